What follows belongs to an exercise in optimizing a design on an open flow for small area; a production flow would make more cautious choices.
RTL that was checked went through simulation tests only; none was proved equivalent to the original.
Runs are listed by start time; runs that overlapped did not see each other's results, and the first one shown may already differ from the original design.
Not every run is shown, and edits may drop behaviour that the tests do not exercise.
Function not checked in runs 1 to 3, 5, 6 and 9: the RTL went through the layout flow alone.
No activity file was given, so power comes from the tool's default toggle rates.

===== design.v =====
module RegFile 
  #(parameter Data_bus_width    = 8,
              Address_bus_width = 4)
   (
      input      wire       [Data_bus_width - 1:0]      WrData,
      input      wire       [Address_bus_width - 1:0]   Address,
      input      wire                                   WrEn, RdEn,
      input      wire                                   CLK,
      input      wire                                   RST,          
      output     reg        [Data_bus_width - 1:0]      RdData,
      output     wire       [Data_bus_width - 1:0]      REG0, REG1, REG2, REG3, REG4, REG5  
   );
      integer i;
      localparam memory_depth = 1 << Address_bus_width;
      reg     [Data_bus_width - 1:0]     Memory     [0:memory_depth - 1];
      assign REG0 = Memory[0];                                       
      assign REG1 = Memory[1];                                       
      assign REG2 = Memory[2];                                       
      assign REG3 = Memory[3];                                       
      assign REG4 = Memory[4];                                       
      assign REG5 = Memory[5];                                       
      always @(posedge CLK or negedge RST)
        begin
          if (!RST)
            begin
              for (i = 0; i < memory_depth; i = i + 1)
                begin
                  Memory[i]   <= 'b0;
                end
            end
          else if (WrEn)
            begin
              Memory[Address] <= WrData;
            end
          else if (RdEn)
            begin
              RdData <= Memory[Address];
            end
        end
endmodule 
module ALU 
  #(parameter Data_bus_width = 8, 
              ALU_FUNC_width = 4)
   (
    input       wire       [Data_bus_width - 1:0]         A,B,
    input       wire       [ALU_FUNC_width - 1:0]         ALU_FUN,
    input       wire                                      Enable,
    input       wire                                      CLK,
    input       wire                                      CLK_EN,       
    input       wire                                      RST,          
    output      reg        [Data_bus_width - 1:0]         ALU_OUT,
    output      reg                                       OUT_VALID                        
   );
    always @(posedge CLK or negedge RST)
      begin
        if (!RST)
          begin
            ALU_OUT   <=  'b0;
            OUT_VALID <= 1'b0;
          end
        else if (CLK_EN)
         begin
        if (Enable == 1'b1)
          begin
            case (ALU_FUN)
              'b0000 : begin
                        ALU_OUT   <= A + B;
                        OUT_VALID <= 1'b1;
                       end
              'b0001 : begin
                        ALU_OUT   <= A - B;
                        OUT_VALID <= 1'b1;
                       end
              'b0010 : begin
                        ALU_OUT   <= A * B;
                        OUT_VALID <= 1'b1;
                       end
              'b0011 : begin
                        ALU_OUT   <= (B == 'b0) ? {Data_bus_width{1'b1}} : A / B;
                        OUT_VALID <= 1'b1;
                       end
              'b0100 : begin
                        ALU_OUT   <= A & B;
                        OUT_VALID <= 1'b1;
                       end
              'b0101 : begin
                        ALU_OUT   <= A | B;
                        OUT_VALID <= 1'b1;
                       end
              'b0110 : begin
                        ALU_OUT   <= ~(A & B);
                        OUT_VALID <= 1'b1;
                       end
              'b0111 : begin
                        ALU_OUT   <= ~(A | B);
                        OUT_VALID <= 1'b1;
                       end
              'b1000 : begin
                        ALU_OUT   <= A ^ B;
                        OUT_VALID <= 1'b1;
                       end
              'b1001 : begin
                        ALU_OUT   <= A ~^ B;
                        OUT_VALID <= 1'b1;
                       end
              'b1010 : begin
                        ALU_OUT   <= (A == B) ? 'd1 : 'b0;
                        OUT_VALID <= 1'b1;
                       end
              'b1011 : begin
                        ALU_OUT   <= (A > B)  ? 'd2 : 'b0;
                        OUT_VALID <= 1'b1;
                       end
              'b1100 : begin
                        ALU_OUT   <= (A < B)  ? 'd3 : 'b0;
                        OUT_VALID <= 1'b1;
                       end
              'b1101 : begin
                        ALU_OUT   <= A >> 1;
                        OUT_VALID <= 1'b1;
                       end
              'b1110 : begin
                        ALU_OUT   <= A << 1;
                        OUT_VALID <= 1'b1;
                       end
              default: begin
                        ALU_OUT   <=  'b0;
                        OUT_VALID <= 1'b0;
                       end
            endcase
          end
        else 
          begin
            ALU_OUT   <=  'b0;
            OUT_VALID <= 1'b0;
          end
       end
      end
endmodule
module Save_State_Unit (
    input     wire                  Save_Enable,
    input     wire    [4:0]         Prev_Check_State,
    input     wire                  RST,
    input     wire                  CLK,
    output    reg     [4:0]         Saved_State
);
always @(posedge CLK or negedge RST)
    begin
        if(!RST)
            begin
                Saved_State <= 5'b0_0000;
            end 
        else if (Save_Enable)
            begin
                Saved_State <= Prev_Check_State;
            end
    end
endmodule 
module FSM_Control_Unit (
input                        Enable,
input    wire     [7:0]      ALU_Config0,
input    wire     [7:0]      ALU_Config1,
input                        UART_Busy,
input    wire                RST,
input    wire                CLK,
input    wire     [4:0]      Saved_State,
output   reg                 ALU_Enable,
output   reg      [3:0]      ALU_FUN,
output   reg                 CLKG_EN,
output   reg                 Done_Flag, 
output   reg                 Save_Enable,
output   reg      [4:0]      Prev_Check_State
);
reg      [4:0]     Current_state, Next_state;
localparam IDLE_STATE       = 5'b0_0000;
localparam Wait_STATE       = 5'b0_0001;
localparam Check_0          = 5'b0_0010;
localparam Check_1          = 5'b0_0011;
localparam Check_2          = 5'b0_0100;
localparam Check_3          = 5'b0_0101;
localparam Check_4          = 5'b0_0110;
localparam Check_5          = 5'b0_0111;
localparam Check_6          = 5'b0_1000;
localparam Check_7          = 5'b0_1001;
localparam Check_8          = 5'b0_1010;
localparam Check_9          = 5'b0_1011;
localparam Check_10         = 5'b0_1100;
localparam Check_11         = 5'b0_1101;
localparam Check_12         = 5'b0_1110;
localparam Check_13         = 5'b0_1111;
localparam Check_14         = 5'b1_0000;
localparam Check_15         = 5'b1_0001;
localparam ALU_CALC_CYCLE   = 5'b1_0010;
always @(posedge CLK or negedge RST)
    begin
        if (!RST)
          begin
              Current_state <= IDLE_STATE;
          end
        else
          begin
              Current_state <= Next_state;
          end
    end
always @(*)
    begin
        case (Current_state)
            IDLE_STATE       : begin
                                if (Enable)
                                    begin
                                        Next_state = Check_0;
                                    end
                                else 
                                    begin
                                        Next_state = IDLE_STATE;
                                    end
                               end
            ALU_CALC_CYCLE   : begin
                                 Next_state = Wait_STATE;
                               end
            Wait_STATE       : begin
                                if (!UART_Busy)
                                    begin
                                        if (Saved_State != Check_15)
                                            begin
                                                Next_state = Saved_State + 5'b0_0001;
                                            end
                                        else 
                                            begin
                                                Next_state = IDLE_STATE;
                                            end
                                    end
                                else 
                                    begin
                                        Next_state = Wait_STATE;
                                    end
                               end
            Check_0          : begin
                                if (ALU_Config0[0])
                                    begin
                                        Next_state = ALU_CALC_CYCLE;
                                    end
                                else 
                                    begin
                                        Next_state = Check_1;
                                    end
                               end
            Check_1          : begin
                                if (ALU_Config0[1])
                                    begin
                                        Next_state = ALU_CALC_CYCLE;
                                    end
                                else 
                                    begin
                                        Next_state = Check_2;
                                    end
                               end
            Check_2          : begin
                                if (ALU_Config0[2])
                                    begin
                                        Next_state = ALU_CALC_CYCLE;
                                    end
                                else 
                                    begin
                                        Next_state = Check_3;
                                    end
                               end
            Check_3          : begin
                                if (ALU_Config0[3])
                                    begin
                                        Next_state = ALU_CALC_CYCLE;
                                    end
                                else 
                                    begin
                                        Next_state = Check_4;
                                    end
                               end
            Check_4          : begin
                                if (ALU_Config0[4])
                                    begin
                                        Next_state = ALU_CALC_CYCLE;
                                    end
                                else 
                                    begin
                                        Next_state = Check_5;
                                    end
                               end
            Check_5          : begin
                                if (ALU_Config0[5])
                                    begin
                                        Next_state = ALU_CALC_CYCLE;
                                    end
                                else 
                                    begin
                                        Next_state = Check_6;
                                    end
                               end
            Check_6          : begin
                                if (ALU_Config0[6])
                                    begin
                                        Next_state = ALU_CALC_CYCLE;
                                    end
                                else 
                                    begin
                                        Next_state = Check_7;
                                    end
                               end
            Check_7          : begin
                                if (ALU_Config0[7])
                                    begin
                                        Next_state = ALU_CALC_CYCLE;
                                    end
                                else 
                                    begin
                                        Next_state = Check_8;
                                    end
                               end
            Check_8          : begin
                                if (ALU_Config1[0])
                                    begin
                                        Next_state = ALU_CALC_CYCLE;
                                    end
                                else 
                                    begin
                                        Next_state = Check_9;
                                    end
                               end
            Check_9          : begin
                                if (ALU_Config1[1])
                                    begin
                                        Next_state = ALU_CALC_CYCLE;
                                    end
                                else 
                                    begin
                                        Next_state = Check_10;
                                    end
                               end
            Check_10         : begin
                                if (ALU_Config1[2])
                                    begin
                                        Next_state = ALU_CALC_CYCLE;
                                    end
                                else 
                                    begin
                                        Next_state = Check_11;
                                    end
                               end
            Check_11         : begin
                                if (ALU_Config1[3])
                                    begin
                                        Next_state = ALU_CALC_CYCLE;
                                    end
                                else 
                                    begin
                                        Next_state = Check_12;
                                    end
                               end
            Check_12         : begin
                                if (ALU_Config1[4])
                                    begin
                                        Next_state = ALU_CALC_CYCLE;
                                    end
                                else 
                                    begin
                                        Next_state = Check_13;
                                    end
                               end
            Check_13         : begin
                                if (ALU_Config1[5])
                                    begin
                                        Next_state = ALU_CALC_CYCLE;
                                    end
                                else 
                                    begin
                                        Next_state = Check_14;
                                    end
                               end
            Check_14         : begin
                                if (ALU_Config1[6])
                                    begin
                                        Next_state = ALU_CALC_CYCLE;
                                    end
                                else 
                                    begin
                                        Next_state = Check_15;
                                    end
                               end
            Check_15         : begin
                                if (ALU_Config1[7])
                                    begin
                                        Next_state = ALU_CALC_CYCLE;
                                    end
                                else 
                                    begin
                                        Next_state = IDLE_STATE;
                                    end
                               end
            default          : begin
                                Next_state = IDLE_STATE;
                               end
        endcase
    end
always @(*)
    begin
        case (Current_state)
            IDLE_STATE       : begin
                                ALU_Enable                  = 1'b0;
                                ALU_FUN                     = 4'b0000; 
                                CLKG_EN                     = 1'b0;
                                Done_Flag				    = 1'b1;
                                Save_Enable                 = 1'b0;
                                Prev_Check_State            = IDLE_STATE;
                               end
            ALU_CALC_CYCLE   : begin
                                ALU_Enable                  = 1'b0;
                                ALU_FUN                     = 4'b0000; 
                                CLKG_EN                     = 1'b1;
                                Done_Flag				    = 1'b0;
                                Save_Enable                 = 1'b0;
                                Prev_Check_State            = IDLE_STATE;
                               end
            Wait_STATE       : begin
                                ALU_Enable                  = 1'b0;
                                ALU_FUN                     = 4'b0000; 
                                CLKG_EN                     = 1'b0;
                                Done_Flag				    = 1'b0;
                                Save_Enable                 = 1'b0;
                                Prev_Check_State            = IDLE_STATE;
                               end
            Check_0          : begin
                                if (ALU_Config0[0])
                                    begin
                                        ALU_Enable                  = 1'b1;
                                        ALU_FUN                     = 4'b0000; 
                                        CLKG_EN                     = 1'b1;
                                        Done_Flag				    = 1'b0;
                                        Save_Enable                 = 1'b1;
                                        Prev_Check_State            = Check_0;
                                    end
                                else 
                                    begin
                                        ALU_Enable                  = 1'b0;
                                        ALU_FUN                     = 4'b0000; 
                                        CLKG_EN                     = 1'b0;
                                        Done_Flag				    = 1'b0;
                                        Save_Enable                 = 1'b0;
                                        Prev_Check_State            = Check_0;
                                    end
                               end
            Check_1          : begin
                                if (ALU_Config0[1])
                                    begin
                                        ALU_Enable                  = 1'b1;
                                        ALU_FUN                     = 4'b0001; 
                                        CLKG_EN                     = 1'b1;
                                        Done_Flag				    = 1'b0;
                                        Save_Enable                 = 1'b1;
                                        Prev_Check_State            = Check_1;
                                    end
                                else 
                                    begin
                                        ALU_Enable                  = 1'b0;
                                        ALU_FUN                     = 4'b0000; 
                                        CLKG_EN                     = 1'b0;
                                        Done_Flag				    = 1'b0;
                                        Save_Enable                 = 1'b0;
                                        Prev_Check_State            = Check_1;
                                    end
                               end
            Check_2          : begin
                                if (ALU_Config0[2])
                                    begin
                                        ALU_Enable                  = 1'b1;
                                        ALU_FUN                     = 4'b0010; 
                                        CLKG_EN                     = 1'b1;
                                        Done_Flag				    = 1'b0;
                                        Save_Enable                 = 1'b1;
                                        Prev_Check_State            = Check_2;
                                    end
                                else 
                                    begin
                                        ALU_Enable                  = 1'b0;
                                        ALU_FUN                     = 4'b0000; 
                                        CLKG_EN                     = 1'b0;
                                        Done_Flag				    = 1'b0;
                                        Save_Enable                 = 1'b0;
                                        Prev_Check_State            = Check_2;
                                    end
                               end
            Check_3          : begin
                                if (ALU_Config0[3])
                                    begin
                                        ALU_Enable                  = 1'b1;
                                        ALU_FUN                     = 4'b0011; 
                                        CLKG_EN                     = 1'b1;
                                        Done_Flag				    = 1'b0;
                                        Save_Enable                 = 1'b1;
                                        Prev_Check_State            = Check_3;
                                    end
                                else 
                                    begin
                                        ALU_Enable                  = 1'b0;
                                        ALU_FUN                     = 4'b0000; 
                                        CLKG_EN                     = 1'b0;
                                        Done_Flag				    = 1'b0;
                                        Save_Enable                 = 1'b0;
                                        Prev_Check_State            = Check_3;
                                    end
                               end
            Check_4          : begin
                                if (ALU_Config0[4])
                                    begin
                                        ALU_Enable                  = 1'b1;
                                        ALU_FUN                     = 4'b0100; 
                                        CLKG_EN                     = 1'b1;
                                        Done_Flag				    = 1'b0;
                                        Save_Enable                 = 1'b1;
                                        Prev_Check_State            = Check_4;
                                    end
                                else 
                                    begin
                                        ALU_Enable                  = 1'b0;
                                        ALU_FUN                     = 4'b0000; 
                                        CLKG_EN                     = 1'b0;
                                        Done_Flag				    = 1'b0;
                                        Save_Enable                 = 1'b0;
                                        Prev_Check_State            = Check_4;
                                    end
                               end
            Check_5          : begin
                                if (ALU_Config0[5])
                                    begin
                                        ALU_Enable                  = 1'b1;
                                        ALU_FUN                     = 4'b0101; 
                                        CLKG_EN                     = 1'b1;
                                        Done_Flag				    = 1'b0;
                                        Save_Enable                 = 1'b1;
                                        Prev_Check_State            = Check_5;
                                    end
                                else 
                                    begin
                                        ALU_Enable                  = 1'b0;
                                        ALU_FUN                     = 4'b0000; 
                                        CLKG_EN                     = 1'b0;
                                        Done_Flag				    = 1'b0;
                                        Save_Enable                 = 1'b0;
                                        Prev_Check_State            = Check_5;
                                    end
                               end
            Check_6          : begin
                                if (ALU_Config0[6])
                                    begin
                                        ALU_Enable                  = 1'b1;
                                        ALU_FUN                     = 4'b0110; 
                                        CLKG_EN                     = 1'b1;
                                        Done_Flag				    = 1'b0;
                                        Save_Enable                 = 1'b1;
                                        Prev_Check_State            = Check_6;
                                    end
                                else 
                                    begin
                                        ALU_Enable                  = 1'b0;
                                        ALU_FUN                     = 4'b0000; 
                                        CLKG_EN                     = 1'b0;
                                        Done_Flag				    = 1'b0;
                                        Save_Enable                 = 1'b0;
                                        Prev_Check_State            = Check_6;
                                    end
                               end
            Check_7          : begin
                                if (ALU_Config0[7])
                                    begin
                                        ALU_Enable                  = 1'b1;
                                        ALU_FUN                     = 4'b0111; 
                                        CLKG_EN                     = 1'b1;
                                        Done_Flag				    = 1'b0;
                                        Save_Enable                 = 1'b1;
                                        Prev_Check_State            = Check_7;
                                    end
                                else 
                                    begin
                                        ALU_Enable                  = 1'b0;
                                        ALU_FUN                     = 4'b0000; 
                                        CLKG_EN                     = 1'b0;
                                        Done_Flag				    = 1'b0;
                                        Save_Enable                 = 1'b0;
                                        Prev_Check_State            = Check_7;
                                    end
                               end
            Check_8          : begin
                                if (ALU_Config1[0])
                                    begin
                                        ALU_Enable                  = 1'b1;
                                        ALU_FUN                     = 4'b1000; 
                                        CLKG_EN                     = 1'b1;
                                        Done_Flag				    = 1'b0;
                                        Save_Enable                 = 1'b1;
                                        Prev_Check_State            = Check_8;
                                    end
                                else 
                                    begin
                                        ALU_Enable                  = 1'b0;
                                        ALU_FUN                     = 4'b1000; 
                                        CLKG_EN                     = 1'b0;
                                        Done_Flag				    = 1'b0;
                                        Save_Enable                 = 1'b0;
                                        Prev_Check_State            = Check_8;
                                    end
                               end
            Check_9          : begin
                                if (ALU_Config1[1])
                                    begin
                                        ALU_Enable                  = 1'b1;
                                        ALU_FUN                     = 4'b1001; 
                                        CLKG_EN                     = 1'b1;
                                        Done_Flag				    = 1'b0;
                                        Save_Enable                 = 1'b1;
                                        Prev_Check_State            = Check_9;
                                    end
                                else 
                                    begin
                                        ALU_Enable                  = 1'b0;
                                        ALU_FUN                     = 4'b0000; 
                                        CLKG_EN                     = 1'b0;
                                        Done_Flag				    = 1'b0;
                                        Save_Enable                 = 1'b0;
                                        Prev_Check_State            = Check_9;
                                    end
                               end
            Check_10         : begin
                                if (ALU_Config1[2])
                                     begin
                                        ALU_Enable                  = 1'b1;
                                        ALU_FUN                     = 4'b1010; 
                                        CLKG_EN                     = 1'b1;
                                        Done_Flag				    = 1'b0;
                                        Save_Enable                 = 1'b1;
                                        Prev_Check_State            = Check_10;
                                    end
                                else 
                                    begin
                                        ALU_Enable                  = 1'b0;
                                        ALU_FUN                     = 4'b0000; 
                                        CLKG_EN                     = 1'b0;
                                        Done_Flag				    = 1'b0;
                                        Save_Enable                 = 1'b0;
                                        Prev_Check_State            = Check_10;
                                    end
                               end
            Check_11         : begin
                                if (ALU_Config1[3])
                                    begin
                                        ALU_Enable                  = 1'b1;
                                        ALU_FUN                     = 4'b1011; 
                                        CLKG_EN                     = 1'b1;
                                        Done_Flag				    = 1'b0;
                                        Save_Enable                 = 1'b1;
                                        Prev_Check_State            = Check_11;
                                    end
                                else 
                                    begin
                                        ALU_Enable                  = 1'b0;
                                        ALU_FUN                     = 4'b0000; 
                                        CLKG_EN                     = 1'b0;
                                        Done_Flag				    = 1'b0;
                                        Save_Enable                 = 1'b0;
                                        Prev_Check_State            = Check_11;
                                    end
                               end
            Check_12         : begin
                                if (ALU_Config1[4])
                                    begin
                                        ALU_Enable                  = 1'b1;
                                        ALU_FUN                     = 4'b1100; 
                                        CLKG_EN                     = 1'b1;
                                        Done_Flag				    = 1'b0;
                                        Save_Enable                 = 1'b1;
                                        Prev_Check_State            = Check_12;
                                    end
                                else 
                                    begin
                                        ALU_Enable                  = 1'b0;
                                        ALU_FUN                     = 4'b0000; 
                                        CLKG_EN                     = 1'b0;
                                        Done_Flag				    = 1'b0;
                                        Save_Enable                 = 1'b0;
                                        Prev_Check_State            = Check_12;
                                    end
                               end
            Check_13         : begin
                                if (ALU_Config1[5])
                                    begin
                                        ALU_Enable                  = 1'b1;
                                        ALU_FUN                     = 4'b1101; 
                                        CLKG_EN                     = 1'b1;
                                        Done_Flag				    = 1'b0;
                                        Save_Enable                 = 1'b1;
                                        Prev_Check_State            = Check_13;
                                    end
                                else 
                                    begin
                                        ALU_Enable                  = 1'b0;
                                        ALU_FUN                     = 4'b0000; 
                                        CLKG_EN                     = 1'b0;
                                        Done_Flag				    = 1'b0;
                                        Save_Enable                 = 1'b0;
                                        Prev_Check_State            = Check_13;
                                    end
                               end
            Check_14         : begin
                                if (ALU_Config1[6])
                                    begin
                                        ALU_Enable                  = 1'b1;
                                        ALU_FUN                     = 4'b1110; 
                                        CLKG_EN                     = 1'b1;
                                        Done_Flag				    = 1'b0;
                                        Save_Enable                 = 1'b1;
                                        Prev_Check_State            = Check_14;
                                    end
                                else 
                                    begin
                                        ALU_Enable                  = 1'b0;
                                        ALU_FUN                     = 4'b0000; 
                                        CLKG_EN                     = 1'b0;
                                        Done_Flag				    = 1'b0;
                                        Save_Enable                 = 1'b0;
                                        Prev_Check_State            = Check_14;
                                    end
                               end
            Check_15         : begin
                                if (ALU_Config1[7])
                                    begin
                                        ALU_Enable                  = 1'b1;
                                        ALU_FUN                     = 4'b1111; 
                                        CLKG_EN                     = 1'b1;
                                        Done_Flag				    = 1'b0;
                                        Save_Enable                 = 1'b1;
                                        Prev_Check_State            = Check_15;
                                    end
                                else 
                                    begin
                                        ALU_Enable                  = 1'b0;
                                        ALU_FUN                     = 4'b0000; 
                                        CLKG_EN                     = 1'b0;
                                        Done_Flag				    = 1'b0;
                                        Save_Enable                 = 1'b0;
                                        Prev_Check_State            = Check_15;
                                    end
                               end
            default          : begin
                                ALU_Enable                  = 1'b0;
                                ALU_FUN                     = 4'b0000; 
                                CLKG_EN                     = 1'b0;
                                Done_Flag				    = 1'b1;
                                Save_Enable                 = 1'b0;
                                Prev_Check_State            = IDLE_STATE;
                               end
        endcase
    end
endmodule 
module FSM_Controller (
input                        Enable,
input    wire     [7:0]      ALU_Config0,
input    wire     [7:0]      ALU_Config1,
input                        UART_Busy,
input    wire                RST,
input    wire                CLK,
output   wire                ALU_Enable,
output   wire     [3:0]      ALU_FUN,
output   wire                CLKG_EN,
output   wire                Done_Flag
);
wire    [4:0]      Prev_Check_State;
wire               Save_Enable;
wire    [4:0]      Saved_State;
Save_State_Unit SaveUnit (
    .Save_Enable(Save_Enable), .Prev_Check_State(Prev_Check_State),
    .Saved_State(Saved_State), .CLK(CLK), .RST(RST)
);
FSM_Control_Unit FSMUnit (
    .Enable(Enable), .ALU_Config0(ALU_Config0), .ALU_Config1(ALU_Config1),
    .UART_Busy(UART_Busy), .CLK(CLK), .RST(RST), .Saved_State(Saved_State),
    .ALU_Enable(ALU_Enable), .ALU_FUN(ALU_FUN), .CLKG_EN(CLKG_EN), 
    .Done_Flag(Done_Flag), .Save_Enable(Save_Enable),
    .Prev_Check_State(Prev_Check_State)
);
endmodule
module Parity
(
    input      wire      [7:0]                         P_DATA,
    input      wire      [1:0]                         Configuration,     
    input      wire                                    CLK,
    input          wire                           CLK_EN,
    input      wire                                    RST,
    input      wire                                    Load_Data_En,
    output     reg                                     Parity_bit
);
always @(posedge CLK or negedge RST)
    begin
        if (!RST)
            begin
                Parity_bit <= 1'b0;
            end
        else if (CLK_EN & Configuration[0] & Load_Data_En)
            begin
                Parity_bit <= Configuration[1] ? ~^P_DATA : ^P_DATA;
            end
    end
endmodule
module Counter_Data 
(
    input          wire                           En,
    input          wire                           CLK,
    input          wire                           CLK_EN,
    input          wire                           RST,
    output         wire                           Finish_Data_Transmission
);
reg   [3:0]    Counter;
always @(posedge CLK or negedge RST)
    begin
        if (!RST)
            begin
                Counter <= 4'b0000;
            end
        else if (CLK_EN)
            begin
                if (En)
                    Counter <= Counter + 4'b0001;
                else
                    Counter <= 4'b0000;
            end
    end
assign Finish_Data_Transmission = (Counter == 4'd7);
endmodule
module Serializer 
(
    input      wire      [7:0]                         P_DATA,
    input      wire                                    CLK,
    input          wire                           CLK_EN,
    input      wire                                    RST,
    input      wire                                    Load_Data_en,
    output     reg                                     DATA
);
reg    [7:0]  Parallel_Data;
always @(posedge CLK or negedge RST)
    begin
        if (!RST)
            begin
                Parallel_Data   <=   8'b0;
            end
        else if (!CLK_EN)
            begin
            end
        else if (Load_Data_en)
            begin
                Parallel_Data   <=   P_DATA;
            end
        else 
            begin
                Parallel_Data   <=   {1'b0,Parallel_Data[7:1]};
                DATA            <= Parallel_Data[0];
            end
    end
endmodule
module FSM_Data_Transmission 
(
  input      wire                                    DATA,
  input      wire                                    DATA_VALID,
  input      wire                                    Parity_bit,
  input      wire                                    Parity_en,
  input      wire                                    Finish_Data_Transmission,
  input      wire                                    CLK,
    input          wire                           CLK_EN,
  input      wire                                    RST,            
  output     reg                                     S_DATA,
  output     reg                                     Busy,
  output     reg                                     En_Data_Counter,
  output     reg                                     Load_Data_en
);
reg      [2:0]     Current_state, Next_state;
localparam IDLE_STATE       = 3'b000;
localparam TRANSMIT_START   = 3'b001;
localparam TRANSMIT_DATA    = 3'b011;
localparam TRANSMIT_PARITY  = 3'b010; 
localparam TRANSMIT_STOP    = 3'b110;
always @(posedge CLK or negedge RST)
    begin
        if (!RST)
          begin
              Current_state <= IDLE_STATE;
          end
        else if (CLK_EN)
          begin
              Current_state <= Next_state;
          end
    end
always @(*)
    begin
        case (Current_state)
        IDLE_STATE      : begin
                            if (DATA_VALID)
                              begin
                                Next_state = TRANSMIT_START;
                              end
                            else
                              begin
                                Next_state = IDLE_STATE;
                              end
                          end
        TRANSMIT_START  : begin
                            Next_state = TRANSMIT_DATA;
                          end
        TRANSMIT_DATA   : begin
                            if (Finish_Data_Transmission & Parity_en)
                                  begin
                                    Next_state = TRANSMIT_PARITY;
                                  end
                            else if (Finish_Data_Transmission & !Parity_en)
                                  begin
                                    Next_state = TRANSMIT_STOP;
                                  end
                            else
                                  begin
                                    Next_state = TRANSMIT_DATA;
                                  end                      
                          end
        TRANSMIT_PARITY : begin
                            Next_state = TRANSMIT_STOP;
                          end 
        TRANSMIT_STOP   : begin
                            Next_state = IDLE_STATE;
                          end 
        default         : begin
                            Next_state = IDLE_STATE;
                          end
        endcase
    end
always @(*)
    begin
        case (Current_state)
          IDLE_STATE      : begin
                             Busy            = 1'b0;
                             S_DATA          = 1'b1;
                             En_Data_Counter = 1'b0;
                             if (DATA_VALID)
                                begin
                                  Load_Data_en    = 1'b1;
                                end
                             else 
                                begin
                                  Load_Data_en    = 1'b0;
                                end
                            end
          TRANSMIT_START  : begin
                             Busy            = 1'b1;
                             S_DATA          = 1'b0;
                             En_Data_Counter = 1'b0;
                             Load_Data_en    = 1'b0;
                            end
          TRANSMIT_DATA   : begin
                             Busy            = 1'b1;
                             S_DATA          = DATA;
                             En_Data_Counter = 1'b1;
                             Load_Data_en    = 1'b0;
                            end
          TRANSMIT_PARITY : begin
                             Busy            = 1'b1;
                             S_DATA          = Parity_bit;
                             En_Data_Counter = 1'b0;
                             Load_Data_en    = 1'b0;
                            end
          TRANSMIT_STOP   : begin
                             Busy            = 1'b1;
                             S_DATA          = 1'b1;
                             En_Data_Counter = 1'b0;
                             Load_Data_en    = 1'b0;
                            end
          default         : begin
                             Busy            = 1'b0;
                             S_DATA          = 1'b1;
                             En_Data_Counter = 1'b0;
                             Load_Data_en    = 1'b0;
                            end
        endcase
    end
endmodule 
module UART 
  (
  input      wire      [7:0]                         P_DATA,
  input      wire                                    DATA_VALID,
  input      wire      [1:0]                         Configuration,  
  input      wire                                    CLK,
  input      wire                                    CLK_EN,         
  input      wire                                    RST,            
  output     wire                                    S_DATA,
  output     wire                                    Busy
  );
    wire    Parity_bit, DATA, En_Data, Finish_Data_Transmission, Load_Data_En;
    Parity P1 (
        .P_DATA(P_DATA), .Configuration(Configuration), .CLK(CLK), .CLK_EN(CLK_EN),
        .RST(RST), .Load_Data_En(Load_Data_En), .Parity_bit(Parity_bit)
    );
    Counter_Data CD1 (
        .En(En_Data), .CLK(CLK), .CLK_EN(CLK_EN), .RST(RST), .Finish_Data_Transmission(Finish_Data_Transmission)
    );
    Serializer S1(
        .P_DATA(P_DATA), .CLK(CLK), .CLK_EN(CLK_EN), .RST(RST), .Load_Data_en(Load_Data_En),
        .DATA(DATA)
    );
FSM_Data_Transmission FSM(
    .DATA(DATA), .DATA_VALID(DATA_VALID), .Parity_bit(Parity_bit),
    .Parity_en(Configuration[0]), .Finish_Data_Transmission(Finish_Data_Transmission),
    .CLK(CLK), .CLK_EN(CLK_EN), .RST(RST), .S_DATA(S_DATA), .Busy(Busy), .En_Data_Counter(En_Data),
    .Load_Data_en(Load_Data_En)
);
endmodule 
module Clock_Divider 
#(parameter RATIO_WD = 4)
(
  input   wire               i_ref_clk,
  input   wire               i_rst_en,
  input   wire               i_clk_en,
  input   wire    [7:0]      i_div_ratio,
  output  wire                o_div_tick      
  );
reg  [RATIO_WD-2 : 0]  count ;
wire [RATIO_WD-2 :0]   edge_flip_half ;  
wire [RATIO_WD-2 :0]   edge_flip_full ;                                                                        
reg                    div_clk ;
reg                    odd_edge_tog ;               
wire                   is_one ;
wire                   is_zero;
wire                   clk_en;
wire                   is_odd;
wire                   flip;
always @(posedge i_ref_clk or negedge i_rst_en)                
 begin : counter_proc
  if(!i_rst_en)
   begin
    count <= 0 ;
	div_clk <= 0 ;	
    odd_edge_tog <= 1 ;
   end
    else if(clk_en) 
     begin
      if(!is_odd && (count == edge_flip_half))               
       begin
        count <= 0 ;                                         
        div_clk <= ~div_clk ;                                
       end
      else if((is_odd && (count == edge_flip_half) && odd_edge_tog ) || (is_odd && (count == edge_flip_full) && !odd_edge_tog ))   
       begin  
        count <= 0 ;                                         
        div_clk <= ~div_clk ;		                         
        odd_edge_tog <= ~odd_edge_tog ;                      
       end
    else
     count <= count + 1'b1 ;
   end
 end
assign is_odd = i_div_ratio[0] ;
assign edge_flip_half = ((i_div_ratio >> 1) - 1 ) ;
assign edge_flip_full = (i_div_ratio >> 1) ;
assign is_zero = ~|i_div_ratio ;                                
assign is_one  = (i_div_ratio == 1'b1) ;                        
assign clk_en = i_clk_en & !is_one & !is_zero;                  
assign flip = (!is_odd && (count == edge_flip_half)) ||
              (is_odd && (count == edge_flip_half) && odd_edge_tog) ||
              (is_odd && (count == edge_flip_full) && !odd_edge_tog) ;
assign o_div_tick = clk_en ? (flip & !div_clk) : 1'b1 ;         
endmodule
module System_Top #(parameter WIDTH = 8, ADDR = 4 , ALU_FUN_WD = 4) (
input    wire                CONTROL_EN,
input    wire                CLKDIV_EN,
input    wire                CLK,
input    wire                RST,
input    wire                WrEn,
input    wire                RdEn,
input    wire   [ADDR-1:0]   Address,
input    wire   [WIDTH-1:0]  WrData,
output   wire   [WIDTH-1:0]  RdData,
output   wire                SYS_OUT,
output   wire                SYS_VLD,
output   wire                DONE_FLAG
);
wire    [WIDTH-1:0]      ALU_A,
                         ALU_B,
						 ALU_Config0,
						 ALU_Config1,
						 UART_Config,
						 CLKDIV_Config;
wire 	                 ALU_Enable,
					     CLKG_EN,
						 ALU_CLK,
						 ALU_VLD,
						 UART_CLK,
						 UART_CLK_div;
wire   [WIDTH-1:0]       ALU_OUT ;
wire   [ALU_FUN_WD-1:0]  ALU_FUN ;
FSM_Controller U0_FSM_Controller (
.CLK(CLK),
.RST(RST),
.Enable(CONTROL_EN),
.ALU_Config0(ALU_Config0),
.ALU_Config1(ALU_Config1),
.UART_Busy(SYS_VLD),
.ALU_Enable(ALU_Enable),
.ALU_FUN(ALU_FUN),
.CLKG_EN(CLKG_EN),
.Done_Flag(DONE_FLAG)
);
RegFile U0_RegFile (
.CLK(CLK),
.RST(RST),
.WrEn(WrEn),
.RdEn(RdEn),
.Address(Address),
.WrData(WrData),
.RdData(RdData),
.REG0(ALU_A),
.REG1(ALU_B),
.REG2(ALU_Config0),
.REG3(ALU_Config1),
.REG4(UART_Config),
.REG5(CLKDIV_Config)
);
ALU U0_ALU (
.CLK(CLK),
.CLK_EN(CLKG_EN),
.RST(RST),
.A(ALU_A), 
.B(ALU_B),
.Enable(ALU_Enable),
.ALU_FUN(ALU_FUN),
.ALU_OUT(ALU_OUT),
.OUT_VALID(ALU_VLD)
);
UART  U0_UART_TX (
.CLK(CLK),
.CLK_EN(UART_CLK_div),
.RST(RST),
.P_DATA(ALU_OUT),
.DATA_VALID(ALU_VLD),
.Configuration(UART_Config[1:0]),
.S_DATA(SYS_OUT),
.Busy(SYS_VLD)
);
Clock_Divider U0_ClkDiv (
.i_ref_clk(CLK),             
.i_rst_en(RST),               
.i_clk_en(CLKDIV_EN),               
.i_div_ratio(CLKDIV_Config),            
.o_div_tick(UART_CLK_div)           
);
endmodule

===== run.sh =====
#!/bin/bash
# synth_recipe.tcl (not shown) runs the flow's synth.tcl, then flattens the netlist and writes it again
# the make line also repeats each setting of config.mk as NAME=value (left out here)
make -C /OpenROAD-flow-scripts/flow DESIGN_CONFIG=/design/flow/config.mk WORK_HOME=/design/flow/orfs CLKGATE_MAP_FILE= SYNTH_SCRIPT=/design/flow/synth_recipe.tcl finish

===== config.mk =====
export PLATFORM = sky130hd
export DESIGN_NAME = System_Top
export DESIGN_NICKNAME = System_Top
export VERILOG_FILES = /design/flow/design.v
export SDC_FILE = /design/flow/constraint.sdc
export NUM_CORES = 4
export LEC_CHECK = 0
export CAP_MARGIN = 20
export CORE_MARGIN = 2
export CORE_UTILIZATION = 40
export SLEW_MARGIN = 20

===== constraint.sdc =====
create_clock -name core_clock -period 12.0 [get_ports {CLK}]
set_input_delay 2.4000 -clock core_clock [delete_from_list [all_inputs] [get_ports {CLK}]]
set_output_delay 2.4000 -clock core_clock [all_outputs]
set_load 0.01 [all_outputs]

==> results.toml, run 1 <==
[power]
clkPwrFrac_pct = 16.7
p_comb_share_pct = 55.8
p_sw_share_pct = 43.6
power_density_mw_per_mm2 = 248
seqPwrFrac_pct = 27.5
vdd_drop_max_v = 0.000168
p_switching_mw = 1.50
p_int_mw = 1.94
leakage_nw = 5.94

[floorplan]
io_pins = 29
rows = 64
fp.dieW_um = 181
coreArea_mm2 = 0.0307
die-area_mm2 = 0.0328
die_y_um = 181
initial_core_util_pct = 40.8

[yosys]
synth_warnings = 10
synth_cell_types = 90
yosysTopAreaCellShare_pct = 33.3
synth_top_area_cell = "dfrtp_1"
netlist_area_mm2 = 0.0125
synth_cells = 1293
synth_edf_count = 9
ys_async_sr_fraction_pct = 94.9
dominantRegCellSynth = "dfrtp_1"
avgSynthCellArea_um2 = 9.70
yosys-top-cells-area = "dfrtp_1, mux2_2, ha_1, nor2_1, nand2_1"
ys_ff_latch = 177
yosysSeqAreaShare_pct = 35.7
synth_nets = 1409

[global_routing]
grt_usage_pct = 23.3
grt_pass1_vias = 10200
grt_pass1_wl_mm = 59.2
grt_max_degree = 70
grt.overflow.total = 0
antenna_found_initial = 0

[clock_network]
clk_pin_slew_ns = 0.08
cts.sinks = 177
ctsHoldBuffers = 0
cts_tree = "done"
clockBufferDepth = 2
numCtsBuffers = 17
root_buffer = "clkbuf_16"
cts.htree.levels = 4
clk_latency_ns = 0.45

[layout]
n_antenna_cell = 0
area_growth_pct = 10.3
drive_above_1_share_pct = 16.7
design_area_mm2 = 0.0138
postLayoutCoreUtil_pct = 45.0
layout_commonest_cell = "dfrtp_1"
final_cell_mix = "dfrtp_1, mux2_2, nor2_1"
layout.nets = 1408

[timing]
tns_ns = 0
fin_crit_sh_pct = 93.8
max_freq_ghz = 0.0889
finClkSkew_ns = 0.0123
rsz0062_at_grt = "false"
finalMaxSlewViolations = 0
tightestPinTransition_ns = 1.07
setup_viol = 0
maxSlewHeadroom_pct = 28.3
hold_viol = 0
post-route-min-period_ns = 11.25

[routing]
wl_per_cell_um = 22.2
drc = 0
wirelength_mm = 37.8
drt-initial-drc-count = 864
vias = 10300
viasPerCell = 6.05
drtPass1Iterations = 6
antenna_left = 0

[placed_design]
placed_area_mm2 = 0.0132
io_buffers = 28
routabilityCongestion = 0.909
dp.final_hpwl_mm = 26.6

[hold_path]
hold_depth = 0
hold_class = "register to register"

[worst_setup_path]
cp_data_required_time_ns = 12.33
startpoint_type = "register"
max_stage_delay_ns = 0.63
cp_slowest_cell = "or4_4"
crit_type = "register to register"
arrival_ns = 11.58
reg2regPathDepth = 46
cp_common_cell = "ha_1"
endpoint_kind = "register"
crit_fanout = 8

[job]
drv_cap = 0

[outcome]
status = "no timing/DRC/antenna violations"
## power groups by stage
stage / Combinational (mW) / Sequential [mW] / Clock, mW
global route: 2.13 / 0.967 / 0.613
finish: 1.92 / 0.944 / 0.575
global placement: 1.83 / 0.948 / 0
detailed placement: 1.85 / 0.952 / 0
CTS: 1.87 / 0.941 / 0.586
floorplan: 1.48 / 0.864 / 0
## state kept, by name, indices dropped and copies added, names as in the netlist
register                                 cells
U0_FSM_Controller.SaveUnit.Saved_State       5
U0_UART_TX.S1.Parallel_Data                  8
U0_UART_TX.S1.DATA                           1
U0_FSM_Controller.FSMUnit.Current_state      5
U0_ClkDiv.div_clk                            1
U0_RegFile.Memory                          128
U0_ALU.OUT_VALID                             1
U0_UART_TX.CD1.Counter                       4
U0_RegFile.RdData                            8
U0_ClkDiv.count                              3
U0_UART_TX.FSM.Current_state                 3
U0_ClkDiv.odd_edge_tog                       1
U0_ALU.ALU_OUT                               8
U0_UART_TX.P1.Parity_bit                     1
## synth_stat cells, types with 5 or more instances
| master | count |
|---|---|
| nor3_1 | 20 |
| nand2_1 | 90 |
| o21ai_0 | 55 |
| o21bai_1 | 6 |
| a21oi_1 | 60 |
| o211ai_1 | 15 |
| fa_1 | 14 |
| or4_1 | 5 |
| mux2i_1 | 28 |
| nand4_1 | 7 |
| o22ai_1 | 16 |
| a211oi_1 | 12 |
| a32oi_1 | 7 |
| o2bb2ai_1 | 6 |
| nand2b_1 | 15 |
| a31oi_1 | 18 |
| mux2_2 | 140 |
| a22oi_1 | 19 |
| nand3_1 | 41 |
| a221oi_1 | 9 |
| a2111oi_0 | 6 |
| xor2_1 | 16 |
| ha_1 | 84 |
| o31ai_1 | 5 |
| xnor2_1 | 26 |
| a22o_1 | 13 |
| o21a_1 | 18 |
| nor2_1 | 119 |
| dfrtp_1 | 167 |
| nor2b_1 | 15 |
| a21o_1 | 12 |
| edfxtp_1 | 9 |
| inv_1 | 57 |
| clkbuf_1 | 55 |
| and3_1 | 16 |
## cell type report
type,instances,area (um^2)
Clock buffer,17,425
Clock inverter,15,183
Fill cell,2941,16900
Inverter,59,221
Multi-Input combinational cell,991,7620
Sequential cell,177,4480
Tap cell,396,495
Timing Repair Buffer,46,417
## per-layer routing
| layer | share of wire, % | routed length [um] | global-route usage (%) | vias up |
|---|---|---|---|---|
| met1 | 45 | 17100 | 31.8 | 5077 |
| met3 | 5.4 | 2030 | 4.19 | 101 |
| li1 | - | - | - | 4747 |
| met4 | 3.8 | 1430 | 9.63 | 0 |
| met2 | 46 | 17300 | 36.4 | 362 |
| met5 | 0 | 0 | 0 | - |
## worst max-delay path: cells and delay by family, from the launching register on
family | cells | cell delay [ns]
and+or+nand+nor | 9 | 2.32
AOI/OAI and AO/OA | 27 | 5.22
muxes | 3 | 1.00
DFF | 1 | 0.47
adders and majority gates | 7 | 2.10
## cells by family after synthesis
logic type / count (synthesis) / synth area share (%)
and+or+nand+nor: 366 / 14.4
AOI/OAI and AO/OA: 313 / 17.0
DFF: 177 / 35.7
muxes: 170 / 15.1
buffers and inverters: 125 / 3.95
adders and majority gates: 98 / 10.6
xor gates and xnor gates: 44 / 3.29
## final timing paths
check	start	to	slack, ns
worst max-delay path	U0_RegFile.Memory[1][6]$_DFFE_PN0P_	U0_ALU.ALU_OUT[0]$_DFFE_PN0P_	0.75
worst min-delay path	U0_UART_TX.S1.Parallel_Data[0]$_DFFE_PN0P_	U0_UART_TX.S1.DATA$_DFFE_PP_	0.48
worst max register to register	U0_RegFile.Memory[1][6]$_DFFE_PN0P_	U0_ALU.ALU_OUT[0]$_DFFE_PN0P_	0.75
worst min register to register	U0_UART_TX.S1.Parallel_Data[0]$_DFFE_PN0P_	U0_UART_TX.S1.DATA$_DFFE_PP_	0.48
max in group asynchronous	RST	U0_RegFile.Memory[6][2]$_DFFE_PN0P_	8.10
min in group asynchronous	RST	U0_UART_TX.FSM.Current_state[1]$_DFFE_PN0P_	1.88
## per-stage QoR
step	setup WS [ns]	hold slack [ns]	std cells	power, mW
floorplan	1.69	0.426	1293	2.34
global placement	0.667	0.446	1667	2.77
detailed placement	0.227	0.459	1667	2.80
CTS	0.165	0.483	1699	3.40
global route	0.0189	0.485	1701	3.71
finish	0.749	0.477	1701	3.44
## repair_timing
item / 4_1_cts / 5_1_grt
endpoints found under the setup margin: 0 / 1
buffers inserted: 0 / 2
gates resized for setup: 0 / 9
==> run 2: changes to the inputs <==
==> design.v (replaced) <==
module ALU(input [7:0] A, B, input [3:0] k, output reg [7:0] res);
wire MUL = (k == 4'd2);
wire DIV = (k == 4'd3);
wire ADD = (k == 4'd0);
wire [7:0] nb = ~B;
wire [7:0] P [0:8];
wire [7:0] q;
wire [7:0] s0;
wire co0;
assign P[8] = A & {8{~MUL}};
genvar i, j;
generate for (i=7;i>=1;i=i-1) begin: gr
  localparam W = 8-i;
  wire [W:0] cc; assign cc[0] = DIV;
  wire [W-1:0] d;
  wire mrow = MUL & B[i];
  for (j=0;j<W;j=j+1) begin: gc
    wire x = P[i+1][i+j];
    wire y = (mrow & A[j]) | (~MUL & nb[j]);
    assign d[j] = x ^ y ^ cc[j];
    assign cc[j+1] = (x & y) | (cc[j] & (x ^ y));
  end
  wire z = ~|B[7:W];
  assign q[i] = cc[W] & z;
  wire sel = MUL | (DIV & q[i]);
  for (j=0;j<8;j=j+1) begin: go
    if (j < i) assign P[i][j] = P[i+1][j];
    else assign P[i][j] = sel ? d[j-i] : P[i+1][j];
  end
end endgenerate
wire inv0 = ~ADD;
wire [8:0] c0; assign c0[0] = ~(ADD | MUL);
generate for (j=0;j<8;j=j+1) begin: g0
  wire x = P[1][j];
  wire y = MUL ? (B[0] & A[j]) : (B[j] ^ inv0);
  assign s0[j] = x ^ y ^ c0[j];
  assign c0[j+1] = (x & y) | (c0[j] & (x ^ y));
end endgenerate
assign q[0] = c0[8];
wire lt = ~c0[8];
wire eq = ~|s0;
wire gt = c0[8] & ~eq;
always @(*) begin
  case (k)
    4'd0, 4'd1, 4'd2 : res = s0;
    4'd3 : res = q;
    4'd4 : res = A & B;
    4'd5 : res = A | B;
    4'd6 : res = ~(A & B);
    4'd7 : res = ~(A | B);
    4'd8 : res = A ^ B;
    4'd9 : res = A ~^ B;
    4'd10: res = {7'b0, eq};
    4'd11: res = {6'b0, gt, 1'b0};
    4'd12: res = {6'b0, lt, lt};
    4'd13: res = A >> 1;
    4'd14: res = A << 1;
    default: res = 8'b0;
  endcase
end
endmodule
module System_Top #(parameter WIDTH = 8, ADDR = 4 , ALU_FUN_WD = 4) (
input    wire                CONTROL_EN,
input    wire                CLKDIV_EN,
input    wire                CLK,
input    wire                RST,
input    wire                WrEn,
input    wire                RdEn,
input    wire   [ADDR-1:0]   Address,
input    wire   [WIDTH-1:0]  WrData,
output   reg    [WIDTH-1:0]  RdData,
output   wire                SYS_OUT,
output   wire                SYS_VLD,
output   wire                DONE_FLAG
);
reg [7:0] mem [0:15];
wire [3:0] lo = 4'b1 << Address[1:0];
wire [3:0] hi = 4'b1 << Address[3:2];
wire [15:0] rsel;
reg  [7:0] rmux;
genvar r;
generate for (r = 0; r < 16; r = r + 1) begin : g_reg
  assign rsel[r] = hi[r/4] & lo[r%4];
  always @(posedge CLK or negedge RST)
    if (!RST) mem[r] <= 8'b0;
    else if (WrEn & rsel[r]) mem[r] <= WrData;
end endgenerate
integer i;
always @(*) begin
  rmux = 8'b0;
  for (i = 0; i < 16; i = i + 1) rmux = rmux | (mem[i] & {8{rsel[i]}});
end
always @(posedge CLK)
  if (RdEn && !WrEn) RdData <= rmux;
wire [7:0]  A   = mem[0];
wire [7:0]  B   = mem[1];
wire [15:0] cfg = {mem[3], mem[2]};
wire [1:0]  ucfg = mem[4][1:0];
wire [7:0]  ratio = mem[5];
reg [2:0] dcnt;
reg       div_clk, odd_tog;
wire      div_on  = CLKDIV_EN & (|ratio[7:1]);
wire [2:0] dcnt_inc = dcnt + 3'd1;
wire      flip = (ratio[0] & ~odd_tog) ? (dcnt == ratio[3:1]) : (dcnt_inc == ratio[3:1]);
wire      tick = ~div_on | (flip & ~div_clk);
always @(posedge CLK or negedge RST)
  if (!RST) begin
    dcnt <= 3'd0; div_clk <= 1'b0; odd_tog <= 1'b1;
  end else if (div_on) begin
    if (flip) begin
      dcnt <= 3'd0;
      div_clk <= ~div_clk;
      if (ratio[0]) odd_tog <= ~odd_tog;
    end else
      dcnt <= dcnt_inc;
  end
localparam P_IDLE = 2'd0, P_CHECK = 2'd1, P_CALC = 2'd2, P_WAIT = 2'd3;
reg [1:0] ph;
reg [3:0] k;
reg [3:0] u;                  
wire busy   = |u;
wire en_k   = cfg[k];
wire last   = &k;
wire alu_en = (ph == P_CHECK) & en_k;
wire valid  = (ph == P_CALC) & ~last;
wire k_inc  = ((ph == P_CHECK) & ~en_k) | ((ph == P_WAIT) & ~busy);
always @(posedge CLK or negedge RST)
  if (!RST) begin
    ph <= P_IDLE; k <= 4'd0;
  end else begin
    if (k_inc) k <= k + 4'd1;
    case (ph)
      P_IDLE : if (CONTROL_EN) ph <= P_CHECK;
      P_CHECK: if (en_k) ph <= P_CALC; else if (last) ph <= P_IDLE;
      P_CALC : ph <= P_WAIT;
      P_WAIT : if (!busy) ph <= last ? P_IDLE : P_CHECK;
    endcase
  end
assign DONE_FLAG = (ph == P_IDLE);
wire [7:0] res;
ALU U0_ALU (.A(A), .B(B), .k(k), .res(res));
reg [7:0] sr;
reg       par;
wire      load = tick & valid;
always @(posedge CLK)
  if (alu_en) sr <= res;
  else if (tick & u[3]) sr <= {sr[7], sr[7:1]};
always @(posedge CLK or negedge RST)
  if (!RST) begin
    u <= 4'd0; par <= 1'b0;
  end else if (tick) begin
    if (load & ucfg[0]) par <= ucfg[1] ^ (^sr);
    case (u)
      4'd0: if (valid) u <= 4'd1;
      4'd1: u <= 4'd8;
      4'd2: u <= 4'd3;
      4'd3: u <= 4'd0;
      4'd15: u <= ucfg[0] ? 4'd2 : 4'd3;
      default: u <= u + 4'd1;
    endcase
  end
assign SYS_VLD = busy;
assign SYS_OUT = u[3] ? sr[0] : (u == 4'd1) ? 1'b0 : (u == 4'd2) ? par : 1'b1;
endmodule
--- a/config.mk
+++ b/config.mk
@@ -7,2 +7,3 @@
 export LEC_CHECK = 0
+export ABC_AREA = 1
 export CAP_MARGIN = 20
==> run 2 against run 1 <==
Effect of this change:
- the layout now fails its checks (negative setup slack)
- worst hold slack lost 0.0056 ns
- critical endpoint is now sr[0]$_DFFE_PP_
- final cell count shrank 4.4%
- die area shrank 22%
- area after synthesis shrank 22%
- clock power shrank 5.0%
- routed wire length shrank 26%
- via count shrank 16%
- count of clock-buffer cells in the layout grew 1
==> results.toml, run 2 <==
[layout]
largest_reg_flops = 128
largestRegisters = "mem (128), RdData (8), sr (8)"
layout.nets = 1369
fillerInstances = 2342
drive_above_1_share_pct = 22.2
layout_commonest_cell = "nand2_1"
n_antenna_cell = 0
area_growth_pct = 24.7
final_cell_mix = "nand2_1, o21ai_0, dfrtp_1"
top_register = "mem"
instances_no_fill = 1627

[power]
clkPwrFrac_pct = 16.9
vdd_drop_max_v = 0.000149
power_density_mw_per_mm2 = 266
leakage_nw = 5.56
p_int_mw = 1.87
p_switching_mw = 1.37
p_comb_share_pct = 58.8
seqPwrFrac_pct = 24.4
p_sw_share_pct = 42.3

[timing]
maxSlewHeadroom_pct = 33.7
finalMaxSlewViolations = 0
max_freq_ghz = 0.0699
post-route-min-period_ns = 14.31
hold_viol = 0
final.setup.worst_slack_ns = -2.31
tightestPinTransition_ns = 0.985
fin_crit_sh_pct = 119
setup_viol = 8
finClkSkew_ns = 0.0178
hold_ws_ns = 0.471
rsz0062_at_grt = "true"

[outcome]
failed_checks = "negative setup slack"
status = "failed layout checks"

[yosys]
synth_warnings = 3
yosys.cell_count.top_type = "nand2_1"
avgSynthCellArea_um2 = 8.46
synth_common_cells = "nand2_1, o21ai_0, dfrtp_1, inv_1, nor2_1"
netlist_area_mm2 = 0.00976
ys_async_sr_fraction_pct = 90.0
yosys-top-cells-area = "dfrtp_1, nand2_1, o21ai_0, fa_1, edfxtp_1"
yosysTopAreaCellShare_pct = 36.7
ys_ff_latch = 160
synth_cells = 1154
synth_nets = 1233
yosysSeqAreaShare_pct = 41.9
synth_edf_count = 16
synth_top_area_cell = "dfrtp_1"
synth_cell_types = 56
dominantRegCellSynth = "dfrtp_1"

[routing]
viasPerCell = 5.31
wirelength_mm = 28.0
drc = 0
wl_per_cell_um = 17.2
vias = 8643
drt-initial-drc-count = 706
drtPass1Iterations = 5
antenna_left = 0

[worst_setup_path]
crit_fanout = 4
cp_slowest_cell = "fa_1"
r2r_slack_ns = -2.31
arrival_ns = 14.48
path_delay_family = "adder cells"
crit_type = "register to register"
endpoint_kind = "register"
cp_data_required_time_ns = 12.16
max_stage_delay_ns = 0.44
startpoint_type = "register"
cp_common_cell = "fa_2"
crit_buf_inv = 18

[floorplan]
io_pins = 29
initial_core_util_pct = 40.5
coreArea_mm2 = 0.0241
fp.dieW_um = 160
rows = 57
die_y_um = 160
die-area_mm2 = 0.0257

[clock_network]
root_buffer = "clkbuf_16"
cts.htree.levels = 4
clk_pin_slew_ns = 0.07
clk_latency_ns = 0.43
cts_tree = "done"
numCtsBuffers = 17
cts.sinks = 160
ctsHoldBuffers = 0
clockBufferDepth = 2

[global_routing]
grt_usage_pct = 22.1
antenna_found_initial = 0
grt_pass1_wl_mm = 44.9
grt_max_degree = 93
grt_pass1_vias = 8472
grt.overflow.total = 0

[placed_design]
dp.final_hpwl_mm = 20.2
placedCellCount = 1577
routabilityCongestion = 0.912
io_buffers = 28

[hold_path]
hold_class = "register to register"

[job]
drv_cap = 0
-- run 2: cells by family after synthesis --
| kind of cell | synth area share, % |
|---|---|
| buffers and inverters | 5.96 |
| muxes | 0.641 |
| DFF | 41.9 |
| and+or+nand+nor | 19.5 |
| xor gates and xnor gates | 1.88 |
| AOI/OAI and AO/OA | 19.8 |
| adders and majority gates | 10.4 |
-- run 2: metrics by stage --
| step | TNS, ns | worst slack [ns] | power (mW) | utilization [%] | area [um^2] |
|---|---|---|---|---|---|
| after global routing | -17.71 | -3.01 | 3.52 | 50.5 | 12200 |
| final | -12.91 | -2.31 | 3.24 | 50.5 | 12200 |
| after CTS | -13.58 | -2.36 | 3.14 | 49.6 | 12000 |
| after global placement | -11.92 | -2.20 | 2.49 | 46.7 | 11300 |
| after floorplan | -14.20 | -2.52 | 1.91 | - | 9950 |
| after detailed placement | -14.23 | -2.57 | 2.52 | 46.7 | 11300 |
-- run 2: metal layers --
layer  GRT usage [%]  vias to the layer above  share of wire [%]  routed length [um]
li1                -                     4192                  -                   -
met1            31.1                     4161                 46               13000
met2            36.2                      256                 47               13200
met3            3.12                       34                5.2                1450
met4            5.65                        0                1.5                 416
met5               0                        -                  0                   0
-- run 2: final timing paths --
path,start,endpoint,depth (start not counted)
max,k[0]$_DFFE_PN0P_,sr[0]$_DFFE_PP_,92
min,div_clk$_DFFE_PN0P_,div_clk$_DFFE_PN0P_,1
max reg2reg,k[0]$_DFFE_PN0P_,sr[0]$_DFFE_PP_,92
min reg2reg,div_clk$_DFFE_PN0P_,div_clk$_DFFE_PN0P_,1
max in group asynchronous,RST,mem[2][0]$_DFFE_PN0P_,2
min in group asynchronous,RST,async pin,1
-- run 2: final cells by class --
class,count,area [um^2],share of cell area (%)
multi-input combinational,844,5410,44.5
sequential,160,4090,33.6
timing repair buffer,153,1230,10.1
inverter,114,440,3.62
clock buffer,18,429,3.53
tap,324,405,3.33
clock inverter,14,164,1.35
-- run 2: power by group through the flow --
stage	registers [mW]	clock network, mW	logic [mW]
finish	0.789	0.546	1.90
CTS	0.788	0.557	1.80
global route	0.807	0.577	2.14
floorplan	0.787	0	1.12
global placement	0.792	0	1.70
detailed placement	0.797	0	1.72
-- run 2: worst reg2reg max path: cells and delay by family, from the launching register on --
family | cells | cell delay, ns
AO/OA/AOI/OAI | 10 | 1.06
flip-flops | 1 | 0.40
XOR/XNOR | 3 | 0.39
AND/OR/NAND/NOR | 31 | 2.62
buffers and inverters | 18 | 1.03
adder cells (fa/ha/maj) | 30 | 8.55
-- run 2: repair_timing --
| item | CTS | global route |
|---|---|---|
| pin swaps | 13 | 16 |
| gates resized for setup | 11 | 31 |
| setup buffers | 9 | 13 |
| endpoints found under the setup margin | 8 | 8 |
==> run 3: changes to the inputs <==
--- a/config.mk
+++ b/config.mk
@@ -11,2 +11,5 @@
 export CORE_UTILIZATION = 40
+export CTS_BUF_LIST = sky130_fd_sc_hd__clkbuf_4 sky130_fd_sc_hd__clkbuf_8
+export CTS_CLUSTER_DIAMETER = 100
+export CTS_CLUSTER_SIZE = 40
 export SLEW_MARGIN = 20
==> run 3 against run 2 <==
Effect of this change:
- still fails the layout checks on negative setup slack
- worst hold slack gained 0.0041 ns
- non-clock buffer count grew 2
- die area is the same
- via count grew 0.14%
- sequential power is essentially flat
- synthesized cell count is the same
- largest power group unchanged
==> results.toml, run 3 <==
[yosys]
synth_cells = 1154
netlist_area_mm2 = 0.00976
yosysTopAreaCellShare_pct = 36.7
synth_common_cells = "nand2_1, o21ai_0, dfrtp_1, inv_1, nor2_1"
synth_top_family_by_area = "compound AO/OA/AOI/OAI gates"
yosys-top-cells-area = "dfrtp_1, nand2_1, o21ai_0, fa_1, edfxtp_1"
synth_top_area_cell = "dfrtp_1"
synth-xor-area-share_pct = 1.88
avgSynthCellArea_um2 = 8.46
ys_ff_latch = 160
synth_cell_types = 56
yosys.area_share.simple_pct = 19.5
ys_async_sr_fraction_pct = 90.0
yosys.cell_count.top_type = "nand2_1"
synth_nets = 1233
synth_fa_ha_area_share_pct = 10.4
synth_edf_count = 16
synth_warnings = 3
synthMuxAreaShare_pct = 0.641
yosysSeqAreaShare_pct = 41.9
synth_compound_area_share_pct = 19.8
dominantRegCellSynth = "dfrtp_1"

[timing]
final.setup.worst_slack_ns = -2.45
rsz0062_at_grt = "true"
hold_viol = 0
max_freq_ghz = 0.0692
fin_crit_sh_pct = 120
maxSlewHeadroom_pct = 33.9
finClkSkew_ns = 0.0154
tns_ns = -13.31
setup_viol = 8
finalMaxSlewViolations = 0
post-route-min-period_ns = 14.45
tightestPinTransition_ns = 0.982

[placed_design]
placedCellCount = 1577
dp.final_hpwl_mm = 20.2
io_buffers = 28
placed_area_mm2 = 0.0113
routabilityCongestion = 0.912

[clock_network]
root_buffer = "clkbuf_8"
clk_latency_ns = 0.47
clockBufferDepth = 2
cts_tree = "done"
cts.sinks = 160
cts.htree.levels = 4
ctsHoldBuffers = 0
numCtsBuffers = 17
clk_pin_slew_ns = 0.09

[global_routing]
grt.overflow.total = 0
antenna_found_initial = 0
grt_usage_pct = 22.1
grt_max_degree = 93
grt_pass1_wl_mm = 44.8
grt_pass1_vias = 8453

[layout]
area_growth_pct = 22.9
largestRegisters = "mem (128), RdData (8), sr (8)"
top_register = "mem"
largest_reg_flops = 128
n_antenna_cell = 0
design_area_mm2 = 0.0120
instances_no_fill = 1629
final_cell_mix = "nand2_1, o21ai_0, dfrtp_1"
layout_commonest_cell = "nand2_1"
layout.nets = 1371
postLayoutCoreUtil_pct = 49.7
drive_above_1_share_pct = 22.4

[routing]
routed.top_layer = "met4"
drt-initial-drc-count = 608
viasPerCell = 5.31
drtPass1Iterations = 5
wl_per_cell_um = 17.2
antenna_left = 0
wl_met2_mm = 13.0
vias = 8655
met1_length_mm = 13.0
wirelength_mm = 28.0
drc = 0
wl_met3_mm = 1.46

[worst_setup_path]
cp_common_cell = "fa_2"
endpoint_kind = "register"
cp_data_required_time_ns = 12.21
crit_buf_inv = 18
startpoint_type = "register"
crit_type = "register to register"
cp_slowest_cell = "fa_1"
path_delay_family = "adder cells"
arrival_ns = 14.65
max_stage_delay_ns = 0.44
crit_fanout = 4

[power]
vdd_drop_max_v = 0.000150
power_mw = 3.13
leakage_nw = 5.49
power_density_mw_per_mm2 = 261

[floorplan]
rows = 57
die_y_um = 160
die-area_mm2 = 0.0257
fp.dieW_um = 160
initial_core_util_pct = 40.5
io_pins = 29
coreArea_mm2 = 0.0241

[job]
drv_cap = 0

[outcome]
failed_checks = "negative setup slack"
status = "failed layout checks"

[hold_path]
hold_class = "register to register"
==> run 3: final timing paths <==
path	from	endpoint	slack, ns	depth (start not counted)
worst min register to register	div_clk$_DFFE_PN0P_	div_clk$_DFFE_PN0P_	0.48	1
max in group asynchronous	RST	mem[2][0]$_DFFE_PN0P_	8.73	2
worst max register to register	k[0]$_DFFE_PN0P_	sr[0]$_DFFE_PP_	-2.45	92
min in group asynchronous	RST	async pin	1.98	1
worst min-delay path	div_clk$_DFFE_PN0P_	div_clk$_DFFE_PN0P_	0.48	1
worst max-delay path	k[0]$_DFFE_PN0P_	sr[0]$_DFFE_PP_	-2.45	92
==> run 3: per-layer routing <==
metal | up-vias | global-route usage, %
met5 | - | 0
met4 | 0 | 5.94
met3 | 41 | 3.19
met2 | 244 | 36.0
met1 | 4175 | 31.0
li1 | 4195 | -
==> run 3: worst register-to-register path: cells and delay by family (launching register included) <==
kind / cells / cell delay, ns
flops: 1 / 0.41
buf+inv: 18 / 1.02
compound gates: 10 / 1.06
xor+xnor: 3 / 0.39
fa+ha+maj: 30 / 8.55
simple gates: 31 / 2.74
==> run 3: cell families after synthesis <==
family / after synthesis
XOR/XNOR: 21
multiplexers: 5
adder cells (fa/ha/maj): 61
buffers and inverters: 150
flip-flops: 160
AND/OR/NAND/NOR: 435
AO/OA/AOI/OAI: 322
==> run 3: timing repair <==
item / CTS / global route
resized for setup: 11 / 30
cloned: 0 / 0
endpoints found under the hold margin: 0 / 0
pin swaps: 13 / 17
setup endpoints to repair: 8 / 8
setup buffers: 9 / 13
==> run 3: where the power goes <==
| group | leakage, nW | internal, mW | switching (mW) |
|---|---|---|---|
| Clock | 0.204 | 0.179 | 0.234 |
| Combinational | 3.32 | 0.889 | 1.04 |
| Sequential | 1.97 | 0.696 | 0.0919 |
| Total | 5.49 | 1.76 | 1.36 |
==> run 3: per-stage QoR <==
| step | hold WS, ns | setup WS (ns) |
|---|---|---|
| after detailed placement | 0.462 | -2.57 |
| after CTS | 0.479 | -2.37 |
| after floorplan | 0.442 | -2.52 |
| after global routing | 0.504 | -3.06 |
| final | 0.475 | -2.45 |
| after global placement | 0.457 | -2.20 |
==> run 3: area by class of cell <==
cell class / instances / area [um^2]
Clock inverter: 14 / 164
Timing Repair Buffer: 155 / 1240
Tap cell: 324 / 405
Sequential cell: 160 / 4090
Clock buffer: 18 / 241
Inverter: 114 / 440
Fill cell: 2373 / 12100
Multi-Input combinational cell: 844 / 5410
==> run 4: changes to the inputs <==
--- a/design.v
+++ b/design.v
@@ -1,5 +1,10 @@
-module ALU(input [7:0] A, B, input [3:0] k, output reg [7:0] res);
-wire MUL = (k == 4'd2);
-wire DIV = (k == 4'd3);
+module ALU(input [7:0] A, input [7:0] Bin, input [3:0] k, output [7:0] res);
+wire sh  = (k == 4'd13) | (k == 4'd14);
+wire [7:0] B = sh ? 8'd2 : Bin;
+wire MUL = (k == 4'd2) | (k == 4'd14);
+wire DIV = (k == 4'd3) | (k == 4'd13);
 wire ADD = (k == 4'd0);
+wire SUB = (k == 4'd1) | (k == 4'd10) | (k == 4'd11) | (k == 4'd12);
+wire CMP = (k == 4'd10) | (k == 4'd11) | (k == 4'd12);
+wire arith = ADD | SUB | MUL | DIV;
 wire [7:0] nb = ~B;
@@ -8,3 +13,2 @@
 wire [7:0] s0;
-wire co0;
 assign P[8] = A & {8{~MUL}};
@@ -14,4 +18,4 @@
   wire [W:0] cc; assign cc[0] = DIV;
-  wire [W-1:0] d;
   wire mrow = MUL & B[i];
+  wire [W-1:0] t;
   for (j=0;j<W;j=j+1) begin: gc
@@ -19,4 +23,4 @@
     wire y = (mrow & A[j]) | (~MUL & nb[j]);
-    assign d[j] = x ^ y ^ cc[j];
-    assign cc[j+1] = (x & y) | (cc[j] & (x ^ y));
+    assign t[j] = y ^ cc[j];
+    assign cc[j+1] = (x & y) | (cc[j] & (x | y));
   end
@@ -27,12 +31,24 @@
     if (j < i) assign P[i][j] = P[i+1][j];
-    else assign P[i][j] = sel ? d[j-i] : P[i+1][j];
+    else assign P[i][j] = P[i+1][j] ^ (sel & t[j-i]);
   end
 end endgenerate
-wire inv0 = ~ADD;
-wire [8:0] c0; assign c0[0] = ~(ADD | MUL);
+reg [3:0] tt;    
+always @(*) begin
+  case (k)
+    4'd0:  tt = 4'b1010;            
+    4'd2, 4'd14: tt = {B[0], B[0], 2'b00};  
+    4'd4:  tt = 4'b0100;            
+    4'd5:  tt = 4'b0010;            
+    4'd6:  tt = 4'b1011;            
+    4'd7:  tt = 4'b1101;            
+    4'd8:  tt = 4'b1010;            
+    default: tt = 4'b0101;          
+  endcase
+end
+wire [8:0] c0; assign c0[0] = SUB | DIV;
 generate for (j=0;j<8;j=j+1) begin: g0
   wire x = P[1][j];
-  wire y = MUL ? (B[0] & A[j]) : (B[j] ^ inv0);
+  wire y = tt[{A[j], B[j]}];
   assign s0[j] = x ^ y ^ c0[j];
-  assign c0[j+1] = (x & y) | (c0[j] & (x ^ y));
+  assign c0[j+1] = (x & y & arith) | (c0[j] & (x | y));
 end endgenerate
@@ -42,20 +58,4 @@
 wire gt = c0[8] & ~eq;
-always @(*) begin
-  case (k)
-    4'd0, 4'd1, 4'd2 : res = s0;
-    4'd3 : res = q;
-    4'd4 : res = A & B;
-    4'd5 : res = A | B;
-    4'd6 : res = ~(A & B);
-    4'd7 : res = ~(A | B);
-    4'd8 : res = A ^ B;
-    4'd9 : res = A ~^ B;
-    4'd10: res = {7'b0, eq};
-    4'd11: res = {6'b0, gt, 1'b0};
-    4'd12: res = {6'b0, lt, lt};
-    4'd13: res = A >> 1;
-    4'd14: res = A << 1;
-    default: res = 8'b0;
-  endcase
-end
+wire [1:0] cmpr = (k == 4'd10) ? {1'b0, eq} : (k == 4'd11) ? {gt, 1'b0} : {lt, lt};
+assign res = DIV ? q : CMP ? {6'b0, cmpr} : s0;
 endmodule
@@ -140,3 +140,3 @@
 wire [7:0] res;
-ALU U0_ALU (.A(A), .B(B), .k(k), .res(res));
+ALU U0_ALU (.A(A), .Bin(B), .k(k), .res(res));
 reg [7:0] sr;
==> run 4 against run 3 <==
Effect of this change:
- the run now finishes clean
- area after synthesis rose by 2.8%
- worst setup slack better by 4.7 ns
- combinational power increased by 6%
- count of clock-buffer cells in the layout down 1
- clock power up 2%
- final cell count is 6.1% higher
- sequential share of layout area rose by 3.0 points
- die area increased by 2.7%
- non-clock buffer count is 123 lower
- largest cell class unchanged
- largest power group unchanged
==> results.toml, run 4 <==
[outcome]
status = "no timing/DRC/antenna violations"

[clock_network]
cts_setup_buffers = 0
cts_tree = "done"
numCtsBuffers = 17
cts.sinks = 160
clockBufferDepth = 2
root_buffer = "clkbuf_8"
cts.htree.levels = 4
clk_latency_ns = 0.46
cts_resized = 0
clk_pin_slew_ns = 0.10
ctsHoldBuffers = 0

[yosys]
synth_nets = 1418
synth_edf_count = 16
synth_common_cells = "nand2_1, o21ai_0, inv_1, dfrtp_1, nor2_1"
ys_ff_latch = 160
dominantRegCellSynth = "dfrtp_1"
yosys-top-cells-area = "dfrtp_1, nand2_1, o21ai_0, inv_1, edfxtp_1"
synth_top_area_cell = "dfrtp_1"
yosysSeqAreaShare_pct = 40.7
yosysTopAreaCellShare_pct = 35.7
ys_async_sr_fraction_pct = 90.0
synth_cells = 1375
yosys.cell_count.top_type = "nand2_1"
netlist_area_mm2 = 0.0100
synth_cell_types = 52
synth_warnings = 3
avgSynthCellArea_um2 = 7.29

[layout]
largest_reg_flops = 128
regArea_mm2 = 0.00409
final_cell_mix = "nand2_1, o21ai_0, inv_1"
largestRegisters = "mem (128), RdData (8), sr (8)"
layout.nets = 1435
top_register = "mem"
drive_above_1_share_pct = 6.12
multiInputGateArea_mm2 = 0.00521
layout_commonest_cell = "nand2_1"
design_area_mm2 = 0.0110
area_growth_pct = 9.81
n_antenna_cell = 0
fillerInstances = 2508

[routing]
drt-initial-drc-count = 665
drtPass1Iterations = 7
antenna_left = 0
met1_length_mm = 12.6
vias = 9018
wl_met3_mm = 1.10
routed.top_layer = "met4"
viasPerCell = 5.22
wirelength_mm = 27.7
wl_met2_mm = 13.5
drc = 0
wl_per_cell_um = 16.0

[timing]
maxSlewHeadroom_pct = 38.4
tns_ns = 0
fin_crit_sh_pct = 81.2
finClkSkew_ns = 0.0144
max_freq_ghz = 0.103
setup_viol = 0
rsz0062_at_grt = "false"
final.setup.worst_slack_ns = 2.26
hold_viol = 0
finalMaxSlewViolations = 0
tightestPinTransition_ns = 0.917
post-route-min-period_ns = 9.74

[floorplan]
initial_core_util_pct = 41.0
coreArea_mm2 = 0.0245
rows = 57
die-area_mm2 = 0.0264
die_y_um = 162
fp.dieW_um = 162
io_pins = 29

[worst_setup_path]
max_stage_delay_ns = 0.52
cp_data_required_time_ns = 12.22
crit_type = "register to register"
startpoint_type = "register"
cp_common_cell = "nand2_1"
arrival_ns = 9.96
endpoint_kind = "register"
crit_fanout = 20
cp_slowest_cell = "dfrtp_1"

[placed_design]
dp.final_hpwl_mm = 20.1
pre_cts_slack_ns = 2.31
io_buffers = 28
placed_area_mm2 = 0.0106
routabilityCongestion = 0.899

[global_routing]
grt_max_degree = 74
grt.overflow.total = 0
grt_pass1_vias = 8548
grt_usage_pct = 21.7
grt_pass1_wl_mm = 44.9
antenna_found_initial = 0

[power]
leakage_nw = 5.28
vdd_drop_max_v = 0.000289
power_density_mw_per_mm2 = 298

[hold_path]
hold_class = "register to register"

[job]
drv_cap = 0
-- run 4: worst max-delay path, delay by kind of cell, from the launching register on --
kind / cells / cell delay, ns
AOI/OAI and AO/OA: 10 / 1.51
adders and majority gates: 2 / 0.48
xor gates and xnor gates: 4 / 0.82
DFF: 1 / 0.52
and+or+nand+nor: 50 / 5.44
buffers and inverters: 4 / 0.63
-- run 4: cell type report --
cell class	instances	share of cell area, %
inverter	155	5.31
timing repair buffer	32	2.83
clock inverter	15	1.61
tap	324	3.68
sequential	160	37.1
clock buffer	17	2.12
multi-input combinational	1026	47.3
-- run 4: final timing paths --
kind / start / end / slack, ns / depth (start not counted)
setup reg to reg: k[0]$_DFFE_PN0P_ / sr[1]$_DFFE_PP_ / 2.26 / 70
hold / removal: div_clk$_DFFE_PN0P_ / div_clk$_DFFE_PN0P_ / 0.47 / 1
setup / recovery: k[0]$_DFFE_PN0P_ / sr[1]$_DFFE_PP_ / 2.26 / 70
min in group asynchronous: RST / dcnt[2]$_DFFE_PN0P_ / 1.94 / 1
max in group asynchronous: RST / mem[13][2]$_DFFE_PN0P_ / 8.66 / 2
hold reg to reg: div_clk$_DFFE_PN0P_ / div_clk$_DFFE_PN0P_ / 0.47 / 1
-- run 4: cell families after synthesis --
group,share of synthesized area [%]
AND/OR/NAND/NOR,29.1
AO/OA/AOI/OAI,15.7
adder cells (fa/ha/maj),3.12
flip-flops,40.7
buffers and inverters,7.27
XOR/XNOR,4.07
-- run 4: per-layer routing --
metal  track usage [%]  up-vias
li1                  -     4539
met1              28.8     4250
met2              37.2      196
met3              2.98       33
met4              5.95        0
met5                 0        -
-- run 4: power by group --
part | switching, mW | total (mW) | internal, mW | leakage (nW)
Clock | 0.230 | 0.422 | 0.192 | 0.213
Combinational | 1.34 | 2.05 | 0.710 | 3.10
Sequential | 0.110 | 0.808 | 0.698 | 1.97
Total | 1.68 | 3.28 | 1.60 | 5.28
-- run 4: per-stage QoR --
step	total power [mW]	hold WS, ns	util (%)	std cells
after floorplan	2.36	0.437	-	1375
after global placement	2.84	0.451	43.3	1697
after detailed placement	2.86	0.456	43.3	1697
after CTS	3.29	0.472	45.0	1729
after global routing	3.63	0.503	45.0	1729
final	3.28	0.469	45.0	1729
==> run 5: changes to the inputs <==
--- a/design.v
+++ b/design.v
@@ -100,6 +100,6 @@
 reg [2:0] dcnt;
-reg       div_clk, odd_tog;
+reg       div_clk, odd_n;       
 wire      div_on  = CLKDIV_EN & (|ratio[7:1]);
 wire [2:0] dcnt_inc = dcnt + 3'd1;
-wire      flip = (ratio[0] & ~odd_tog) ? (dcnt == ratio[3:1]) : (dcnt_inc == ratio[3:1]);
+wire      flip = (ratio[0] & odd_n) ? (dcnt == ratio[3:1]) : (dcnt_inc == ratio[3:1]);
 wire      tick = ~div_on | (flip & ~div_clk);
@@ -107,3 +107,3 @@
   if (!RST) begin
-    dcnt <= 3'd0; div_clk <= 1'b0; odd_tog <= 1'b1;
+    dcnt <= 3'd0; div_clk <= 1'b0; odd_n <= 1'b0;
   end else if (div_on) begin
@@ -112,3 +112,3 @@
       div_clk <= ~div_clk;
-      if (ratio[0]) odd_tog <= ~odd_tog;
+      if (ratio[0]) odd_n <= ~odd_n;
     end else
@@ -146,3 +146,2 @@
   if (alu_en) sr <= res;
-  else if (tick & u[3]) sr <= {sr[7], sr[7:1]};
 always @(posedge CLK or negedge RST)
@@ -162,3 +161,3 @@
 assign SYS_VLD = busy;
-assign SYS_OUT = u[3] ? sr[0] : (u == 4'd1) ? 1'b0 : (u == 4'd2) ? par : 1'b1;
+assign SYS_OUT = u[3] ? sr[u[2:0]] : (u == 4'd1) ? 1'b0 : (u == 4'd2) ? par : 1'b1;
 endmodule
==> run 5 against run 4 <==
Effect of this change:
- worst setup slack improved by 0.18 ns
- combinational power rose by 2%
- clock skew up 0.0099 ns
- flip-flop and latch count unchanged
- critical endpoint unchanged
- utilization shrank 0.81 points
- final cell count grew 1.2%
- largest cell class unchanged
- still clean on timing, DRC and antenna
- register-to-register slack gained 0.18 ns
- routed wire length fell by 2.3%
- worst hold slack improved by 0.0040 ns
- critical path depth up 5
- global-route usage down 0.88 points
==> results.toml, run 5 <==
[routing]
wl_per_cell_um = 15.5
drt-initial-drc-count = 722
antenna_left = 0
viasPerCell = 5.20
vias = 9096
drc = 0
wirelength_mm = 27.0
drtPass1Iterations = 7

[yosys]
ys_ff_latch = 160
yosys-top-cells-area = "dfrtp_1, nand2_1, o21ai_0, inv_1, edfxtp_1"
synth_edf_count = 16
netlist_area_mm2 = 0.0102
synth_cell_types = 54
synth_common_cells = "nand2_1, o21ai_0, inv_1, dfrtp_1, nor2_1"
dominantRegCellSynth = "dfrtp_1"
synth_warnings = 3
yosys.cell_count.top_type = "nand2_1"
yosysSeqAreaShare_pct = 39.9
synth_top_area_cell = "dfrtp_1"
synth_cells = 1394
ys_async_sr_fraction_pct = 90.0
synth_nets = 1437
avgSynthCellArea_um2 = 7.34
yosysTopAreaCellShare_pct = 35.2

[clock_network]
cts_setup_buffers = 0
clk_pin_slew_ns = 0.10
ctsHoldBuffers = 0
clockBufferDepth = 2
numCtsBuffers = 17
cts_resized = 0
cts.sinks = 160
cts.htree.levels = 4
cts_tree = "done"
clk_latency_ns = 0.48
root_buffer = "clkbuf_8"

[timing]
rsz0062_at_grt = "false"
max_freq_ghz = 0.105
post-route-min-period_ns = 9.56
hold_ws_ns = 0.473
tns_ns = 0
setup_viol = 0
maxSlewHeadroom_pct = 32.9
hold_viol = 0
finalMaxSlewViolations = 0
finClkSkew_ns = 0.0243
final.setup.worst_slack_ns = 2.44
fin_crit_sh_pct = 79.7
tightestPinTransition_ns = 1.00

[layout]
layout.nets = 1449
largestRegisters = "mem (128), RdData (8), sr (8)"
layout_commonest_cell = "nand2_1"
fillerInstances = 2630
final_cell_mix = "nand2_1, o21ai_0, inv_1"
largest_reg_flops = 128
top_register = "mem"
n_antenna_cell = 0
area_growth_pct = 8.73
drive_above_1_share_pct = 8.03
instances_no_fill = 1749

[global_routing]
top_usage_layer = "met2"
use_met3_pct = 2.88
grt_usage_pct = 20.8
grt_pass1_wl_mm = 44.0
grt_use_met2_pct = 33.0
grt.overflow.total = 0
grt_max_degree = 92
grt_pass1_vias = 8461
antenna_found_initial = 0
grt.met1_usage_pct = 30.1

[worst_setup_path]
crit_type = "register to register"
r2r_slack_ns = 2.44
cp_data_required_time_ns = 12.30
arrival_ns = 9.87
endpoint_kind = "register"
startpoint_type = "register"
cp_slowest_cell = "nor2_1"
max_stage_delay_ns = 0.56
cp_common_cell = "nand2_1"
crit_fanout = 25

[power]
vdd_drop_max_v = 0.000212
power_density_mw_per_mm2 = 300
leakage_nw = 5.38

[floorplan]
io_pins = 29
die-area_mm2 = 0.0269
fp.dieW_um = 164
die_y_um = 164
rows = 58
coreArea_mm2 = 0.0252
initial_core_util_pct = 40.7

[placed_design]
pre_cts_slack_ns = 2.57
placedCellCount = 1717
routabilityCongestion = 0.889
dp.final_hpwl_mm = 19.6
io_buffers = 28

[job]
drv_cap = 0

[hold_path]
hold_class = "register to register"

[outcome]
status = "no timing/DRC/antenna violations"
-- run 5: cell types whose count changed after synthesis, sizes merged, moves of 5 or more --
cell	change
o21ai	-7
inv	+18
a21oi	+22
nor2	-5
o22ai	+5
a31oi	-5
o211ai	-12
nor3	-5
nand3	+15
or2	-10
-- run 5: power by group --
| group | switching, mW | internal, mW |
|---|---|---|
| sequential | 0.120 | 0.722 |
| combinational | 1.39 | 0.709 |
| clock | 0.241 | 0.157 |
-- run 5: path summary, 6_finish.rpt --
| path | from | end | depth (start not counted) |
|---|---|---|---|
| worst min-delay path | div_clk$_DFFE_PN0P_ | div_clk$_DFFE_PN0P_ | 1 |
| worst min register to register | div_clk$_DFFE_PN0P_ | div_clk$_DFFE_PN0P_ | 1 |
| worst max-delay path | k[0]$_DFFE_PN0P_ | sr[1]$_DFFE_PP_ | 75 |
| worst max register to register | k[0]$_DFFE_PN0P_ | sr[1]$_DFFE_PP_ | 75 |
| min in group asynchronous | RST | u[1]$_DFFE_PN0P_ | 1 |
| max in group asynchronous | RST | mem[4][7]$_DFFE_PN0P_ | 2 |
-- run 5: worst max-delay path, delay by kind of cell (launching register included) --
family | cells | cell delay (ns)
AO/OA/AOI/OAI | 8 | 1.38
XOR/XNOR | 3 | 0.66
adder cells (fa/ha/maj) | 2 | 0.50
buffers and inverters | 7 | 0.82
flip-flops | 1 | 0.53
AND/OR/NAND/NOR | 55 | 5.45
-- run 5: cells by family (layout without fill, tap and decap cells) --
family	Yosys count	after routing	share of synthesized area, %
simple gates	674	674	29.4
compound gates	281	281	15.3
xor+xnor	43	43	3.83
fa+ha+maj	25	25	3.06
flops	160	160	39.9
buf+inv	211	236	8.49
-- run 5: cell type report --
| type | count | area (um^2) | share of cell area [%] |
|---|---|---|---|
| tap | 330 | 413 | 3.71 |
| clock buffer | 17 | 234 | 2.10 |
| sequential | 160 | 4080 | 36.7 |
| multi-input combinational | 1023 | 5290 | 47.5 |
| timing repair buffer | 29 | 289 | 2.60 |
| inverter | 175 | 662 | 5.95 |
| clock inverter | 15 | 165 | 1.48 |
-- run 5: per-layer routing --
| layer | up-vias | share of wire, % |
|---|---|---|
| met2 | 226 | 45 |
| met3 | 33 | 4.7 |
| li1 | 4560 | - |
| met1 | 4277 | 48 |
| met5 | - | 0 |
| met4 | 0 | 1.5 |
-- run 5: metrics by stage --
stage | area, um^2 | total power, mW | utilization [%]
floorplan | 10200 | 2.44 | -
global placement | 10700 | 2.94 | 42.6
detailed placement | 10700 | 2.94 | 42.6
CTS | 11100 | 3.35 | 44.2
global route | 11100 | 3.69 | 44.2
finish | 11100 | 3.33 | 44.2
==> run 6: changes to the inputs <==
==> flow/run.sh (new file) <==
#!/bin/bash
set -euo pipefail
W=$(pwd)
rm -rf "$W/scripts_area"
cp -r "$FLOW_HOME/scripts" "$W/scripts_area"
cp "$W/flow/abc_area.script" "$W/scripts_area/abc_area.script"
export SCRIPTS_DIR="$W/scripts_area"
export BUFFER_PORTS_ARGS="-buffer_cell sky130_fd_sc_hd__buf_1"
bash "$W/standard.sh" > "$W/standard_flow.log" 2>&1
==> flow/abc_area.script (new file) <==
strash
dch
map -a
&get -n
&st
&dch
&nf -R 1000
&put
topo
==> standard.sh (new file) <==
#!/bin/bash
# synth_recipe.tcl (not shown) runs the flow's synth.tcl, then flattens the netlist and writes it again
# the make line also repeats each setting of config.mk as NAME=value (left out here)
make -C /OpenROAD-flow-scripts/flow DESIGN_CONFIG=/design/flow/config.mk WORK_HOME=/design/flow/orfs CLKGATE_MAP_FILE= SYNTH_SCRIPT=/design/flow/synth_recipe.tcl "${@:-finish}"
--- a/config.mk
+++ b/config.mk
@@ -14,2 +14,3 @@
 export CTS_CLUSTER_SIZE = 40
+export SETUP_SLACK_MARGIN = 0.3
 export SLEW_MARGIN = 20
removed: run.sh
==> run 6 against run 5 <==
Effect of this change:
- the layout now fails its checks (negative setup slack)
- combinational power increased by 28%
- area after synthesis fell by 9.6%
- global-route usage is 1.2 points higher
- count of clock-buffer cells in the layout increased by 1
- routed wire length is 4.9% lower
- first-iteration DRC count is 27% lower
- non-clock buffer count rose by 119
- critical endpoint unchanged
==> results.toml, run 6 <==
[hold_path]
hold_end = "div_clk$_DFFE_PN0P_"
hold_depth = 1
min_from = "div_clk$_DFFE_PN0P_"
hold_class = "register to register"

[placed_design]
placedCellCount = 1259
io_buffers = 28
placed_area_mm2 = 0.0104
dp.final_hpwl_mm = 18.1
routabilityCongestion = 0.876

[worst_setup_path]
startpoint_type = "register"
cp_common_cell = "buf_4"
r2r_slack_ns = -0.03
crit_fanout = 4
endpoint_kind = "register"
worstReg2RegStart = "k[0]$_DFFE_PN0P_"
crit_type = "register to register"
reg2regPathDepth = 84
r2r_end = "sr[1]$_DFFE_PP_"
arrival_ns = 12.24
max_stage_delay_ns = 0.48
cp_slowest_cell = "dfrtp_2"
cp_data_required_time_ns = 12.21

[power]
power_density_mw_per_mm2 = 345
p_sw_share_pct = 43.7
p_comb_share_pct = 67.1
leakage_nw = 4.90
p_int_mw = 2.24
vdd_drop_max_v = 0.000207
clkPwrFrac_pct = 10.9
seqPwrFrac_pct = 21.9
p_switching_mw = 1.74

[layout]
drive_above_1_share_pct = 23.5
layout_commonest_cell = "dfrtp_1"
top_register = "mem"
largestRegisters = "mem (128), RdData (8), sr (8)"
layout.nets = 1092
final_cell_mix = "dfrtp_1, mux2_1, buf_4"
instances_no_fill = 1348
area_growth_pct = 24.7
largest_reg_flops = 128
postLayoutCoreUtil_pct = 50.8
design_area_mm2 = 0.0115

[timing]
maxSlewHeadroom_pct = 28.4
setup_viol = 1
finalMaxSlewViolations = 0
max_freq_ghz = 0.0831
post-route-min-period_ns = 12.03
tightestPinTransition_ns = 1.07
hold_viol = 0
final.setup.worst_slack_ns = -0.0326
fin_crit_sh_pct = 100
finClkSkew_ns = 0.0190
rsz0062_at_grt = "true"

[global_routing]
grt_pass1_vias = 7520
grt_max_degree = 76
grt_pass1_wl_mm = 41.4
grt.overflow.total = 0
antenna_found_initial = 1
grt_usage_pct = 22.0

[yosys]
avgSynthCellArea_um2 = 10.5
synth_cell_types = 45
synth_nets = 924
netlist_area_mm2 = 0.00925
synth_top_area_cell = "dfrtp_1"
ys_async_sr_fraction_pct = 90.0
synth_warnings = 3
yosysTopAreaCellShare_pct = 38.9
synth_common_cells = "dfrtp_1, mux2_1, nand2_1, nor2_1, a21oi_1"
synth_edf_count = 16
yosys-top-cells-area = "dfrtp_1, mux2_1, edfxtp_1, nand2_1, ha_1"
dominantRegCellSynth = "dfrtp_1"
yosysSeqAreaShare_pct = 44.1
ys_ff_latch = 160
yosys.cell_count.top_type = "dfrtp_1"
synth_cells = 881

[clock_network]
clk_pin_slew_ns = 0.09
root_buffer = "clkbuf_8"
ctsHoldBuffers = 0
clk_latency_ns = 0.48
cts.sinks = 160
clockBufferDepth = 2
numCtsBuffers = 17
cts_tree = "done"
cts.htree.levels = 4

[outcome]
failed_checks = "negative setup slack"
status = "failed layout checks"

[routing]
antenna_left = 0
viasPerCell = 5.70
wl_per_cell_um = 19.1
drtPass1Iterations = 9
wirelength_mm = 25.7
vias = 7678
drc = 0
drt-initial-drc-count = 524

[floorplan]
fp.dieW_um = 156
io_pins = 29
rows = 55
coreArea_mm2 = 0.0227
die_y_um = 156
initial_core_util_pct = 40.7
die-area_mm2 = 0.0244

[job]
drv_cap = 0
-- run 6: changes by cell type after synthesis, sizes merged, moves of 17 or more --
cell / previous run / this run
a22oi: 0 / 23
a221oi: 21 / 4
nor2: 93 / 56
clkinv: 3 / 33
xnor2: 13 / 31
o21ai: 186 / 32
nand2: 456 / 120
mux2: 0 / 128
a222oi: 0 / 24
inv: 172 / 0
nand3: 82 / 34
clkbuf: 32 / 0
-- run 6: cell type report --
class                   instances  area (um^2)
fillers                      2081        11200
diodes                          1         2.50
multi-input cells             689         5510
clock inverters                14          185
inverters                      33          136
flip-flops and latches        160         4090
repair buffers                148         1020
well taps                     285          357
clock buffers                  18          248
-- run 6: repair_timing --
action	in CTS	in global routing
cloned	1	0
pin swaps	38	32
gates resized for setup	21	33
hold endpoints to repair	0	0
buffers inserted	36	19
endpoints found under the setup margin	4	7
-- run 6: worst max-delay path by stage --
stage | from | endpoint | slack, ns | depth (start not counted)
after floorplan | k[0]$_DFFE_PN0P_ | sr[1]$_DFFE_PP_ | 0.05 | 82
after global placement | k[1]$_DFFE_PN0P_ | sr[1]$_DFFE_PP_ | 0.06 | 80
after detailed placement | k[1]$_DFFE_PN0P_ | sr[1]$_DFFE_PP_ | -0.42 | 80
after CTS | k[0]$_DFFE_PN0P_ | sr[1]$_DFFE_PP_ | 0.29 | 81
after global routing | k[0]$_DFFE_PN0P_ | sr[1]$_DFFE_PP_ | -0.86 | 80
final | k[0]$_DFFE_PN0P_ | sr[1]$_DFFE_PP_ | -0.03 | 84
-- run 6: worst max-delay path, delay by kind of cell (launching register included) --
family                     cells  cell delay [ns]
DFF                            1             0.48
AOI/OAI and AO/OA             18             2.43
xor gates and xnor gates       8             0.96
buffers and inverters         19             2.22
adders and majority gates      5             1.22
and+or+nand+nor               34             4.40
-- run 6: power by group through the flow --
stage,Sequential (mW),Clock (mW),Combinational (mW)
2_1_floorplan,0.849,0,1.59
3_3_place_gp,0.878,0,2.14
3_5_place_dp,0.882,0,2.16
4_1_cts,0.872,0.445,2.41
5_1_grt,0.896,0.470,2.94
6_report,0.872,0.435,2.67
-- run 6: cell families (layout without fill, tap and decap cells) --
group                      after synthesis  in the layout  synth area share (%)
and+or+nand+nor                        299            299                  14.9
other                                    0              1                     0
DFF                                    160            160                  44.1
buffers and inverters                   33            213                  1.34
muxes                                  140            140                  18.4
AOI/OAI and AO/OA                      159            160                  11.6
adders and majority gates               30             30                  3.92
xor gates and xnor gates                60             60                  5.68
-- run 6: routing by layer --
metal,wire length (um),share of wire [%],GRT usage [%],vias up
met3,1240,4.8,4.08,58
li1,-,-,-,3599
met1,11600,45,29.6,3817
met5,0,0,0,-
met4,795,3.1,8.26,0
met2,12100,47,35.3,204
-- run 6: metrics by stage --
stage               hold WS [ns]  power, mW  setup TNS [ns]  setup slack, ns
floorplan                  0.442       2.44               0           0.0494
global placement           0.457       3.02               0           0.0558
detailed placement         0.460       3.04          -0.695           -0.424
CTS                        0.479       3.73               0            0.289
global route               0.502       4.31           -2.03           -0.858
finish                     0.477       3.98         -0.0326          -0.0326
==> run 7: changes to the inputs <==
--- a/design.v
+++ b/design.v
@@ -8,26 +8,37 @@
 wire CMP = (k == 4'd10) | (k == 4'd11) | (k == 4'd12);
-wire arith = ADD | SUB | MUL | DIV;
+wire arith = ADD | SUB | MUL;
+genvar i, j;
 wire [7:0] nb = ~B;
-wire [7:0] P [0:8];
+wire [7:0] R [0:8];
 wire [7:0] q;
-wire [7:0] s0;
-assign P[8] = A & {8{~MUL}};
-genvar i, j;
-generate for (i=7;i>=1;i=i-1) begin: gr
+assign R[8] = A;
+generate for (i=7;i>=0;i=i-1) begin: gd
   localparam W = 8-i;
-  wire [W:0] cc; assign cc[0] = DIV;
-  wire mrow = MUL & B[i];
-  wire [W-1:0] t;
+  wire [W:0] cc; assign cc[0] = 1'b1;
   for (j=0;j<W;j=j+1) begin: gc
-    wire x = P[i+1][i+j];
-    wire y = (mrow & A[j]) | (~MUL & nb[j]);
-    assign t[j] = y ^ cc[j];
+    wire x = R[i+1][i+j];
+    wire y = nb[j];
     assign cc[j+1] = (x & y) | (cc[j] & (x | y));
   end
-  wire z = ~|B[7:W];
+  wire z;
+  if (i == 0) begin: gz assign z = 1'b1; end else begin: gz2 assign z = ~|B[7:W]; end
   assign q[i] = cc[W] & z;
-  wire sel = MUL | (DIV & q[i]);
   for (j=0;j<8;j=j+1) begin: go
+    if (j < i) assign R[i][j] = R[i+1][j];
+    else assign R[i][j] = R[i+1][j] ^ (q[i] & (nb[j-i] ^ cc[j-i]));
+  end
+end endgenerate
+wire [7:0] P [1:8];
+assign P[8] = 8'b0;
+generate for (i=7;i>=1;i=i-1) begin: gm
+  localparam W = 8-i;
+  wire [W:0] cc; assign cc[0] = 1'b0;
+  for (j=0;j<8;j=j+1) begin: gc
     if (j < i) assign P[i][j] = P[i+1][j];
-    else assign P[i][j] = P[i+1][j] ^ (sel & t[j-i]);
+    else begin
+      wire x = P[i+1][j];
+      wire y = A[j-i] & B[i];
+      assign P[i][j] = x ^ y ^ cc[j-i];
+      assign cc[j-i+1] = (x & y) | (cc[j-i] & (x ^ y));
+    end
   end
@@ -37,15 +48,16 @@
   case (k)
-    4'd0:  tt = 4'b1010;            
+    4'd0:  tt = 4'b1010;                    
     4'd2, 4'd14: tt = {B[0], B[0], 2'b00};  
-    4'd4:  tt = 4'b0100;            
-    4'd5:  tt = 4'b0010;            
-    4'd6:  tt = 4'b1011;            
-    4'd7:  tt = 4'b1101;            
-    4'd8:  tt = 4'b1010;            
-    default: tt = 4'b0101;          
+    4'd4:  tt = 4'b0100;                    
+    4'd5:  tt = 4'b0010;                    
+    4'd6:  tt = 4'b1011;                    
+    4'd7:  tt = 4'b1101;                    
+    4'd8:  tt = 4'b1010;                    
+    default: tt = 4'b0101;                  
   endcase
 end
-wire [8:0] c0; assign c0[0] = SUB | DIV;
+wire [7:0] s0;
+wire [8:0] c0; assign c0[0] = SUB;
 generate for (j=0;j<8;j=j+1) begin: g0
-  wire x = P[1][j];
+  wire x = MUL ? P[1][j] : A[j];
   wire y = tt[{A[j], B[j]}];
@@ -54,5 +66,4 @@
 end endgenerate
-assign q[0] = c0[8];
 wire lt = ~c0[8];
-wire eq = ~|s0;
+wire eq = (A == Bin);
 wire gt = c0[8] & ~eq;
@@ -132,7 +143,8 @@
     case (ph)
-      P_IDLE : if (CONTROL_EN) ph <= P_CHECK;
-      P_CHECK: if (en_k) ph <= P_CALC; else if (last) ph <= P_IDLE;
-      P_CALC : ph <= P_WAIT;
-      P_WAIT : if (!busy) ph <= last ? P_IDLE : P_CHECK;
+      P_IDLE : if (CONTROL_EN) ph[0] <= 1'b1;
+      P_CHECK: if (en_k | last) ph[0] <= 1'b0;
+      P_CALC : ph[0] <= 1'b1;
+      P_WAIT : if (!busy & last) ph[0] <= 1'b0;
     endcase
+    if (alu_en | (ph == P_WAIT & !busy)) ph[1] <= (ph == P_CHECK);
   end
--- a/flow/run.sh
+++ b/flow/run.sh
@@ -3,2 +3,3 @@
 W=$(pwd)
+RES="$W/orfs/results/sky130hd/System_Top/base"
 rm -rf "$W/scripts_area"
@@ -8,2 +9,5 @@
 export BUFFER_PORTS_ARGS="-buffer_cell sky130_fd_sc_hd__buf_1"
-bash "$W/standard.sh" > "$W/standard_flow.log" 2>&1
+export CTS_ARGS="-sink_clustering_enable -repair_clock_nets -sink_clustering_size 30 -sink_clustering_max_diameter 150 -buf_list sky130_fd_sc_hd__clkbuf_8 -dont_use_dummy_load"
+bash "$W/standard.sh" "$RES/1_2_yosys.v" > "$W/flow_synth.log" 2>&1
+python3 "$W/flow/mux2a22o.py" "$RES/1_2_yosys.v" > "$W/flow_mux2a22o.log" 2>&1
+bash "$W/standard.sh" > "$W/flow_layout.log" 2>&1
==> flow/mux2a22o.py (new file) <==
#!/usr/bin/env python3
"""Rewrite a Yosys netlist: each sky130 mux2_1 whose select also drives another mux2_1
becomes an a22o_1 (X = S&A1 | ~S&A0), with one shared inverter per select net."""
import re, sys
path = sys.argv[1]
src = open(path).read()
pat = re.compile(r'  sky130_fd_sc_hd__mux2_1 (\S+) \(\n\s*\.A0\(([^\n]*?)\),\n\s*\.A1\(([^\n]*?)\),\n\s*\.S\(([^\n]*?)\),\n\s*\.X\(([^\n]*?)\)\n\s*\);\n')
muxes = pat.findall(src)
count = {}
for m in muxes:
    count[m[3]] = count.get(m[3], 0) + 1
inv_of = {}
decls = []
def repl(mo):
    name, a0, a1, s, x = mo.groups()
    if count[s] < 2:
        return mo.group(0)
    out = ''
    if s not in inv_of:
        n = len(inv_of)
        inv_of[s] = f'mxsel_n_{n}'
        decls.append(f'  wire mxsel_n_{n};\n')
        out += (f'  sky130_fd_sc_hd__inv_1 mxsel_inv_{n} (\n    .A({s}),\n    .Y(mxsel_n_{n})\n  );\n')
    out += (f'  sky130_fd_sc_hd__a22o_1 {name} (\n    .A1({s}),\n    .A2({a1}),\n'
            f'    .B1({inv_of[s]}),\n    .B2({a0}),\n    .X({x})\n  );\n')
    return out
new = pat.sub(repl, src)
# declare the new wires right after the module header
i = new.index(');\n', new.index('module ')) + 3
new = new[:i] + ''.join(decls) + new[i:]
open(path, 'w').write(new)
print(f'mux2a22o: {len(muxes)} mux2_1, rewrote {sum(c for c in count.values() if c >= 2)}, {len(inv_of)} inverters')
--- a/config.mk
+++ b/config.mk
@@ -11,5 +11,2 @@
 export CORE_UTILIZATION = 40
-export CTS_BUF_LIST = sky130_fd_sc_hd__clkbuf_4 sky130_fd_sc_hd__clkbuf_8
-export CTS_CLUSTER_DIAMETER = 100
-export CTS_CLUSTER_SIZE = 40
 export SETUP_SLACK_MARGIN = 0.3
==> run 7 against run 6 <==
Effect of this change:
- the run now finishes clean
- worst setup slack better by 1.4 ns
- routed wire length rose by 8.0%
- largest cell class unchanged
- design area down 11%
==> results.toml, run 7 <==
[global_routing]
grt_usage_pct = 23.3
grt.overflow.total = 0
grt_max_degree = 74
antenna_found_initial = 0
grt_pass1_vias = 7500
grt_pass1_wl_mm = 43.7

[routing]
antenna_left = 0
viasPerCell = 6.19
vias = 7806
drtPass1Iterations = 5
wirelength_mm = 27.8
drc = 0
wl_per_cell_um = 22.0
drt-initial-drc-count = 721

[power]
p_sw_share_pct = 44.1
p_comb_share_pct = 55.5
clkPwrFrac_pct = 11.4
p_switching_mw = 1.14
p_int_mw = 1.45
seqPwrFrac_pct = 33.1
power_mw = 2.58
power_density_mw_per_mm2 = 253
leakage_nw = 4.32
vdd_drop_max_v = 0.0000813

[timing]
post-route-min-period_ns = 10.64
hold_ws_ns = 0.480
finClkSkew_ns = 0.0437
tns_ns = 0
setup_viol = 0
maxSlewHeadroom_pct = 20.6
max_freq_ghz = 0.0940
fin_crit_sh_pct = 88.6
rsz0062_at_grt = "false"
finalMaxSlewViolations = 0
hold_viol = 0
tightestPinTransition_ns = 1.19

[clock_network]
root_buffer = "clkbuf_8"
clk_latency_ns = 0.45
clockBufferDepth = 2
cts_tree = "done"
ctsHoldBuffers = 0
cts.htree.levels = 4
cts.sinks = 160
numCtsBuffers = 17
clk_pin_slew_ns = 0.07

[worst_setup_path]
crit_buf_inv = 1
startpoint_type = "register"
crit_start = "k[1]$_DFFE_PN0P_"
crit_type = "register to register"
worstReg2RegStart = "k[1]$_DFFE_PN0P_"
endpoint_kind = "register"
max_stage_delay_ns = 0.47
path_delay_family = "compound AO/OA/AOI/OAI gates"
cp_slowest_cell = "dfrtp_2"
crit_fanout = 8
cp_data_required_time_ns = 12.14
arrival_ns = 10.78

[yosys]
synth_warnings = 3
synth_cells = 906
avgSynthCellArea_um2 = 10.2
netlist_area_mm2 = 0.00922
synth_nets = 964

[floorplan]
die-area_mm2 = 0.0243
die_y_um = 156
coreArea_mm2 = 0.0226
fp.dieW_um = 156
initial_core_util_pct = 40.7
rows = 55
io_pins = 29

[layout]
largestRegisters = "mem (128), RdData (8), sr (8)"
area_growth_pct = 10.9
n_antenna_cell = 0
drive_above_1_share_pct = 7.07
final_cell_mix = "dfrtp_1, a22o_1, nand2_1"
layout_commonest_cell = "dfrtp_1"
fillerInstances = 2182
layout.nets = 1036
top_register = "mem"
largest_reg_flops = 128

[job]
drv_cap = 0

[hold_path]
min_from = "par$_DFFE_PN0P_"
hold_class = "register to register"

[placed_design]
io_buffers = 28
routabilityCongestion = 0.879
dp.final_hpwl_mm = 19.4

[outcome]
status = "no timing/DRC/antenna violations"
==> run 7: layout make-up <==
class / count / area (um^2) / share of cell area [%]
repair buffers: 53 / 314 / 3.07
inverters: 51 / 195 / 1.91
multi-input cells: 695 / 5040 / 49.3
flip-flops and latches: 160 / 4090 / 40.0
well taps: 285 / 357 / 3.49
clock buffers: 17 / 234 / 2.29
==> run 7: repair_timing <==
action | CTS | global route
buffers inserted | 0 | 6
pin swaps | 0 | 5
setup endpoints to repair | 1 | 2
gates cloned | 0 | 0
resized for setup | 2 | 27
==> run 7: final timing paths <==
kind                                     endpoint  slack (ns)  cells after the start
min in group asynchronous     dcnt[1]$_DFFE_PN0P_        2.08                      1
max in group asynchronous  mem[11][4]$_DFFE_PN0P_        8.37                      2
max                               sr[0]$_DFFE_PP_        1.36                     60
max reg2reg                       sr[0]$_DFFE_PP_        1.36                     60
min reg2reg                       par$_DFFE_PN0P_        0.48                      2
min                               par$_DFFE_PN0P_        0.48                      2
==> run 7: metrics by stage <==
step	cell area (um^2)	utilization, %	instances	setup slack, ns
after global placement	9820	43.4	1237	0.538
after detailed placement	9820	43.4	1237	0.124
after CTS	10100	44.4	1254	0.353
final	10200	45.2	1261	1.36
after global routing	10200	45.2	1261	0.318
after floorplan	9220	-	906	0.890
==> run 7: power by group through the flow <==
stage | logic (mW) | registers, mW | clock network [mW]
after floorplan | 1.03 | 0.804 | 0
after global placement | 1.34 | 0.861 | 0
after detailed placement | 1.36 | 0.863 | 0
after CTS | 1.37 | 0.853 | 0.303
after global routing | 1.59 | 0.875 | 0.321
final | 1.43 | 0.854 | 0.295
==> run 7: per-layer routing <==
layer,global-route usage (%),vias up,part of all wire (%)
met5,0,-,0
li1,-,3580,-
met2,37.6,263,47
met3,4.47,46,5.8
met1,32.0,3917,44
met4,7.30,0,2.8
==> run 7: worst register-to-register path, delay by kind of cell, from the launching register on <==
family	cells	cell delay [ns]
flops	1	0.47
simple gates	23	2.90
xor+xnor	4	0.59
fa+ha+maj	7	2.46
buf+inv	1	0.10
compound gates	25	3.81
==> run 8: changes to the inputs <==
--- a/config.mk
+++ b/config.mk
@@ -10,4 +10,4 @@
 export CORE_MARGIN = 2
-export CORE_UTILIZATION = 40
-export SETUP_SLACK_MARGIN = 0.3
+export CORE_UTILIZATION = 55
+export SETUP_SLACK_MARGIN = 0.1
 export SLEW_MARGIN = 20
==> run 8 against run 7 <==
Effect of this change:
- worst hold slack improved by 0.0038 ns
- first-iteration DRC count grew 27%
- sequential power hardly changed
- utilization increased by 16 points
- register-to-register slack worse by 0.49 ns
- critical path type unchanged
- critical endpoint unchanged
==> results.toml, run 8 <==
[outcome]
status = "no timing/DRC/antenna violations"

[floorplan]
rows = 47
initial_core_util_pct = 56.0
die_y_um = 133
fp.dieW_um = 133
die-area_mm2 = 0.0178
coreArea_mm2 = 0.0165
io_pins = 29

[worst_setup_path]
arrival_ns = 11.25
crit_fanout = 15
max_stage_delay_ns = 0.44
endpoint_kind = "register"
cp_common_cell = "a21oi_1"
startpoint_type = "register"
crit_type = "register to register"
cp_slowest_cell = "or4_1"
cp_data_required_time_ns = 12.13

[layout]
final_cell_mix = "dfrtp_1, a22o_1, nand2_1"
n_antenna_cell = 0
design_area_mm2 = 0.0101
drive_above_1_share_pct = 6.75
layout.nets = 1038
layout_commonest_cell = "dfrtp_1"
postLayoutCoreUtil_pct = 61.4
area_growth_pct = 9.72
top_register = "mem"
largest_reg_flops = 128
instances_no_fill = 1198
largestRegisters = "mem (128), RdData (8), sr (8)"

[clock_network]
cts_tree = "done"
cts.sinks = 160
clockBufferDepth = 2
clk_pin_slew_ns = 0.10
numCtsBuffers = 17
ctsHoldBuffers = 0
root_buffer = "clkbuf_8"
clk_latency_ns = 0.45
cts.htree.levels = 4

[placed_design]
routabilityCongestion = 0.933
placed_area_mm2 = 0.00975
io_buffers = 28
dp.final_hpwl_mm = 19.7
placedCellCount = 1172

[global_routing]
grt_pass1_vias = 7780
grt_max_degree = 54
grt_usage_pct = 32.0
grt_pass1_wl_mm = 43.4
antenna_found_initial = 0
grt.overflow.total = 0

[routing]
drt-initial-drc-count = 913
drc = 0
wl_per_cell_um = 23.4
viasPerCell = 6.65
antenna_left = 0
drtPass1Iterations = 6
vias = 7966
wirelength_mm = 28.0

[power]
seqPwrFrac_pct = 32.4
clkPwrFrac_pct = 11.5
p_sw_share_pct = 44.7
leakage_nw = 4.32
p_int_mw = 1.45
p_switching_mw = 1.17
p_comb_share_pct = 56.1
power_density_mw_per_mm2 = 259
vdd_drop_max_v = 0.000135
power_mw = 2.62

[job]
drv_cap = 0

[timing]
finalMaxSlewViolations = 0
hold_viol = 0
setup_viol = 0
finClkSkew_ns = 0.0422
fin_crit_sh_pct = 92.7
rsz0062_at_grt = "false"
max_freq_ghz = 0.0899
maxSlewHeadroom_pct = 19.4
post-route-min-period_ns = 11.13
tightestPinTransition_ns = 1.21

[yosys]
synth_nets = 964
synth_warnings = 3
avgSynthCellArea_um2 = 10.2
netlist_area_mm2 = 0.00922
synth_cells = 906

[hold_path]
hold_class = "register to register"
-- run 8: cell count changes in the layout (fill, tap and decap cells not counted), sizes merged --
cell and delta:
buf +1, clkbuf +1, clkinv +1, clkinvlp -1
-- run 8: through the flow --
step	setup slack (ns)	hold WS, ns	setup TNS (ns)
detailed placement	-0.113	0.470	-0.113
CTS	0.102	0.487	0
finish	0.872	0.484	0
global route	0.0437	0.502	0
global placement	0.601	0.461	0
floorplan	0.890	0.442	0
-- run 8: cell type report --
cell class	instances	area (um^2)
sequential	160	4090
fill	1381	6350
clock buffer	17	234
timing repair buffer	55	319
multi-input combinational	695	5010
tap	220	275
inverter	51	191
-- run 8: repair_timing --
action	4_1_cts	5_1_grt
gates resized for setup	2	21
endpoints found under the setup margin	1	1
pin swaps	0	5
buffers inserted	0	9
hold endpoints to repair	0	0
-- run 8: final timing paths --
kind                       cells past startpoint           startpoint  slack (ns)                    end
setup / recovery                              61     k[0]$_DFFE_PN0P_        0.87        sr[0]$_DFFE_PP_
hold / removal                                 1  div_clk$_DFFE_PN0P_        0.48    div_clk$_DFFE_PN0P_
setup reg to reg                              61     k[0]$_DFFE_PN0P_        0.87        sr[0]$_DFFE_PP_
hold reg to reg                                1  div_clk$_DFFE_PN0P_        0.48    div_clk$_DFFE_PN0P_
max in group asynchronous                      2                  RST        8.84  mem[7][6]$_DFFE_PN0P_
min in group asynchronous                      1                  RST        1.97  mem[0][4]$_DFFE_PN0P_
-- run 8: critical path, delay by kind of cell (launching register included) --
kind / cells / cell delay [ns]
AO/OA/AOI/OAI: 24 / 4.01
AND/OR/NAND/NOR: 23 / 2.95
adder cells (fa/ha/maj): 7 / 2.33
XOR/XNOR: 4 / 0.59
buffers and inverters: 3 / 0.48
flip-flops: 1 / 0.43
-- run 8: metal layers --
layer	GRT usage [%]	routed length [um]	share of wire [%]
met3	4.60	1670	6.0
met2	53.9	13800	49
met1	41.5	11300	41
met4	14.1	1190	4.3
met5	0	0	0
-- run 8: power groups by stage --
stage	clock network [mW]	logic (mW)	registers, mW
floorplan	0	1.03	0.804
global placement	0	1.33	0.855
detailed placement	0	1.37	0.861
CTS	0.306	1.39	0.851
global route	0.326	1.62	0.868
finish	0.301	1.47	0.852
==> run 9: changes to the inputs <==
--- a/design.v
+++ b/design.v
@@ -8,37 +8,26 @@
 wire CMP = (k == 4'd10) | (k == 4'd11) | (k == 4'd12);
-wire arith = ADD | SUB | MUL;
+wire arith = ADD | SUB | MUL | DIV;
+wire [7:0] nb = ~B;
+wire [7:0] P [0:8];
+wire [7:0] q;
+wire [7:0] s0;
+assign P[8] = A & {8{~MUL}};
 genvar i, j;
-wire [7:0] nb = ~B;
-wire [7:0] R [0:8];
-wire [7:0] q;
-assign R[8] = A;
-generate for (i=7;i>=0;i=i-1) begin: gd
+generate for (i=7;i>=1;i=i-1) begin: gr
   localparam W = 8-i;
-  wire [W:0] cc; assign cc[0] = 1'b1;
+  wire [W:0] cc; assign cc[0] = DIV;
+  wire mrow = MUL & B[i];
+  wire [W-1:0] t;
   for (j=0;j<W;j=j+1) begin: gc
-    wire x = R[i+1][i+j];
-    wire y = nb[j];
+    wire x = P[i+1][i+j];
+    wire y = (mrow & A[j]) | (~MUL & nb[j]);
+    assign t[j] = y ^ cc[j];
     assign cc[j+1] = (x & y) | (cc[j] & (x | y));
   end
-  wire z;
-  if (i == 0) begin: gz assign z = 1'b1; end else begin: gz2 assign z = ~|B[7:W]; end
+  wire z = ~|B[7:W];
   assign q[i] = cc[W] & z;
+  wire sel = MUL | (DIV & q[i]);
   for (j=0;j<8;j=j+1) begin: go
-    if (j < i) assign R[i][j] = R[i+1][j];
-    else assign R[i][j] = R[i+1][j] ^ (q[i] & (nb[j-i] ^ cc[j-i]));
-  end
-end endgenerate
-wire [7:0] P [1:8];
-assign P[8] = 8'b0;
-generate for (i=7;i>=1;i=i-1) begin: gm
-  localparam W = 8-i;
-  wire [W:0] cc; assign cc[0] = 1'b0;
-  for (j=0;j<8;j=j+1) begin: gc
     if (j < i) assign P[i][j] = P[i+1][j];
-    else begin
-      wire x = P[i+1][j];
-      wire y = A[j-i] & B[i];
-      assign P[i][j] = x ^ y ^ cc[j-i];
-      assign cc[j-i+1] = (x & y) | (cc[j-i] & (x ^ y));
-    end
+    else assign P[i][j] = P[i+1][j] ^ (sel & t[j-i]);
   end
@@ -48,16 +37,15 @@
   case (k)
-    4'd0:  tt = 4'b1010;                    
+    4'd0:  tt = 4'b1010;            
     4'd2, 4'd14: tt = {B[0], B[0], 2'b00};  
-    4'd4:  tt = 4'b0100;                    
-    4'd5:  tt = 4'b0010;                    
-    4'd6:  tt = 4'b1011;                    
-    4'd7:  tt = 4'b1101;                    
-    4'd8:  tt = 4'b1010;                    
-    default: tt = 4'b0101;                  
+    4'd4:  tt = 4'b0100;            
+    4'd5:  tt = 4'b0010;            
+    4'd6:  tt = 4'b1011;            
+    4'd7:  tt = 4'b1101;            
+    4'd8:  tt = 4'b1010;            
+    default: tt = 4'b0101;          
   endcase
 end
-wire [7:0] s0;
-wire [8:0] c0; assign c0[0] = SUB;
+wire [8:0] c0; assign c0[0] = SUB | DIV;
 generate for (j=0;j<8;j=j+1) begin: g0
-  wire x = MUL ? P[1][j] : A[j];
+  wire x = P[1][j];
   wire y = tt[{A[j], B[j]}];
@@ -66,4 +54,5 @@
 end endgenerate
+assign q[0] = c0[8];
 wire lt = ~c0[8];
-wire eq = (A == Bin);
+wire eq = ~|s0;
 wire gt = c0[8] & ~eq;
==> run 9 against run 8 <==
Effect of this change:
- the layout now fails its checks (negative setup slack)
- routed wire length up 3.0%
- synthesized cell count shrank 3.3%
- combinational power is 96% higher
- final cell count is 4.8% higher
- non-clock buffer count up 92
- critical path depth rose by 18
- critical endpoint unchanged
- worst setup slack worse by 1.5 ns
- sequential share of layout area is 2.8 points lower
- sequential power up 0.9%
- utilization increased by 6.8 points
- critical path type unchanged
- via count grew 3.9%
- design area is 7.5% higher
==> results.toml, run 9 <==
[outcome]
status = "failed layout checks"
failed_checks = "negative setup slack"

[routing]
drtPass1Iterations = 7
wl_per_cell_um = 22.9
drt-initial-drc-count = 763
antenna_left = 0
wirelength_mm = 28.8
vias = 8279
drc = 0
viasPerCell = 6.59

[worst_setup_path]
path_delay_family = "compound AO/OA/AOI/OAI gates"
crit_type = "register to register"
arrival_ns = 12.88
max_stage_delay_ns = 0.43
cp_data_required_time_ns = 12.21
cp_slowest_cell = "dfrtp_2"
reg2regPathDepth = 79
crit_fanout = 3
worst-path-stages = 79
startpoint_type = "register"
endpoint_kind = "register"
cp_common_cell = "a21oi_2"
crit_buf_inv = 2

[power]
p_switching_mw = 1.74
seqPwrFrac_pct = 21.4
leakage_nw = 4.80
power_mw = 4.03
clkPwrFrac_pct = 7.3
p_sw_share_pct = 43.2
p_comb_share_pct = 71.4
p_int_mw = 2.29
vdd_drop_max_v = 0.000380
power_density_mw_per_mm2 = 370

[timing]
hold_ws_ns = 0.483
fin_crit_sh_pct = 106
tightestPinTransition_ns = 1.12
hold_viol = 0
post-route-min-period_ns = 12.67
final.setup.worst_slack_ns = -0.674
maxSlewHeadroom_pct = 24.6
rsz0062_at_grt = "true"
max_freq_ghz = 0.0789
setup_viol = 5
finalMaxSlewViolations = 0
finClkSkew_ns = 0.0201

[yosys]
avgSynthCellArea_um2 = 10.3
netlist_area_mm2 = 0.00898
synth_warnings = 3
synth_cells = 876
synth_nets = 919

[layout]
final_cell_mix = "dfrtp_1, a22o_1, buf_4"
largest_reg_flops = 128
top_register = "mem"
area_growth_pct = 21.2
drive_above_1_share_pct = 21.9
instances_no_fill = 1256
layout.nets = 1085
n_antenna_cell = 0
largestRegisters = "mem (128), RdData (8), sr (8)"
layout_commonest_cell = "dfrtp_1"

[global_routing]
antenna_found_initial = 0
grt_max_degree = 81
grt.overflow.total = 0
grt_pass1_wl_mm = 45.1
grt_pass1_vias = 8155
grt_usage_pct = 33.4

[clock_network]
cts.htree.levels = 4
clk_latency_ns = 0.46
ctsHoldBuffers = 0
root_buffer = "clkbuf_8"
cts_tree = "done"
clockBufferDepth = 2
numCtsBuffers = 17
cts.sinks = 160
clk_pin_slew_ns = 0.09

[placed_design]
placedCellCount = 1215
dp.final_hpwl_mm = 20.3
routabilityCongestion = 0.987
io_buffers = 28
pre_cts_slack_ns = -0.894

[hold_path]
hold_class = "register to register"
hold_depth = 1

[floorplan]
io_pins = 29
die_y_um = 132
initial_core_util_pct = 56.3
die-area_mm2 = 0.0174
fp.dieW_um = 132
rows = 46
coreArea_mm2 = 0.0159

[job]
drv_cap = 0
## run 9: per-stage QoR
stage          setup TNS (ns)  instance area (um^2)  util (%)
3_3_place_gp           -0.355                 10300      64.4
6_report                -1.97                 10900      68.2
3_5_place_dp            -3.09                 10300      64.4
4_1_cts                 -1.45                 10600      66.8
2_1_floorplan          -0.983                  9170         -
5_1_grt                 -5.45                 10900      68.2
## run 9: worst paths after layout
path | start | endpoint | slack (ns)
setup / recovery | k[0]$_DFFE_PN0P_ | sr[0]$_DFFE_PP_ | -0.67
hold / removal | odd_n$_DFFE_PN0P_ | odd_n$_DFFE_PN0P_ | 0.48
setup reg to reg | k[0]$_DFFE_PN0P_ | sr[0]$_DFFE_PP_ | -0.67
hold reg to reg | odd_n$_DFFE_PN0P_ | odd_n$_DFFE_PN0P_ | 0.48
max in group asynchronous | RST | k[1]$_DFFE_PN0P_ | 8.34
min in group asynchronous | RST | u[1]$_DFFE_PN0P_ | 2.07
## run 9: what timing repair did
action / CTS / global route
resized for setup: 10 / 36
buffers inserted: 12 / 13
pin swaps: 15 / 50
setup endpoints to repair: 6 / 8
## run 9: per-layer routing
| metal | vias up | global-route usage [%] | wire [um] |
|---|---|---|---|
| li1 | 3681 | - | - |
| met1 | 4094 | 42.7 | 11500 |
| met2 | 422 | 57.2 | 14400 |
| met3 | 82 | 4.54 | 1810 |
| met4 | 0 | 14.4 | 1140 |
| met5 | - | 0 | 0 |
## run 9: cell type report
class / count / area [um^2]
Sequential cell: 160 / 4090
Clock buffer: 17 / 234
Inverter: 43 / 169
Fill cell: 1242 / 5060
Tap cell: 216 / 270
Multi-Input combinational cell: 673 / 5110
Timing Repair Buffer: 147 / 1010
## run 9: power by group through the flow
stage	clock, mW	combinational, mW	sequential, mW
after floorplan	0	1.51	0.830
after global placement	0	2.28	0.858
after detailed placement	0	2.38	0.866
after CTS	0.294	2.55	0.857
after global routing	0.320	3.11	0.875
final	0.293	2.88	0.860
==> run 10: changes to the inputs <==
--- a/design.v
+++ b/design.v
@@ -8,26 +8,37 @@
 wire CMP = (k == 4'd10) | (k == 4'd11) | (k == 4'd12);
-wire arith = ADD | SUB | MUL | DIV;
+wire arith = ADD | SUB | MUL;
+genvar i, j;
 wire [7:0] nb = ~B;
-wire [7:0] P [0:8];
+wire [7:0] R [0:8];
 wire [7:0] q;
-wire [7:0] s0;
-assign P[8] = A & {8{~MUL}};
-genvar i, j;
-generate for (i=7;i>=1;i=i-1) begin: gr
+assign R[8] = A;
+generate for (i=7;i>=0;i=i-1) begin: gd
   localparam W = 8-i;
-  wire [W:0] cc; assign cc[0] = DIV;
-  wire mrow = MUL & B[i];
-  wire [W-1:0] t;
+  wire [W:0] cc; assign cc[0] = 1'b1;
   for (j=0;j<W;j=j+1) begin: gc
-    wire x = P[i+1][i+j];
-    wire y = (mrow & A[j]) | (~MUL & nb[j]);
-    assign t[j] = y ^ cc[j];
+    wire x = R[i+1][i+j];
+    wire y = nb[j];
     assign cc[j+1] = (x & y) | (cc[j] & (x | y));
   end
-  wire z = ~|B[7:W];
+  wire z;
+  if (i == 0) begin: gz assign z = 1'b1; end else begin: gz2 assign z = ~|B[7:W]; end
   assign q[i] = cc[W] & z;
-  wire sel = MUL | (DIV & q[i]);
   for (j=0;j<8;j=j+1) begin: go
+    if (j < i) assign R[i][j] = R[i+1][j];
+    else assign R[i][j] = R[i+1][j] ^ (q[i] & (nb[j-i] ^ cc[j-i]));
+  end
+end endgenerate
+wire [7:0] P [1:8];
+assign P[8] = 8'b0;
+generate for (i=7;i>=1;i=i-1) begin: gm
+  localparam W = 8-i;
+  wire [W:0] cc; assign cc[0] = 1'b0;
+  for (j=0;j<8;j=j+1) begin: gc
     if (j < i) assign P[i][j] = P[i+1][j];
-    else assign P[i][j] = P[i+1][j] ^ (sel & t[j-i]);
+    else begin
+      wire x = P[i+1][j];
+      wire y = A[j-i] & B[i];
+      assign P[i][j] = x ^ y ^ cc[j-i];
+      assign cc[j-i+1] = (x & y) | (cc[j-i] & (x ^ y));
+    end
   end
@@ -37,15 +48,16 @@
   case (k)
-    4'd0:  tt = 4'b1010;            
+    4'd0:  tt = 4'b1010;                    
     4'd2, 4'd14: tt = {B[0], B[0], 2'b00};  
-    4'd4:  tt = 4'b0100;            
-    4'd5:  tt = 4'b0010;            
-    4'd6:  tt = 4'b1011;            
-    4'd7:  tt = 4'b1101;            
-    4'd8:  tt = 4'b1010;            
-    default: tt = 4'b0101;          
+    4'd4:  tt = 4'b0100;                    
+    4'd5:  tt = 4'b0010;                    
+    4'd6:  tt = 4'b1011;                    
+    4'd7:  tt = 4'b1101;                    
+    4'd8:  tt = 4'b1010;                    
+    default: tt = 4'b0101;                  
   endcase
 end
-wire [8:0] c0; assign c0[0] = SUB | DIV;
+wire [7:0] s0;
+wire [8:0] c0; assign c0[0] = SUB;
 generate for (j=0;j<8;j=j+1) begin: g0
-  wire x = P[1][j];
+  wire x = MUL ? P[1][j] : A[j];
   wire y = tt[{A[j], B[j]}];
@@ -54,5 +66,4 @@
 end endgenerate
-assign q[0] = c0[8];
 wire lt = ~c0[8];
-wire eq = ~|s0;
+wire eq = ~|s0;           
 wire gt = c0[8] & ~eq;
--- a/config.mk
+++ b/config.mk
@@ -11,2 +11,3 @@
 export CORE_UTILIZATION = 55
+export GPL_TIMING_DRIVEN = 0
 export SETUP_SLACK_MARGIN = 0.1
==> run 10 against run 9 <==
Effect of this change:
- now clean on timing, DRC and antenna
- design area shrank 7.0%
- utilization fell by 6.8 points
- clock skew increased by 0.0074 ns
- global-route usage decreased by 1.7 points
- flip-flop and latch count did not move
- critical path depth shrank 19
- final cell count fell by 4.5%
- sequential share of layout area up 2.8 points
- fmax rose by 13%
- area after synthesis rose by 2.6%
- first-iteration DRC count rose by 7.7%
- critical path type unchanged
==> results.toml, run 10 <==
[outcome]
status = "no timing/DRC/antenna violations"

[global_routing]
grt_pass1_vias = 7718
grt_max_degree = 35
grt_pass1_wl_mm = 43.2
grt_usage_pct = 31.6
antenna_found_initial = 0
grt.overflow.total = 0

[power]
power_density_mw_per_mm2 = 272
leakage_nw = 4.37
vdd_drop_max_v = 0.000275

[routing]
wirelength_mm = 27.5
wl_per_cell_um = 22.9
antenna_left = 0
vias = 7923
viasPerCell = 6.61
drt-initial-drc-count = 822
drc = 0
drtPass1Iterations = 6

[placed_design]
routabilityCongestion = 0.948
dp.final_hpwl_mm = 19.3
io_buffers = 28
placedCellCount = 1170

[yosys]
avgSynthCellArea_um2 = 10.1
netlist_area_mm2 = 0.00922
synth_warnings = 3
synth_nets = 973
synth_cells = 915

[timing]
tightestPinTransition_ns = 1.16
finClkSkew_ns = 0.0275
finalMaxSlewViolations = 0
hold_ws_ns = 0.496
hold_viol = 0
max_freq_ghz = 0.0889
fin_crit_sh_pct = 93.8
maxSlewHeadroom_pct = 22.5
post-route-min-period_ns = 11.25
setup_viol = 0

[worst_setup_path]
r2r_end = "sr[0]$_DFFE_PP_"
cp_data_required_time_ns = 12.18
worstReg2RegStart = "k[0]$_DFFE_PN0P_"
crit_type = "register to register"
cp_slowest_cell = "or4_4"
arrival_ns = 11.43
r2r_slack_ns = 0.75
reg2regPathDepth = 60
endpoint_kind = "register"
crit_fanout = 15
cp_common_cell = "nand2_1"
startpoint_type = "register"
max_stage_delay_ns = 0.52

[floorplan]
fp.dieW_um = 133
die_y_um = 133
rows = 47
initial_core_util_pct = 56.0
io_pins = 29
die-area_mm2 = 0.0178
coreArea_mm2 = 0.0165

[layout]
top_register = "mem"
drive_above_1_share_pct = 6.74
largestRegisters = "mem (128), RdData (8), sr (8)"
n_antenna_cell = 0
regArea_mm2 = 0.00409
multiInputGateArea_mm2 = 0.00503
area_growth_pct = 9.76
final_cell_mix = "dfrtp_1, a22o_1, nand2_1"
largest_reg_flops = 128
layout.nets = 1039
instances_no_fill = 1199
fillerInstances = 1428
layout_commonest_cell = "dfrtp_1"

[clock_network]
numCtsBuffers = 17
clk_pin_slew_ns = 0.08
cts_tree = "done"
cts.sinks = 160
ctsHoldBuffers = 0
clk_latency_ns = 0.46
cts.htree.levels = 4
root_buffer = "clkbuf_8"
clockBufferDepth = 2

[hold_path]
min_from = "odd_n$_DFFE_PN0P_"
hold_depth = 1
hold_class = "register to register"
hold_end = "odd_n$_DFFE_PN0P_"

[job]
drv_cap = 0
run 10: worst max-delay path by stage:
stage	from	to	slack [ns]	cells past startpoint
6_report	k[0]$_DFFE_PN0P_	sr[0]$_DFFE_PP_	0.75	60
5_1_grt	k[0]$_DFFE_PN0P_	sr[0]$_DFFE_PP_	-0.02	59
4_1_cts	k[0]$_DFFE_PN0P_	sr[0]$_DFFE_PP_	0.19	60
3_5_place_dp	k[0]$_DFFE_PN0P_	sr[0]$_DFFE_PP_	-0.34	59
3_3_place_gp	k[0]$_DFFE_PN0P_	sr[0]$_DFFE_PP_	-1.09	57
2_1_floorplan	k[0]$_DFFE_PN0P_	sr[0]$_DFFE_PP_	1.36	57
run 10: worst max-delay path, delay by kind of cell (launching register included):
family          cells  cell delay [ns]
fa+ha+maj           6             2.20
simple gates       28             3.71
flops               1             0.45
xor+xnor            4             0.73
compound gates     19             3.30
buf+inv             3             0.58
run 10: power by group:
group / total (mW) / internal, mW / switching [mW] / leakage (nW)
sequential: 0.850 / 0.703 / 0.147 / 1.96
clock: 0.299 / 0.125 / 0.174 / 0.122
combinational: 1.61 / 0.685 / 0.923 / 2.29
run 10: layer usage:
layer	wire length (um)	share of wire (%)	vias up	track usage (%)
li1	-	-	3592	-
met1	11500	42	3971	42.4
met2	13600	49	306	53.2
met3	1590	5.8	54	4.41
met4	797	2.9	0	11.3
met5	0	0	-	0
run 10: cell type report:
type	instances	area share [%]
clock buffer	17	2.31
sequential	160	40.4
inverter	50	1.89
tap	220	2.72
timing repair buffer	47	2.96
multi-input combinational	705	49.7
run 10: metrics by stage:
stage	total power, mW	setup slack [ns]	instance area (um^2)	setup TNS, ns	util (%)
6_report	2.76	0.747	10100	0	61.4
5_1_grt	2.96	-0.0169	10100	-0.0169	61.4
3_5_place_dp	2.35	-0.342	9720	-0.342	59.1
4_1_cts	2.65	0.186	9960	0	60.5
3_3_place_gp	2.27	-1.09	9600	-1.09	58.3
2_1_floorplan	1.96	1.36	9220	0	-
run 10: repair_timing:
action	CTS	global route
resized for setup	5	15
pin swaps	0	2
setup buffers	0	12
setup endpoints to repair	1	1
cloned	0	0
==> run 11: changes to the inputs <==
--- a/config.mk
+++ b/config.mk
@@ -11,3 +11,2 @@
 export CORE_UTILIZATION = 55
-export GPL_TIMING_DRIVEN = 0
 export SETUP_SLACK_MARGIN = 0.1
==> run 11 against run 10 <==
Effect of this change:
- largest power group unchanged
- worst setup slack improved by 0.11 ns
- still clean
- global-route usage is 0.72 points higher
- combinational power about the same
- sequential share of layout area grew 0.065 points
- critical path type unchanged
==> results.toml, run 11 <==
[worst_setup_path]
startpoint_type = "register"
cp_data_required_time_ns = 12.18
endpoint_kind = "register"
path_delay_family = "compound AO/OA/AOI/OAI gates"
cp_common_cell = "nand2_1"
crit_type = "register to register"
crit_buf_inv = 2
cp_slowest_cell = "or4_4"
max_stage_delay_ns = 0.48
crit_fanout = 9
arrival_ns = 11.33

[layout]
area_growth_pct = 9.58
fillerInstances = 1440
layout.nets = 1048
n_antenna_cell = 0
postLayoutCoreUtil_pct = 61.3
layout_commonest_cell = "dfrtp_1"
largest_reg_flops = 128
final_cell_mix = "dfrtp_1, a22o_1, nand2_1"
drive_above_1_share_pct = 6.88
top_register = "mem"
largestRegisters = "mem (128), RdData (8), sr (8)"

[timing]
max_freq_ghz = 0.0897
rsz0062_at_grt = "false"
post-route-min-period_ns = 11.14
finClkSkew_ns = 0.0408
fin_crit_sh_pct = 92.9
finalMaxSlewViolations = 0
hold_viol = 0
tns_ns = 0
tightestPinTransition_ns = 1.16
setup_viol = 0
maxSlewHeadroom_pct = 22.4

[floorplan]
coreArea_mm2 = 0.0165
die-area_mm2 = 0.0178
io_pins = 29
fp.dieW_um = 133
initial_core_util_pct = 56.0
rows = 47
die_y_um = 133

[clock_network]
clk_latency_ns = 0.47
cts.htree.levels = 4
cts.sinks = 160
root_buffer = "clkbuf_8"
cts_tree = "done"
clockBufferDepth = 2
numCtsBuffers = 17
clk_pin_slew_ns = 0.08

[routing]
wl_per_cell_um = 23.5
wirelength_mm = 28.4
drtPass1Iterations = 8
vias = 8121
drt-initial-drc-count = 1176
antenna_left = 0
viasPerCell = 6.72
drc = 0

[power]
seqPwrFrac_pct = 30.7
p_sw_share_pct = 45.6
vdd_drop_max_v = 0.000193
p_comb_share_pct = 58.8
clkPwrFrac_pct = 10.5
leakage_nw = 4.41
p_int_mw = 1.51
p_switching_mw = 1.27
power_density_mw_per_mm2 = 276

[global_routing]
grt.overflow.total = 0
grt_pass1_wl_mm = 44.2
grt_usage_pct = 32.4
grt_pass1_vias = 7980
grt_max_degree = 51
antenna_found_initial = 0

[job]
drv_cap = 0

[yosys]
netlist_area_mm2 = 0.00922
synth_warnings = 3
avgSynthCellArea_um2 = 10.1
synth_nets = 973
synth_cells = 915

[placed_design]
routabilityCongestion = 0.933
dp.final_hpwl_mm = 20.0
io_buffers = 28

[outcome]
status = "no timing/DRC/antenna violations"

[hold_path]
hold_class = "register to register"
run 11: cell types whose count changed in the layout (fill, tap and decap cells not counted), moves of 2 or more:
cell / change
buf_12: -4
buf_4: +11
nor3_2: -5
nor3_1: +5
buf_8: +2
run 11: area by class of cell:
class                   count  area (um^2)  share of cell area (%)
inverters                  50          188                    1.86
clock buffers              17          234                    2.32
flip-flops and latches    160         4090                    40.5
well taps                 220          275                    2.73
multi-input cells         705         4980                    49.3
repair buffers             56          335                    3.32
run 11: path summary, 6_finish.rpt:
kind / start / end / slack (ns) / depth (start not counted)
worst min register to register: div_clk$_DFFE_PN0P_ / div_clk$_DFFE_PN0P_ / 0.49 / 1
worst min-delay path: div_clk$_DFFE_PN0P_ / div_clk$_DFFE_PN0P_ / 0.49 / 1
worst max-delay path: k[0]$_DFFE_PN0P_ / sr[0]$_DFFE_PP_ / 0.86 / 59
max in group asynchronous: RST / k[0]$_DFFE_PN0P_ / 8.22 / 3
min in group asynchronous: RST / mem[0][2]$_DFFE_PN0P_ / 2.00 / 1
worst max register to register: k[0]$_DFFE_PN0P_ / sr[0]$_DFFE_PP_ / 0.86 / 59
run 11: repair_timing:
action	4_1_cts	5_1_grt
resized for setup	0	15
endpoints found under the setup margin	0	1
hold buffers	0	0
buffers inserted	0	12
run 11: layer usage:
| metal | part of all wire [%] | track usage [%] | vias to the layer above |
|---|---|---|---|
| met5 | 0 | 0 | - |
| met4 | 4.5 | 16.5 | 0 |
| met3 | 7.4 | 6.24 | 105 |
| met2 | 48 | 52.2 | 408 |
| met1 | 40 | 42.0 | 4014 |
| li1 | - | - | 3594 |
run 11: power groups by stage:
stage                     clock [mW]  combinational, mW  sequential [mW]
after floorplan                    0               1.16            0.803
after global placement             0               1.46            0.853
after detailed placement           0               1.52            0.859
after CTS                      0.298               1.53            0.849
after global routing           0.317               1.81            0.871
final                          0.291               1.64            0.854
run 11: metrics by stage:
step           worst slack, ns  total power [mW]  hold WS, ns  area [um^2]  cells
6_report                 0.856              2.78        0.485        10100   1208
5_1_grt                 0.0882              2.99        0.497        10100   1208
4_1_cts                  0.188              2.67        0.491         9960   1195
3_5_place_dp             0.223              2.38        0.475         9720   1178
3_3_place_gp              1.09              2.31        0.463         9710   1177
2_1_floorplan             1.36              1.96        0.442         9220    915
==> run 12: changes to the inputs <==
--- a/flow/run.sh
+++ b/flow/run.sh
@@ -11,3 +11,3 @@
 bash "$W/standard.sh" "$RES/1_2_yosys.v" > "$W/flow_synth.log" 2>&1
-python3 "$W/flow/mux2a22o.py" "$RES/1_2_yosys.v" > "$W/flow_mux2a22o.log" 2>&1
+python3 "$W/flow/netfix.py" "$RES/1_2_yosys.v" > "$W/flow_netfix.log" 2>&1
 bash "$W/standard.sh" > "$W/flow_layout.log" 2>&1
==> flow/netfix.py (new file) <==
#!/usr/bin/env python3
"""Rewrite a Yosys netlist in place: each sky130 mux2_1 whose select also drives another mux2_1
becomes an a22o_1 (X = S&A1 | ~S&A0), with one shared inverter per select net."""
import re, sys
path = sys.argv[1]
src = open(path).read()
pat = re.compile(r'  sky130_fd_sc_hd__mux2_1 (\S+) \(\n\s*\.A0\(([^\n]*?)\),\n\s*\.A1\(([^\n]*?)\),\n\s*\.S\(([^\n]*?)\),\n\s*\.X\(([^\n]*?)\)\n\s*\);\n')
muxes = pat.findall(src)
count = {}
for m in muxes:
    count[m[3]] = count.get(m[3], 0) + 1
inv_of = {}
decls = []
def repl(mo):
    name, a0, a1, s, x = mo.groups()
    if count[s] < 2:
        return mo.group(0)
    out = ''
    if s not in inv_of:
        n = len(inv_of)
        inv_of[s] = f'mxsel_n_{n}'
        decls.append(f'  wire mxsel_n_{n};\n')
        out += (f'  sky130_fd_sc_hd__inv_1 mxsel_inv_{n} (\n    .A({s}),\n    .Y(mxsel_n_{n})\n  );\n')
    out += (f'  sky130_fd_sc_hd__a22o_1 {name} (\n    .A1({s}),\n    .A2({a1}),\n'
            f'    .B1({inv_of[s]}),\n    .B2({a0}),\n    .X({x})\n  );\n')
    return out
new = pat.sub(repl, src)
# declare the new wires right after the module header
i = new.index(');\n', new.index('module ')) + 3
new = new[:i] + ''.join(decls) + new[i:]
open(path, 'w').write(new)
print(f'mux2a22o: {len(muxes)} mux2_1, rewrote {sum(c for c in count.values() if c >= 2)}, {len(inv_of)} inverters')

# Half adders whose sum output drives nothing become plain and2 gates.
src = open(path).read()
hpat = re.compile(r'  sky130_fd_sc_hd__ha_1 (\S+) \(\n\s*\.A\(([^\n]*?)\),\n\s*\.B\(([^\n]*?)\),\n\s*\.COUT\(([^\n]*?)\),\n\s*\.SUM\(([^\n]*?)\)\n\s*\);\n')
def net_uses(net):
    return len(re.findall(r'\(' + re.escape(net) + r'\)', src))
nha = 0
def hrepl(mo):
    global nha
    name, a, b, co, sm = mo.groups()
    if net_uses(sm) != 1 or re.search(r'output\s[^;]*\b' + re.escape(sm.strip()) + r'\b', src):
        return mo.group(0)
    nha += 1
    return (f'  sky130_fd_sc_hd__and2_0 {name} (\n    .A({a}),\n    .B({b}),\n    .X({co})\n  );\n')
src2 = hpat.sub(hrepl, src)
open(path, 'w').write(src2)
print(f'ha_1 with unused sum rewritten to and2_0: {nha}')
removed: flow/mux2a22o.py
==> run 12 against run 11 <==
Effect of this change:
- flip-flop and latch count stayed put
- sequential power hardly changed
- synthesized cell count stayed put
- count of clock-buffer cells in the layout stayed put
- sequential share of layout area is 0.83 points higher
- register-to-register slack better by 0.14 ns
- fmax is 1.3% higher
- non-clock buffer count is 11 lower
- power is 2.1% lower
- area after synthesis is 0.95% lower
- global-route usage is 0.098 points higher
- critical path type unchanged
- highest routed layer unchanged
==> results.toml, run 12 <==
[clock_network]
clk_latency_ns = 0.46
cts.sinks = 160
clk_pin_slew_ns = 0.09
root_buffer = "clkbuf_8"
cts.htree.levels = 4
numCtsBuffers = 17
cts_tree = "done"
ctsHoldBuffers = 0
clockBufferDepth = 2

[timing]
post-route-min-period_ns = 11.00
max_freq_ghz = 0.0909
hold_viol = 0
final.setup.worst_slack_ns = 0.999
tightestPinTransition_ns = 1.15
hold_ws_ns = 0.481
finClkSkew_ns = 0.0367
maxSlewHeadroom_pct = 23.1
setup_viol = 0
rsz0062_at_grt = "false"
tns_ns = 0
fin_crit_sh_pct = 91.7
finalMaxSlewViolations = 0

[worst_setup_path]
path_delay_family = "simple AND/OR/NAND/NOR gates"
cp_common_cell = "nand2_1"
max_stage_delay_ns = 0.48
cp_data_required_time_ns = 12.17
startpoint_type = "register"
cp_slowest_cell = "or4_1"
crit_fanout = 15
crit_buf_inv = 2
crit_type = "register to register"
arrival_ns = 11.17
endpoint_kind = "register"

[routing]
drc = 0
vias = 8127
wl_per_cell_um = 23.4
drtPass1Iterations = 7
wirelength_mm = 28.0
drt-initial-drc-count = 818
antenna_left = 0
viasPerCell = 6.79

[power]
power_mw = 2.73
p_switching_mw = 1.24
p_comb_share_pct = 57.8
seqPwrFrac_pct = 31.4
p_int_mw = 1.49
power_density_mw_per_mm2 = 275
p_sw_share_pct = 45.4
clkPwrFrac_pct = 10.8
vdd_drop_max_v = 0.000159
leakage_nw = 4.26

[layout]
design_area_mm2 = 0.00990
largestRegisters = "mem (128), RdData (8), sr (8)"
largest_reg_flops = 128
drive_above_1_share_pct = 5.12
layout_commonest_cell = "dfrtp_1"
layout.nets = 1023
multiInputGateArea_mm2 = 0.00487
regArea_mm2 = 0.00409
area_growth_pct = 8.41
fillerInstances = 1396
top_register = "mem"
instances_no_fill = 1197
n_antenna_cell = 0
final_cell_mix = "dfrtp_1, a22o_1, nand2_1"
postLayoutCoreUtil_pct = 60.3

[floorplan]
die_y_um = 133
initial_core_util_pct = 55.6
die-area_mm2 = 0.0176
coreArea_mm2 = 0.0164
io_pins = 29
fp.dieW_um = 133
rows = 47

[global_routing]
use_met3_pct = 4.79
grt_use_met2_pct = 52.2
grt.overflow.total = 0
grt_usage_pct = 32.5
grt.met1_usage_pct = 43.0
grt_pass1_wl_mm = 44.3
grt_max_degree = 88
grt_pass1_vias = 8037
antenna_found_initial = 0
top_usage_layer = "met2"

[placed_design]
placedCellCount = 1174
dp.final_hpwl_mm = 19.5
routabilityCongestion = 0.959
io_buffers = 28
placed_area_mm2 = 0.00960
pre_cts_slack_ns = 0.618

[outcome]
status = "no timing/DRC/antenna violations"

[yosys]
avgSynthCellArea_um2 = 9.98
synth_cells = 915
synth_nets = 959
synth_warnings = 3
netlist_area_mm2 = 0.00913

[job]
drv_cap = 0

[hold_path]
hold_class = "register to register"
==> run 12: worst paths after layout <==
check	startpoint	endpoint	slack (ns)	depth (start not counted)
max reg2reg	k[0]$_DFFE_PN0P_	sr[0]$_DFFE_PP_	1.0	59
min in group asynchronous	RST	mem[0][2]$_DFFE_PN0P_	2.06	1
max	k[0]$_DFFE_PN0P_	sr[0]$_DFFE_PP_	1.0	59
max in group asynchronous	RST	mem[11][1]$_DFFE_PN0P_	8.69	2
min reg2reg	odd_n$_DFFE_PN0P_	odd_n$_DFFE_PN0P_	0.48	1
min	odd_n$_DFFE_PN0P_	odd_n$_DFFE_PN0P_	0.48	1
==> run 12: final cells by class <==
class / instances / share of cell area, %
multi-input cells: 705 / 49.2
flip-flops and latches: 160 / 41.3
well taps: 220 / 2.78
repair buffers: 45 / 2.45
clock buffers: 17 / 2.36
inverters: 50 / 1.90
==> run 12: power groups by stage <==
stage,Sequential (mW),Combinational (mW),Clock (mW)
6_report,0.855,1.58,0.294
5_1_grt,0.873,1.75,0.321
4_1_cts,0.850,1.51,0.297
3_5_place_dp,0.860,1.50,0
3_3_place_gp,0.854,1.45,0
2_1_floorplan,0.802,1.16,0
==> run 12: routing by layer <==
metal	vias up	share of wire, %
li1	3588	-
met1	4051	41
met2	402	48
met3	86	6.2
met4	0	4.6
met5	-	0
==> run 12: timing repair <==
item	4_1_cts	5_1_grt
gates resized for setup	0	12
endpoints found under the setup margin	0	1
buffers inserted	0	5
==> run 12: worst reg2reg max path, delay by kind of cell, from the launching register on <==
family                     cells  cell delay [ns]
and+or+nand+nor               27             3.54
AOI/OAI and AO/OA             20             3.49
adders and majority gates      6             2.10
xor gates and xnor gates       4             0.82
DFF                            1             0.46
buffers and inverters          2             0.33

[what the ideal ports hide]
How much do the figures lean on ideal ports? The routed layouts below were timed once more, with nothing changed but the port constraints.
Step 1 sets driving cells, clkbuf_16 on the clock port and buf_2 on the other inputs (assumed; they add their load-dependent delay and slew).
Step 2 adds t to the input delays and takes it off the output delays; t is the mean of the earliest and latest rising clock arrival at the registers after step 1. Input paths then give back, and output paths get back, about the clock's delay inside the block.
a / b / c = ideal / step 1 / step 2; a / b = the first two.
run	t, ns	setup slack, ns	hold slack, ns	worst data-port slew with drivers (ns)	cell pins on the clock port's net
run 1	0.491	0.749 / 0.749 / 0.749	0.477 / 0.477 / 0.477	0.04	1
run 2	0.472	-2.314 / -2.314 / -2.314	0.471 / 0.471 / 0.471	0.04	1
run 3	0.507	-2.446 / -2.446 / -2.446	0.475 / 0.475 / 0.475	0.04	1
run 4	0.495	2.259 / 2.259 / 2.259	0.469 / 0.469 / 0.469	0.08	1
run 5	0.508	2.438 / 2.438 / 2.438	0.473 / 0.473 / 0.473	0.04	1
run 6	0.506	-0.033 / -0.033 / -0.033	0.477 / 0.477 / 0.477	0.04	1
run 7	0.475	1.364 / 1.364 / 1.364	0.480 / 0.480 / 0.480	0.04	1
run 8	0.479	0.872 / 0.872 / 0.872	0.484 / 0.484 / 0.484	0.03	1
run 9	0.484	-0.674 / -0.674 / -0.674	0.483 / 0.483 / 0.483	0.03	1
run 10	0.490	0.747 / 0.747 / 0.747	0.496 / 0.496 / 0.496	0.04	1
run 11	0.489	0.856 / 0.856 / 0.856	0.485 / 0.485 / 0.485	0.06	1
run 12	0.480	0.999 / 0.999 / 0.999	0.481 / 0.481 / 0.481	0.04	1
